Context: an optimization exercise on an open-source flow, tuned for small area. The choices shown serve that exercise and are no tape-out recipe. At most, simulation tests tie the RTL to the original design; equivalence was not proved. The runs stand in the order in which they began. Some may have run side by side, so a run need not build on the results above it, and the first need not be the original design. The series may have gaps, and a smaller design here may also do less where the tests do not look. For run 2, only the layout was checked, not whether the RTL still works. In runs 5 to 9 the design's own scripts or RTL, not TritonCTS, make the clock network. The clock port is modelled as an ideal driver, which makes a skipped or thinned clock tree look cheaper than it is; a real chip needs a root buffer or a tree. Power and IR drop assume default switching activity.

--- flow/design.v ---
module apb_slave (
	input  wire        pclk      ,
	input  wire        preset_n  ,
	input  wire        psel      ,
	input  wire        pwrite    ,
	input  wire        penable   ,
	output wire        pready    ,
	output wire        wr_en     ,
	output wire        rd_en     
);
reg        pready_r   ;
assign wr_en = psel & pwrite & penable;
assign rd_en = psel & !pwrite & penable           ;
assign pready  = (!psel && !penable) ? 0 : pready_r;
always @(posedge pclk or negedge preset_n) begin
	if (!preset_n)
	begin
		pready_r   <= 0;
	end
	else begin
		if (psel && !penable && !pwrite) begin  
			pready_r <= 0;
		end
		else if (psel && penable && !pwrite) begin  
			pready_r <= 1;
		end
		else if (psel && !penable && pwrite) begin  
			pready_r <= 0;
		end
		else if (psel && penable && pwrite) begin  
			pready_r <= 1;
		end
		else
			pready_r <=  0;
	end
end
endmodule
module counter (
	input  wire        sys_clk   ,
	input  wire        sys_rst_n ,
	input  wire        cnt_en    ,
	input  wire [1:0]  wr_sel    ,
     input  wire [3:0]  pstrb     ,
	input  wire [31:0] wdt       ,
     input  wire        timer_en  ,
	output wire [63:0] cnt
);
parameter DEFAULT     = 32'h00;
parameter CNT_DEFAULT = 64'h00;
reg  [31:0] tdr0_r   ;
reg  [31:0] tdr1_r   ;
wire [31:0] tdr0_tmp ;
wire [31:0] tdr1_tmp ;
wire [63:0] cnt_tmp  ;
assign cnt      = {tdr1_r,tdr0_r};
assign cnt_tmp = cnt + 1'b1;
assign tdr0_tmp [7:0] = (wr_sel == 2'b01) & pstrb[0] ?  wdt[7:0]      : 
                        timer_en                     ?  8'h0          :
			         cnt_en                       ?  cnt_tmp [7:0] :
					     		               tdr0_r [7:0]  ;
assign tdr0_tmp [15:8] = (wr_sel == 2'b01) & pstrb[1] ?  wdt[15:8]     :      
                         timer_en                     ?  8'h0          :
                         cnt_en                       ?  cnt_tmp[15:8] :
                                                         tdr0_r [15:8] ;
assign tdr0_tmp [23:16] = (wr_sel == 2'b01) & pstrb[2] ?  wdt[23:16]     :      
                          timer_en                     ?  8'h0           :
                          cnt_en                       ?  cnt_tmp[23:16] :
                                                          tdr0_r [23:16] ;
assign tdr0_tmp [31:24] = (wr_sel == 2'b01) & pstrb[3] ?  wdt[31:24]      :      
                          timer_en                     ?  8'h0            :
                          cnt_en                       ?  cnt_tmp [31:24] :
                                                          tdr0_r [31:24]  ;
assign tdr1_tmp [7:0] = (wr_sel == 2'b10) & pstrb[0] ?  wdt[7:0]        :      
                        timer_en                     ?  8'h0            :
                        cnt_en                       ?  cnt_tmp [39:32] :
                                                        tdr1_r [7:0]    ;
assign tdr1_tmp [15:8] = (wr_sel == 2'b10) & pstrb[1] ?  wdt[15:8]     :  
                         timer_en                     ?  8'h0          :
                         cnt_en                       ?  cnt_tmp[47:40] :
                                                         tdr1_r [15:8] ;
assign tdr1_tmp [23:16] = (wr_sel == 2'b10) & pstrb[2] ?  wdt[23:16]     :
                          timer_en                     ?  8'h0           :
                          cnt_en                       ?  cnt_tmp[55:48] :
                                                          tdr1_r [23:16] ;
assign tdr1_tmp [31:24] = (wr_sel == 2'b10) & pstrb[3] ?  wdt[31:24]      :
                          timer_en                     ?  8'h0            :
                          cnt_en                       ?  cnt_tmp [63:56] :
                                                          tdr1_r [31:24]  ;
always @(posedge sys_clk or negedge sys_rst_n) begin
	if (!sys_rst_n) begin
		tdr0_r <= DEFAULT;
	end
	else begin
		tdr0_r <= tdr0_tmp;
	end
end		
always @(posedge sys_clk or negedge sys_rst_n) begin
     if (!sys_rst_n) begin
          tdr1_r <= DEFAULT;
     end 
     else begin
          tdr1_r <= tdr1_tmp;
     end 
end
endmodule
module counter_control (
	input  wire       sys_clk   ,
	input  wire       sys_rst_n ,
	input  wire       div_en    ,
	input  wire [3:0] div_val   ,
	input  wire       halt_req  ,
	input  wire       timer_en  ,
	output wire       cnt_en  
);
reg  [7:0]  div             ;
reg  [7:0]  cnt             ;
wire [7:0]  cnt_pre         ;
wire        cnt_rst         ;
wire        default_mode    ;
wire        cnt_ctrl_mode_0 ;
wire        cnt_ctrl_other  ;
assign cnt_rst = (cnt == div) | (!timer_en) | (!div_en);
assign cnt_pre = halt_req   ? cnt  :
                 cnt_rst    ? 8'h0 :
                 cnt + 1'b1 ;
always @(posedge sys_clk or negedge sys_rst_n) begin
     if (!sys_rst_n) begin
          cnt <= 8'h0;
     end else begin
          cnt <= cnt_pre;
     end
end
always @(*) begin
	case (div_val) 
		4'b0000: div = 8'd0   ;
		4'b0001: div = 8'd1   ;
		4'b0010: div = 8'd3   ;
		4'b0011: div = 8'd7   ;
		4'b0100: div = 8'd15  ;
		4'b0101: div = 8'd31  ;
		4'b0110: div = 8'd63  ;
		4'b0111: div = 8'd127 ;
		4'b1000: div = 8'd255 ;
		default: div = 8'd0      ;
	endcase
end
assign default_mode    = !div_en & timer_en ;
assign cnt_ctrl_mode_0 = div_en  & timer_en & (div_val == 0);
assign cnt_ctrl_other  = timer_en & div_en & (div_val != 0) & (cnt == div);
assign cnt_en          = (default_mode | cnt_ctrl_mode_0 | cnt_ctrl_other) & !halt_req ;
endmodule	
module register #(parameter N = 32)
(
	input  wire         sys_clk      ,
     input  wire         sys_rst_n    ,
	input  wire         wr_en        ,
	input  wire         rd_en        ,
	input  wire [11:0]  addr         ,
	input  wire [N-1:0] pwdata       ,
	input  wire [63:0]  cnt          ,
	input  wire         dbg_mode     ,
     input  wire [3:0]   pstrb        ,
	output wire [N-1:0] rdata        ,
	output wire         div_en       ,
	output wire [3:0]   div_val      ,
	output wire         halt_req     ,
	output wire         timer_en     ,
     output wire         timer_en_out ,
	output wire [1:0]   wr_sel       ,
	output wire         pslverr      ,
	output wire         tim_int      ,
	output wire [N-1:0] wdt       
);
parameter ADDR_TCR     = 12'h00;
parameter ADDR_TDR0    = 12'h04;
parameter ADDR_TDR1    = 12'h08;
parameter ADDR_TCMP0   = 12'h0C;
parameter ADDR_TCMP1   = 12'h10;
parameter ADDR_TIER    = 12'h14;
parameter ADDR_TISR    = 12'h18;
parameter ADDR_THCSR   = 12'h1C;
parameter TCR_DEFAULT   = 32'h100 ;
parameter TDR0_DEFAULT  = 32'h0   ;
parameter TDR1_DEFAULT  = 32'h0   ;
parameter TIER_DEFAULT  = 32'b0    ;
parameter TISR_DEFAULT  = 32'b0    ;
parameter THCSR_DEFAULT = 32'b0    ;
parameter TCMP0_DEFAULT = 32'hFFFF_FFFF ;
parameter TCMP1_DEFAULT = 32'hFFFF_FFFF ;
reg [7:0]    sel_reg      ;
reg [N-1:0]  tcr_r        ;
reg [N-1:0]  tcmp0_r      ;
reg [N-1:0]  tcmp1_r      ;
reg [N-1:0]  tisr_r       ;
reg [N-1:0]  tier_r       ;
reg [N-1:0]  thcsr_r      ;
reg [N-1:0]  rdata_r      ;
reg          timer_en_r   ;
wire [N-1:0] tcmp0_tmp    ;
wire [N-1:0] tcmp1_tmp    ;
wire         int_clr      ;
wire         int_set      ;
wire         int_st       ; 
wire         int_en       ;
wire         ctrl         ;
wire         halt_ack     ;
wire         halt_req_tmp ;
wire         err_div_en   ;
wire [N-1:0]   tcr_tmp      ;
wire         div_val_tmp  ;
wire         err_div_val_0  ;
wire         err_div_val_1  ;
always @(*) begin
	case (addr)
		ADDR_TCR   : sel_reg = 8'b0000_0001;
		ADDR_TDR0  : sel_reg = 8'b0000_0010;
		ADDR_TDR1  : sel_reg = 8'b0000_0100;
		ADDR_TCMP0 : sel_reg = 8'b0000_1000;
		ADDR_TCMP1 : sel_reg = 8'b0001_0000;
		ADDR_TIER  : sel_reg = 8'b0010_0000;
          ADDR_TISR  : sel_reg = 8'b0100_0000;
          ADDR_THCSR : sel_reg = 8'b1000_0000;
		default    : sel_reg = 8'b0000_0000;
	endcase
end
assign ctrl         = wr_en & sel_reg[0]     ;
assign timer_en_out = ~tcr_r[0] & timer_en_r ;
always @(posedge sys_clk or negedge sys_rst_n) begin
     if (!sys_rst_n) begin
          timer_en_r <= 1'b0;
     end else begin
          timer_en_r <= tcr_r[0];
     end
end
assign pslverr     = err_div_en | err_div_val_1 | err_div_val_0;
assign div_val_tmp = ctrl && pstrb[1] && (pwdata[11:8] <= 4'h8)            ;
assign div_val     = div_val_tmp & ~pslverr ? pwdata[11:8] : tcr_r[11:8] ;
assign div_en      = ctrl & pstrb[0] & ~pslverr ? pwdata [1] : tcr_r[1]  ;
assign timer_en    = ctrl & pstrb[0] & ~pslverr ? pwdata [0] : tcr_r[0]  ;
assign err_div_en = tcr_r[0] & ctrl & pstrb[0] & (pwdata[1] != tcr_r[1]);
assign err_div_val_1 = ctrl && pstrb[1] && (pwdata[11:8] > 8);
assign err_div_val_0 = tcr_r[0] && ctrl && pstrb[1] && (pwdata[11:8] != tcr_r[11:8]);
assign tcr_tmp = {20'h0, div_val, 6'h0, div_en, timer_en};
always @(posedge sys_clk or negedge sys_rst_n) begin
	if (!sys_rst_n) begin
		tcr_r <= TCR_DEFAULT; 
	end
	else begin
		tcr_r <= tcr_tmp;
	end
end
assign wr_sel    = wr_en & sel_reg[1] ? 2'b01   :
			    wr_en & sel_reg[2] ? 2'b10   :
								2'b00   ;
assign wdt     = (|wr_sel == 1) ? pwdata : 32'h0 ;
assign tcmp0_tmp[7:0]    = wr_en & sel_reg[3] & pstrb[0] ? pwdata[7:0]   : tcmp0_r[7:0]   ;
assign tcmp0_tmp[15:8]   = wr_en & sel_reg[3] & pstrb[1] ? pwdata[15:8]  : tcmp0_r[15:8]  ;
assign tcmp0_tmp[23:16]  = wr_en & sel_reg[3] & pstrb[2] ? pwdata[23:16] : tcmp0_r[23:16] ;
assign tcmp0_tmp[31:24]  = wr_en & sel_reg[3] & pstrb[3] ? pwdata[31:24] : tcmp0_r[31:24] ;
always @(posedge sys_clk or negedge sys_rst_n) begin
     if (!sys_rst_n) begin
          tcmp0_r <= TCMP0_DEFAULT;
     end
     else begin
          tcmp0_r <= tcmp0_tmp;
     end
end
assign tcmp1_tmp[7:0]    = wr_en & sel_reg[4] & pstrb[0] ? pwdata[7:0]   : tcmp1_r[7:0]   ;
assign tcmp1_tmp[15:8]   = wr_en & sel_reg[4] & pstrb[1] ? pwdata[15:8]  : tcmp1_r[15:8]  ;
assign tcmp1_tmp[23:16]  = wr_en & sel_reg[4] & pstrb[2] ? pwdata[23:16] : tcmp1_r[23:16] ;
assign tcmp1_tmp[31:24]  = wr_en & sel_reg[4] & pstrb[3] ? pwdata[31:24] : tcmp1_r[31:24] ;
always @(posedge sys_clk or negedge sys_rst_n) begin
     if (!sys_rst_n) begin
          tcmp1_r <= TCMP1_DEFAULT;
     end
     else begin
          tcmp1_r <= tcmp1_tmp;
     end
end
assign int_en = wr_en & sel_reg[5] & pstrb[0] ? pwdata[0] : tier_r[0];
always @(posedge sys_clk or negedge sys_rst_n) begin
     if (!sys_rst_n) begin
          tier_r <= TIER_DEFAULT;
     end
     else begin
          tier_r <= {31'h0, int_en};
     end
end
assign int_clr  = wr_en & sel_reg[6] & pstrb[0] & (pwdata[0] == 1'b1) & (tisr_r[0] == 1'b1) ;
assign int_set  = (cnt[63:0] == {tcmp1_r,tcmp0_r});
assign int_st   = int_clr ? 1'b0        :
			   int_set ? 1'b1        :
					   tisr_r[0]   ;
always @(posedge sys_clk or negedge sys_rst_n) begin
     if (!sys_rst_n) begin
          tisr_r <= TISR_DEFAULT;
     end
     else begin
          tisr_r <={31'h0, int_st};
     end
end
assign tim_int = int_en & int_st;
assign halt_req_tmp = (wr_en & sel_reg[7] & pstrb[0])? pwdata[0] : thcsr_r[0] ;
assign halt_ack     = dbg_mode & halt_req_tmp;
assign halt_req     = halt_ack       ;
always @(posedge sys_clk or negedge sys_rst_n) begin
     if (!sys_rst_n) begin
          thcsr_r <= THCSR_DEFAULT;
     end 
     else begin
          thcsr_r <= {30'h0, halt_ack, halt_req_tmp};
     end 
end
assign rdata       = rdata_r;
     always @(*) begin
         if (rd_en) begin
               case (addr)
                    ADDR_TCR   : rdata_r = tcr_r      ;
                    ADDR_TDR0  : rdata_r = cnt[31:0]  ; 
          		ADDR_TDR1  : rdata_r = cnt[63:32] ;
          		ADDR_TCMP0 : rdata_r = tcmp0_r    ;
          		ADDR_TCMP1 : rdata_r = tcmp1_r    ;
          		ADDR_TIER  : rdata_r = tier_r     ;
          		ADDR_TISR  : rdata_r = tisr_r     ;
          		ADDR_THCSR : rdata_r = thcsr_r    ;
                    default    : rdata_r = 32'h0      ;
               endcase
          end
          else begin
               rdata_r = 32'h0;
          end
     end
     endmodule
module timer_top (
	input  wire        sys_clk      ,
	input  wire        sys_rst_n    ,
	input  wire        tim_psel     ,
	input  wire        tim_pwrite   ,
	input  wire        tim_penable  ,
	input  wire [11:0] tim_paddr    ,
	input  wire [31:0] tim_pwdata   ,
	input  wire [3:0]  tim_pstrb    ,
	output wire        tim_pready   ,
	input  wire        dbg_mode     ,
	output wire [31:0] tim_prdata   ,
	output wire        tim_pslverr  ,
	output wire        tim_int      
);
wire [31:0] wdta            ;
wire        write_en        ;
wire        read_en         ;
wire [63:0] count           ;
wire        div_en          ;
wire [3:0]  div_val         ;
wire        halt_req        ;
wire        timer_en_out    ;
wire        timer_en_tmp    ;
wire [1:0]  wr_sel          ;
wire        count_en        ;
		apb_slave u_apb (
						.pclk     ( sys_clk     ),
						.preset_n ( sys_rst_n   ),
						.psel     ( tim_psel    ),
						.pwrite   ( tim_pwrite  ),
						.penable  ( tim_penable ),
						.pready   ( tim_pready  ),
						.wr_en    ( write_en    ),
						.rd_en    ( read_en     )
					);
		register u_reg (
						.sys_clk      ( sys_clk     ),
						.sys_rst_n    ( sys_rst_n   ),
						.wr_en        ( write_en    ),
						.rd_en        ( read_en     ),
						.addr         ( tim_paddr   ),
						.pwdata       ( tim_pwdata  ),
						.cnt          ( count       ),
						.dbg_mode     ( dbg_mode    ),
                              .pstrb        ( tim_pstrb   ),
						.rdata        ( tim_prdata  ),
						.div_en       ( div_en      ),					
						.div_val      ( div_val     ),
						.halt_req     ( halt_req	   ), 
  						.timer_en     ( timer_en_tmp),
                              .timer_en_out ( timer_en_out),
						.wr_sel       ( wr_sel      ),
						.pslverr      ( tim_pslverr ),
						.tim_int      ( tim_int     ),
						.wdt          ( wdta        )
					);
		counter_control u_cnt_ctrl (	
			                         .sys_clk   ( sys_clk      ),
     		                         .sys_rst_n ( sys_rst_n    ),
		                              .div_en    ( div_en       ),    
          		                    .div_val   ( div_val      ),
                    		          .halt_req  ( halt_req     ),
                             			.timer_en  ( timer_en_tmp ),
								.cnt_en    ( count_en     )
							);
		counter u_counter (
                                        .sys_clk   ( sys_clk      ),
                                        .sys_rst_n ( sys_rst_n    ),
                                        .cnt_en    ( count_en     ),
		                              .wr_sel    ( wr_sel       ),
                                        .pstrb     ( tim_pstrb    ),
		                              .wdt       ( wdta         ),
                                        .timer_en  ( timer_en_out ),
								.cnt       ( count        )
						);
endmodule
--- flow/run.sh ---
#!/bin/bash
# synth_recipe.tcl (not shown) runs the flow's synth.tcl, then flattens the netlist and writes it again
# the make line also repeats each setting of config.mk as NAME=value (left out here)
make -C /OpenROAD-flow-scripts/flow DESIGN_CONFIG=/design/flow/config.mk WORK_HOME=/design/flow/orfs CLKGATE_MAP_FILE= SYNTH_SCRIPT=/design/flow/synth_recipe.tcl finish
--- flow/config.mk ---
export PLATFORM = sky130hd
export DESIGN_NAME = timer_top
export DESIGN_NICKNAME = timer_top
export VERILOG_FILES = /design/flow/design.v
export SDC_FILE = /design/flow/constraint.sdc
export NUM_CORES = 4
export LEC_CHECK = 0
export CAP_MARGIN = 20
export CORE_MARGIN = 2
export CORE_UTILIZATION = 40
export SLEW_MARGIN = 20
--- flow/constraint.sdc ---
create_clock -name core_clock -period 6.0 [get_ports {sys_clk}]
set_input_delay 1.2000 -clock core_clock [delete_from_list [all_inputs] [get_ports {sys_clk}]]
set_output_delay 1.2000 -clock core_clock [all_outputs]
set_load 0.01 [all_outputs]
==> impl_metrics.env, run 1 <==
export IMPL_status="finished clean"
export IMPL_synth_distinct_cells=69
export IMPL_final_util_pct=48.6
export IMPL_grt_use_total_pct=26.9
export IMPL_htreeDepth=4
export IMPL_finalSetupTns_ns=0
export IMPL_num_nets_final=1128
export IMPL_clk_latency_ns=0.44
export IMPL_area_growth_pct=19.8
export IMPL_yosysTopAreaCell="dfrtp_1"
export IMPL_pin_count=89
export IMPL_leakage_nw=4.34
export IMPL_arrival_ns=4.20
export IMPL_cp_max_fo=6
export IMPL_coreArea_sq_um=23300
export IMPL_clk_pin_slew_ns=0.06
export IMPL_synth_edff_count=0
export IMPL_crit_start="tim_paddr[8]"
export IMPL_detail_route_antenna_nets=0
export IMPL_slew_viol_final=0
export IMPL_multi_input_area_sq_um=5350
export IMPL_min_path_type="flip-flop to flip-flop"
export IMPL_yosys_warnings=4
export IMPL_slew_headroom_pct=37.3
export IMPL_die_area_sq_um=24900
export IMPL_ys_ff_latch=148
export IMPL_finalSetupViolations=0
export IMPL_numCtsBuffers=17
export IMPL_cts_setup_buffers=0
export IMPL_seq_area_frac_synth_pct=40.0
export IMPL_portBuffers=88
export IMPL_antenna_found_initial=0
export IMPL_worst_pin_slew_ns=0.937
export IMPL_die_width_microns=158
export IMPL_synth_area_sq_um=9460
export IMPL_wire_per_inst_microns=23.3
export IMPL_setup_worst_path_start_class="input port"
export IMPL_vdd_ir_drop_max_v=0.000166
export IMPL_viasPerCell=6.29
export IMPL_diodes=0
export IMPL_grt_pass1_wl_microns=50600
export IMPL_hold_start="u_reg.tier_r[0]"
export IMPL_fin_crit_ns=5.40
export IMPL_timing_fmax_mhz=185
export IMPL_start_util_pct=40.5
export IMPL_cts_buffer_depth=2
export IMPL_min_period_over_period_pct=89.9
export IMPL_cts_sinks=148
export IMPL_grt_max_degree=95
export IMPL_cts_tree="done"
export IMPL_syn_nets=1054
export IMPL_gp_congestion=0.901
export IMPL_crit_required_ns=4.80
export IMPL_row_count=56
export IMPL_yosys_top_cells_area="dfrtp_1 22%, dfstp_2 18%, mux2_2 7.6%"
export IMPL_first_pass_iters=6
export IMPL_wl_microns=32700
export IMPL_register_area_sq_um=3780
export IMPL_r2r_start="u_reg.tcr_r[9]"
export IMPL_layout_drive_gt1_share_pct=18.6
export IMPL_synth_flop_cell="dfrtp_1"
export IMPL_finClkSkew_ns=0.0115
export IMPL_hpwlAfterDp_microns=23500
export IMPL_synth_cells=998
export IMPL_die_height_microns=158
export IMPL_end_kind="primary output"
export IMPL_synth_top_cell_area_share_pct=22.0
export IMPL_rsz0062_at_grt="no"
export IMPL_fill_cells=2218
export IMPL_critPathKind="input port to primary output"
export IMPL_overflow=0
export IMPL_drt_iter0_drc=947
export IMPL_avgSynthCellArea_sq_um=9.48
export IMPL_cts_resized=0
export IMPL_drc=0
export IMPL_hold_viol=0
export IMPL_cts_hold_fix_buffers=0
export IMPL_clockRootBuffer="clkbuf_16"
export IMPL_powerDensity_nw_per_um2=198
export IMPL_postSynth_asyncResetShare_pct=100
export IMPL_first_global_vias=8508
export IMPL_num_vias=8825
export IMPL_cap_viol_max_count=0
registers in the layout (all words and copies together), names as in the netlist:
name              cells
u_apb.pready_r        1
u_cnt_ctrl.cnt        8
u_counter.tdr0_r     32
u_counter.tdr1_r     32
u_reg.tcmp0_r        32
u_reg.tcmp1_r        32
u_reg.tcr_r           6
u_reg.thcsr_r         2
u_reg.tier_r          1
u_reg.timer_en_r      1
u_reg.tisr_r          1
synth_stat cells, types with 28 or more instances:
cell type and n:
nand4_1 44, xnor2_1 54, xor2_1 36, a22o_1 35, nand2_1 71, a22oi_1 74, clkbuf_1 44, mux2_2 64
nor2_1 45, a21oi_1 42, dfrtp_1 83, and3_1 34, o21ai_0 31, inv_1 28, nand3_1 53, dfstp_2 65
worst paths after layout:
check | end | slack (ns) | cells past startpoint
setup / recovery | tim_int | 0.60 | 9
hold / removal | u_reg.tier_r[0] | 0.53 | 1
setup reg to reg | u_counter.tdr0_r[21] | 1.80 | 12
hold reg to reg | u_reg.tier_r[0] | 0.53 | 1
max in group asynchronous | u_counter.tdr1_r[27] | 3.87 | 2
min in group asynchronous | u_counter.tdr1_r[22] | 0.86 | 1
placed cells by master (no fill, tap or decap), types with 36 or more instances in the layout:
cell and count:
nor2_1 42, clkdlybuf4s50_1 87, dfstp_2 65, xor2_1 36, dfrtp_1 83, nand3_1 53
xnor2_1 54, a21oi_1 42, a22oi_1 74, nand4_1 44, mux2_2 64, nand2_1 71
through the flow:
step	power, mW	hold slack (ns)	std cells	setup slack (ns)	instance area, sq um
after floorplan	1.04	0.352	998	1.49	9460
after global placement	1.12	0.508	1372	0.483	10700
after detailed placement	1.12	0.517	1372	0.459	10700
after CTS	2.25	0.531	1404	0.612	11300
after global routing	2.30	0.543	1404	0.419	11300
final	2.25	0.528	1404	0.603	11300
routing by layer:
metal  part of all wire, %  global-route usage (%)  up-vias
li1                      -                       -     3949
met1                    43                    37.8     4432
met2                    47                    42.9      389
met3                   7.4                    4.63       55
met4                   2.0                    6.75        0
met5                     0                       0        -
report_power, final:
part | total [mW] | internal [mW] | switching, mW
combinational | 0.0967 | 0.0396 | 0.0570
clock | 1.15 | 0.709 | 0.437
sequential | 1.00 | 1.00 | 0.00182
total | 2.25 | 1.75 | 0.496
cells by family (layout without fill, tap and decap cells):
family	count (synthesis)	in the layout	synth area share [%]
AOI/OAI and AO/OA	278	278	21.7
xor gates and xnor gates	90	90	8.33
adders and majority gates	2	2	0.265
buffers and inverters	87	174	3.57
DFF	148	148	40.0
muxes	67	67	7.94
and+or+nand+nor	326	326	18.2
layout make-up:
| type | instances | area share [%] |
|---|---|---|
| Clock buffer | 24 | 4.43 |
| Timing Repair Buffer | 113 | 9.44 |
| Sequential cell | 148 | 33.4 |
| Clock inverter | 8 | 1.08 |
| Tap cell | 319 | 3.52 |
| Inverter | 29 | 0.960 |
| Multi-Input combinational cell | 763 | 47.2 |
worst max-delay path, stage by stage:
cell and delay, ns:
clkdlybuf4s50_1 0.39, nor4_1 0.28, buf_4 0.19, nor4b_1 0.47, nand2_1 0.24, o31ai_1 0.47
o41ai_1 0.26, and2_1 0.22, clkdlybuf4s50_1 0.47
==> run 2, diff against run 1 <==
==> flow/design.v (replaced) <==
module timer_top (
	input  wire        sys_clk      ,
	input  wire        sys_rst_n    ,
	input  wire        tim_psel     ,
	input  wire        tim_pwrite   ,
	input  wire        tim_penable  ,
	input  wire [11:0] tim_paddr    ,
	input  wire [31:0] tim_pwdata   ,
	input  wire [3:0]  tim_pstrb    ,
	output wire        tim_pready   ,
	input  wire        dbg_mode     ,
	output wire [31:0] tim_prdata   ,
	output wire        tim_pslverr  ,
	output wire        tim_int
);
reg        pready_r;
reg [63:0] cnt;
reg [63:0] tcmp;
reg        ten, den;           
reg [3:0]  dval;               
reg        ten_d;              
reg        tier;
reg        tisr;
reg        hreq, hack;         
reg [7:0]  pc;                 
wire acc  = tim_psel & tim_penable;
wire wr   = acc & tim_pwrite;
wire rd   = acc & ~tim_pwrite;
wire abase = ~|tim_paddr[11:5] & ~|tim_paddr[1:0];
wire [7:0] sel;
assign sel[0] = abase & (tim_paddr[4:2] == 3'd0);
assign sel[1] = abase & (tim_paddr[4:2] == 3'd1);
assign sel[2] = abase & (tim_paddr[4:2] == 3'd2);
assign sel[3] = abase & (tim_paddr[4:2] == 3'd3);
assign sel[4] = abase & (tim_paddr[4:2] == 3'd4);
assign sel[5] = abase & (tim_paddr[4:2] == 3'd5);
assign sel[6] = abase & (tim_paddr[4:2] == 3'd6);
assign sel[7] = abase & (tim_paddr[4:2] == 3'd7);
assign tim_pready = (tim_psel | tim_penable) & pready_r;
wire ctrl  = wr & sel[0];
wire wb0   = ctrl & tim_pstrb[0];
wire wb1   = ctrl & tim_pstrb[1];
wire [3:0] wdv = tim_pwdata[11:8];
wire dv_big = wdv[3] & |wdv[2:0];
wire err   = (wb1 & dv_big)
           | (ten & wb1 & (wdv != dval))
           | (ten & wb0 & (tim_pwdata[1] != den));
assign tim_pslverr = err;
wire ten_c  = (wb0 & ~err) ? tim_pwdata[0] : ten;
wire den_c  = (wb0 & ~err) ? tim_pwdata[1] : den;
wire [3:0] dval_c = (wb1 & ~err) ? wdv : dval;
wire hreq_c = (wr & sel[7] & tim_pstrb[0]) ? tim_pwdata[0] : hreq;
wire halt   = dbg_mode & hreq_c;
wire [7:0] divm;
assign divm[0] = dval_c != 4'd0;
assign divm[1] = dval_c >  4'd1;
assign divm[2] = dval_c >  4'd2;
assign divm[3] = dval_c >  4'd3;
assign divm[4] = dval_c >  4'd4;
assign divm[5] = dval_c >  4'd5;
assign divm[6] = dval_c >  4'd6;
assign divm[7] = dval_c >  4'd7;
wire pc_hit = (pc == divm);
wire pc_rst = pc_hit | ~ten_c | ~den_c;
wire [7:0] pc_n = halt ? pc : pc_rst ? 8'h0 : pc + 8'd1;
wire cnt_en = ten_c & ~halt & (~den_c | ~divm[0] | pc_hit);
wire clr = ~ten & ten_d;
wire [63:0] inc = cnt + {63'd0, cnt_en};
wire [7:0] wcb;
assign wcb[3:0] = {4{wr & sel[1]}} & tim_pstrb;
assign wcb[7:4] = {4{wr & sel[2]}} & tim_pstrb;
wire [63:0] cnt_n;
genvar g;
generate for (g = 0; g < 8; g = g + 1) begin : gb
	assign cnt_n[g*8 +: 8] = wcb[g] ? tim_pwdata[(g%4)*8 +: 8] :
	                         clr    ? 8'h0 : inc[g*8 +: 8];
end endgenerate
wire [7:0] wtb;
assign wtb[3:0] = {4{wr & sel[3]}} & tim_pstrb;
assign wtb[7:4] = {4{wr & sel[4]}} & tim_pstrb;
wire [63:0] tcmp_n;
generate for (g = 0; g < 8; g = g + 1) begin : gt
	assign tcmp_n[g*8 +: 8] = wtb[g] ? tim_pwdata[(g%4)*8 +: 8] : tcmp[g*8 +: 8];
end endgenerate
wire tier_c = (wr & sel[5] & tim_pstrb[0]) ? tim_pwdata[0] : tier;
wire iclr   = wr & sel[6] & tim_pstrb[0] & tim_pwdata[0];
wire iset   = (cnt == tcmp);
wire ist    = tisr ? ~iclr : iset;
assign tim_int = tier_c & ist;
wire [7:0] rs = sel & {8{rd}};
assign tim_prdata =
	  ({32{rs[1]}} & cnt[31:0])
	| ({32{rs[2]}} & cnt[63:32])
	| ({32{rs[3]}} & tcmp[31:0])
	| ({32{rs[4]}} & tcmp[63:32])
	| {20'd0, {4{rs[0]}} & dval, 6'd0,
	   (rs[0] & den) | (rs[7] & hack),
	   (rs[0] & ten) | (rs[5] & tier) | (rs[6] & tisr) | (rs[7] & hreq)};
always @(posedge sys_clk or negedge sys_rst_n) begin
	if (!sys_rst_n) begin
		pready_r <= 1'b0;
		cnt      <= 64'd0;
		tcmp     <= {64{1'b1}};
		ten      <= 1'b0;
		den      <= 1'b0;
		dval     <= 4'd1;
		ten_d    <= 1'b0;
		tier     <= 1'b0;
		tisr     <= 1'b0;
		hreq     <= 1'b0;
		hack     <= 1'b0;
		pc       <= 8'd0;
	end else begin
		pready_r <= acc;
		cnt      <= cnt_n;
		tcmp     <= tcmp_n;
		ten      <= ten_c;
		den      <= den_c;
		dval     <= dval_c;
		ten_d    <= ten;
		tier     <= tier_c;
		tisr     <= ist;
		hreq     <= hreq_c;
		hack     <= halt;
		pc       <= pc_n;
	end
end
endmodule
==> flow/flow/run.sh (new file) <==
#!/bin/bash
# Standard ORFS layout, with small port buffers and a lighter clock tree.
set -euo pipefail
export BUFFER_PORTS_ARGS="-buffer_cell sky130_fd_sc_hd__buf_1"
export CTS_ARGS="-sink_clustering_enable -repair_clock_nets -buf_list {sky130_fd_sc_hd__clkbuf_4 sky130_fd_sc_hd__clkbuf_8} -dont_use_dummy_load"
bash standard.sh > standard.log 2>&1
==> flow/standard.sh (new file) <==
#!/bin/bash
# synth_recipe.tcl (not shown) runs the flow's synth.tcl, then flattens the netlist and writes it again
# the make line also repeats each setting of config.mk as NAME=value (left out here)
make -C /OpenROAD-flow-scripts/flow DESIGN_CONFIG=/design/flow/config.mk WORK_HOME=/design/flow/orfs CLKGATE_MAP_FILE= SYNTH_SCRIPT=/design/flow/synth_recipe.tcl "${@:-finish}"
--- a/flow/config.mk
+++ b/flow/config.mk
@@ -9,3 +9,3 @@
 export CORE_MARGIN = 2
-export CORE_UTILIZATION = 40
+export CORE_UTILIZATION = 60
 export SLEW_MARGIN = 20
removed: flow/run.sh
==> run 2 against run 1 <==
Net effect:
- still clean
- cell count is 15% lower
- global-route usage is 8.1 points higher
- worst setup slack worse by 0.25 ns
- highest routed layer unchanged
==> impl_metrics.env, run 2 <==
export IMPL_status="finished clean"
export IMPL_hold_start="tisr"
export IMPL_first_global_vias=7701
export IMPL_layout_drive_gt1_share_pct=20.6
export IMPL_finalNonFillerCells=1199
export IMPL_synth_distinct_cells=63
export IMPL_yosysMostFrequentCell="nand2_1"
export IMPL_die_height_microns=127
export IMPL_crit_path_max_incr_delay_ns=0.47
export IMPL_row_count=44
export IMPL_layout_commonest_cell="nand2_1"
export IMPL_fin_crit_ns=5.64
export IMPL_start_util_pct=61.6
export IMPL_crit_start="tim_pwdata[8]"
export IMPL_ys_ff_latch=148
export IMPL_antenna_found_initial=0
export IMPL_grt_pass1_wl_microns=43100
export IMPL_syn_nets=990
export IMPL_pin_count=89
export IMPL_critPathKind="input port to flip-flop"
export IMPL_final_util_pct=67.1
export IMPL_avgSynthCellArea_sq_um=9.68
export IMPL_timing_fmax_mhz=177
export IMPL_synth_cells=933
export IMPL_powerDensity_nw_per_um2=169
export IMPL_grt_max_degree=66
export IMPL_synth_top_cell_area_share_pct=23.0
export IMPL_arrival_ns=6.01
export IMPL_cts_tree="done"
export IMPL_hpwlAfterDp_microns=20000
export IMPL_yosys_warnings=1
export IMPL_overflow=0
export IMPL_area_growth_pct=8.91
export IMPL_synth_common_cells="135 x nand2_1, 87 x xnor2_1, 83 x dfrtp_1"
export IMPL_slew_viol_final=0
export IMPL_first_pass_iters=8
export IMPL_wl_microns=27000
export IMPL_finalSetupViolations=0
export IMPL_hold_viol=0
export IMPL_gp_congestion=0.921
export IMPL_die_area_sq_um=16000
export IMPL_postSynth_asyncResetShare_pct=100
export IMPL_finClkSkew_ns=0.0287
export IMPL_end_kind="flip-flop"
export IMPL_synth_flop_cell="dfrtp_1"
export IMPL_clockRootBuffer="clkbuf_8"
export IMPL_largestRegisters="cnt x64, tcmp x64, pc x8"
export IMPL_dp_cells=1182
export IMPL_seq_area_frac_synth_pct=41.9
export IMPL_final_cell_mix="135 x nand2_1, 87 x xnor2_1, 87 x buf_1"
export IMPL_power_total_mw=1.66
export IMPL_synth_edff_count=0
export IMPL_diodes=0
export IMPL_leakage_nw=3.88
export IMPL_grt_use_total_pct=34.9
export IMPL_r2r_start="dval[1]"
export IMPL_cp_cell_sequence="buf_1, xor2_2, o41ai_4, and4b_2, mux2i_1, xor2_1, a211o_1, or3_1, a311oi_1, ha_1, nand2_1, nor3_1, and3_1, nand2_1, nor3_1, buf_4, nand3_1, xor2_1, o21ai_0"
export IMPL_cts_buffer_depth=2
export IMPL_synth_area_sq_um=9030
export IMPL_htreeDepth=4
export IMPL_cap_viol_max_count=0
export IMPL_cp_max_fo=7
export IMPL_yosys_top_cells_area="dfrtp_1 23%, dfstp_2 19%, mux2_2 8.5%"
export IMPL_detail_route_antenna_nets=0
export IMPL_portBuffers=88
export IMPL_drt_iter0_drc=719
export IMPL_viasPerCell=6.53
export IMPL_cts_sinks=148
export IMPL_worst_slack_ns=0.356
export IMPL_cts_setup_buffers=0
export IMPL_drc=0
export IMPL_min_path_type="flip-flop to flip-flop"
export IMPL_crit_required_ns=6.36
export IMPL_rsz0062_at_grt="no"
export IMPL_clk_pin_slew_ns=0.07
export IMPL_post_place_ws_ns=-0.112
export IMPL_cts_hold_fix_buffers=0
export IMPL_wire_per_inst_microns=22.5
export IMPL_die_width_microns=127
export IMPL_finalSetupTns_ns=0
export IMPL_yosysTopAreaCell="dfrtp_1"
export IMPL_whs_ns=0.525
export IMPL_setup_worst_path_start_class="input port"
export IMPL_place_area_sq_um=9590
export IMPL_num_vias=7825
export IMPL_clk_latency_ns=0.45
export IMPL_coreArea_sq_um=14600
export IMPL_slew_headroom_pct=25.7
export IMPL_num_nets_final=1074
export IMPL_worst_pin_slew_ns=1.11
export IMPL_final_cell_area_sq_um=9830
export IMPL_vdd_ir_drop_max_v=0.000129
export IMPL_numCtsBuffers=17
export IMPL_min_period_over_period_pct=94.1
export IMPL_worst_path_max_delay_cell="o41ai_4"
[run 2: changes by cell type in the layout (fill, tap and decap cells not counted), sizes merged, moves of 19 or more]
cell	previous run	this run
a21oi	42	7
a22o	35	1
and3	34	15
buf	26	116
clkdlybuf4s50	87	0
inv	28	9
nand2	72	135
nand3	53	34
o21ai	32	56
xnor2	54	87
[run 2: timing repair]
item                                    CTS  global route
endpoints found under the setup margin    0             1
hold endpoints to repair                  0             0
resized for setup                         0             1
[run 2: worst max-delay path: cells and delay by family]
kind,cells,cell delay (ns)
simple gates,8,2.03
fa+ha+maj,1,0.26
buf+inv,2,0.51
mux,1,0.25
xor+xnor,3,0.44
compound gates,4,1.30
[run 2: kinds of logic after synthesis]
kind of cell,share of synthesized area [%]
compound gates,14.0
xor+xnor,13.6
fa+ha+maj,0.416
buf+inv,2.87
flops,41.9
mux,9.48
simple gates,17.8
[run 2: final cells by class]
class	instances	area [sq um]
Clock buffer	17	234
Fill cell	1211	4810
Inverter	9	33.8
Multi-Input combinational cell	724	5000
Sequential cell	148	3780
Tap cell	184	230
Timing Repair Buffer	117	552
[run 2: power by group]
part	internal [mW]	leakage, nW	switching [mW]
clock	0.250	0.122	0.331
sequential	1.00	1.82	0.00121
combinational	0.0202	1.93	0.0578
[run 2: final timing paths]
path	to	slack, ns	cells after the start
max	cnt[50]	0.36	19
min	tisr	0.52	1
max reg2reg	cnt[50]	0.82	18
min reg2reg	tisr	0.52	1
max in group asynchronous	cnt[8]	3.93	2
min in group asynchronous	cnt[29]	0.91	1
[run 2: per-layer routing]
| metal | part of all wire (%) | global-route usage, % | vias to the layer above |
|---|---|---|---|
| li1 | - | - | 3477 |
| met4 | 3.6 | 12.3 | 0 |
| met1 | 41 | 46.0 | 3923 |
| met3 | 7.7 | 8.81 | 72 |
| met2 | 48 | 56.5 | 353 |
| met5 | 0 | 0 | - |
==> run 3, diff against run 2 <==
--- a/flow/design.v
+++ b/flow/design.v
@@ -53,17 +53,35 @@
 wire halt   = dbg_mode & hreq_c;
-wire [7:0] divm;
-assign divm[0] = dval_c != 4'd0;
-assign divm[1] = dval_c >  4'd1;
-assign divm[2] = dval_c >  4'd2;
-assign divm[3] = dval_c >  4'd3;
-assign divm[4] = dval_c >  4'd4;
-assign divm[5] = dval_c >  4'd5;
-assign divm[6] = dval_c >  4'd6;
-assign divm[7] = dval_c >  4'd7;
-wire pc_hit = (pc == divm);
+function [7:0] divmask;
+	input [3:0] v;
+	integer i;
+	begin
+		for (i = 0; i < 8; i = i + 1) divmask[i] = (v > i);
+	end
+endfunction
+wire wdv_ok = wb1 & ~err;            
+wire hit_r  = (pc == divmask(dval));
+wire hit_w  = (pc == divmask(wdv));
+wire pc_hit = wdv_ok ? hit_w : hit_r;
+wire dz     = wdv_ok ? ~|wdv : ~|dval;
 wire pc_rst = pc_hit | ~ten_c | ~den_c;
 wire [7:0] pc_n = halt ? pc : pc_rst ? 8'h0 : pc + 8'd1;
-wire cnt_en = ten_c & ~halt & (~den_c | ~divm[0] | pc_hit);
+wire cnt_en = ten_c & ~halt & (~den_c | dz | pc_hit);
 wire clr = ~ten & ten_d;
-wire [63:0] inc = cnt + {63'd0, cnt_en};
+wire [15:0] nib;
+wire [16:0] blw;                     
+assign blw[0] = 1'b1;
+genvar g;
+generate for (g = 0; g < 16; g = g + 1) begin : gn
+	assign nib[g] = &cnt[g*4 +: 4];
+	assign blw[g+1] = blw[g] & nib[g];
+end endgenerate
+wire [63:0] cy;
+generate for (g = 0; g < 64; g = g + 1) begin : gc
+	if (g % 4 == 0) begin : h
+		assign cy[g] = cnt_en & blw[g/4];
+	end else begin : r
+		assign cy[g] = cy[g-1] & cnt[g-1];
+	end
+end endgenerate
+wire [63:0] inc = cnt ^ cy;
 wire [7:0] wcb;
@@ -72,3 +90,2 @@
 wire [63:0] cnt_n;
-genvar g;
 generate for (g = 0; g < 8; g = g + 1) begin : gb
==> flow/flow/run.sh (replaced) <==
#!/bin/bash
# The standard ORFS layout with three changes:
#  - synthesis is the standard flow's script, but ABC maps with flow/area.script (area oriented);
#  - every port still gets a buffer, but a buf_1 rather than the default choice;
#  - the clock tree uses smaller buffers and no dummy loads.
set -euo pipefail
W=$PWD
{ head -n 1 synth_recipe.tcl; cat flow/abc_override.tcl; tail -n +2 synth_recipe.tcl; } > flow_synth.tcl
sed "s#SYNTH_SCRIPT=[^ ]*#SYNTH_SCRIPT=$W/flow_synth.tcl#" standard.sh > flow_standard.sh
export MY_ABC_SCRIPT=$W/flow/area.script
export BUFFER_PORTS_ARGS="-buffer_cell sky130_fd_sc_hd__buf_1"
export CTS_ARGS="$(cat flow/cts_args)"
bash flow_standard.sh > standard.log 2>&1
==> flow/flow/abc_override.tcl (new file) <==
# Map with an area-oriented ABC script instead of the speed one (registers are untouched).
proc abc {args} {
  set i [lsearch -exact $args -script]
  if { $i >= 0 && [info exists ::env(MY_ABC_SCRIPT)] } {
    set args [lreplace $args [expr {$i + 1}] [expr {$i + 1}] $::env(MY_ABC_SCRIPT)]
  }
  yosys abc {*}$args
}
==> flow/flow/area.script (new file) <==
strash
&get -n
&st
&syn2
&dch
&nf -a
&put
strash
dch
amap
topo
stime -c
==> flow/flow/cts_args (new file) <==
-sink_clustering_enable -repair_clock_nets -buf_list {sky130_fd_sc_hd__clkbuf_8} -dont_use_dummy_load -sink_clustering_size 25 -sink_clustering_max_diameter 60
==> run 3 against run 2 <==
Net effect:
- routed wire length up 3.7%
- cell area down 3.8%
- via count up 6.5%
- sequential power about the same
- flip-flop and latch count unchanged
- cell count up 3.8%
- synthesized cell count unchanged
- critical path depth up 5
- critical path type unchanged
- critical endpoint is now cnt[51]
- largest cell class unchanged
- largest power group unchanged
- highest routed layer unchanged
==> impl_metrics.env, run 3 <==
export IMPL_min_period_over_period_pct=93.1
export IMPL_synth_flop_cell="dfrtp_1"
export IMPL_status="finished clean"
export IMPL_whs_ns=0.502
export IMPL_cts_setup_buffers=0
export IMPL_portBuffers=88
export IMPL_powerDensity_nw_per_um2=175
export IMPL_setup_worst_path_start_class="input port"
export IMPL_layout_drive_gt1_share_pct=11.0
export IMPL_syn_nets=1036
export IMPL_hpwlAfterDp_microns=20500
export IMPL_synth_edff_count=0
export IMPL_min_path_type="flip-flop to flip-flop"
export IMPL_clockRootBuffer="clkbuf_8"
export IMPL_synth_cells=933
export IMPL_coreArea_sq_um=13800
export IMPL_pin_count=89
export IMPL_postSynth_asyncResetShare_pct=100
export IMPL_post_place_ws_ns=-0.00690
export IMPL_cp_max_fo=8
export IMPL_vdd_ir_drop_max_v=0.000155
export IMPL_power_total_mw=1.66
export IMPL_start_util_pct=61.0
export IMPL_slew_headroom_pct=48.2
export IMPL_antenna_found_initial=0
export IMPL_final_cell_mix="214 x clkinv_1, 116 x o22ai_1, 87 x buf_1"
export IMPL_critPathKind="input port to flip-flop"
export IMPL_leakage_nw=3.62
export IMPL_grt_max_degree=65
export IMPL_htreeDepth=4
export IMPL_grt_use_total_pct=38.5
export IMPL_cts_buffer_depth=2
export IMPL_worst_pin_slew_ns=0.777
export IMPL_yosys_top_cells_area="dfrtp_1 25%, dfstp_2 20%, clkinv_1 9.5%"
export IMPL_end_kind="flip-flop"
export IMPL_finalSetupViolations=0
export IMPL_ys_ff_latch=148
export IMPL_wire_per_inst_microns=22.5
export IMPL_die_area_sq_um=15000
export IMPL_cts_sinks=148
export IMPL_seq_area_frac_synth_pct=44.9
export IMPL_yosysMostFrequentCell="clkinv_1"
export IMPL_finalNonFillerCells=1245
export IMPL_synth_common_cells="214 x clkinv_1, 116 x o22ai_1, 83 x dfrtp_1"
export IMPL_die_height_microns=123
export IMPL_row_count=43
export IMPL_cap_viol_max_count=0
export IMPL_hold_viol=0
export IMPL_layout_commonest_cell="clkinv_1"
export IMPL_grt_pass1_wl_microns=43600
export IMPL_avgSynthCellArea_sq_um=9.04
export IMPL_cts_hold_fix_buffers=0
export IMPL_area_growth_pct=12.2
export IMPL_drt_iter0_drc=1069
export IMPL_dp_cells=1228
export IMPL_largestRegisters="cnt x64, tcmp x64, pc x8"
export IMPL_arrival_ns=5.94
export IMPL_synth_area_sq_um=8430
export IMPL_fin_crit_ns=5.58
export IMPL_num_nets_final=1170
export IMPL_gp_congestion=1.04
export IMPL_numCtsBuffers=17
export IMPL_worst_slack_ns=0.416
export IMPL_detail_route_antenna_nets=0
export IMPL_num_vias=8335
export IMPL_finClkSkew_ns=0.0272
export IMPL_first_pass_iters=6
export IMPL_synth_distinct_cells=39
export IMPL_slew_viol_final=0
export IMPL_final_util_pct=68.4
export IMPL_crit_required_ns=6.35
export IMPL_drc=0
export IMPL_die_width_microns=123
export IMPL_first_global_vias=7967
export IMPL_diodes=0
export IMPL_viasPerCell=6.69
export IMPL_wl_microns=28000
export IMPL_cts_tree="done"
export IMPL_yosysTopAreaCell="dfrtp_1"
export IMPL_overflow=0
export IMPL_yosys_warnings=1
export IMPL_timing_fmax_mhz=179
export IMPL_clk_latency_ns=0.46
export IMPL_synth_top_cell_area_share_pct=24.6
export IMPL_clk_pin_slew_ns=0.07
==> run 3: cell types whose count changed after synthesis, moves of 43 or more <==
cell and delta:
xor2_1 -49, o22ai_1 +115, clkinv_1 +214, nand2_1 -88, mux2_2 -68, clkbuf_1 -43, ha_1 +46, xnor2_1 -87
o32ai_1 +48
==> run 3: path summary, 6_finish.rpt <==
kind | endpoint | slack, ns | cells past startpoint | startpoint
min reg2reg | tcmp[63] | 0.50 | 2 | tcmp[63]
max in group asynchronous | cnt[35] | 4.06 | 2 | sys_rst_n
max reg2reg | cnt[51] | 0.67 | 23 | dval[0]
min | tcmp[63] | 0.50 | 2 | tcmp[63]
max | cnt[51] | 0.42 | 24 | tim_pwdata[8]
min in group asynchronous | cnt[29] | 0.79 | 1 | sys_rst_n
==> run 3: cell families (layout without fill, tap and decap cells) <==
family	after synthesis	after routing	share of synthesized area, %
flip-flops	148	148	44.9
AND/OR/NAND/NOR	194	194	10.5
buffers and inverters	214	346	9.53
adder cells (fa/ha/maj)	49	49	7.27
AO/OA/AOI/OAI	328	328	27.8
==> run 3: report_power, final <==
part	switching, mW	leakage, nW	internal (mW)
clock network	0.329	0.122	0.250
logic	0.0560	1.67	0.0208
registers	0.00135	1.82	1.00
==> run 3: repair_timing <==
item / CTS / global route
hold endpoints to repair: 0 / 0
setup endpoints to repair: 0 / 9
resized for setup: 0 / 5
==> run 3: layout make-up <==
cell class / count / area, sq um
sequential: 148 / 3780
inverter: 214 / 803
timing repair buffer: 115 / 537
multi-input combinational: 571 / 3880
fill: 1186 / 4370
tap: 180 / 225
clock buffer: 17 / 234
==> run 3: metal layers <==
layer | vias up | part of all wire [%] | track usage (%)
met5 | - | 0 | 0
met4 | 0 | 4.5 | 18.7
met3 | 98 | 10 | 9.94
met2 | 505 | 45 | 58.9
met1 | 3976 | 41 | 51.1
li1 | 3756 | - | -
==> run 3: through the flow <==
stage                     TNS [ns]  cell area, sq um
after floorplan                  0              8430
after global placement           0              9210
after detailed placement  -0.00690              9210
after CTS                        0              9440
after global routing       -0.0443              9460
final                            0              9460
==> run 3: critical path: stages <==
cell	delay [ns]
buf_1	0.14
clkinv_1	0.10
o22ai_1	0.16
o221ai_1	0.12
a221oi_1	0.22
o221ai_1	0.16
a21oi_1	0.29
nand3_2	0.19
buf_4	0.22
o22ai_1	0.19
a21oi_1	0.11
a2111oi_1	0.35
o2111ai_1	0.16
o31ai_1	0.29
o211ai_1	0.32
nor2_1	0.24
clkinv_1	0.17
nor3_1	0.29
ha_1	0.22
ha_1	0.15
ha_1	0.16
nor2_1	0.04
a211o_1	0.25
o22ai_1	0.16
==> run 4, diff against run 3 <==
==> flow/flow/cts_args (replaced) <==
-sink_clustering_enable -repair_clock_nets -buf_list {sky130_fd_sc_hd__clkbuf_4 sky130_fd_sc_hd__clkbuf_8} -dont_use_dummy_load -sink_clustering_size 20 -sink_clustering_max_diameter 50
--- a/flow/config.mk
+++ b/flow/config.mk
@@ -7,5 +7,5 @@
 export LEC_CHECK = 0
-export CAP_MARGIN = 20
+export CAP_MARGIN = 5
 export CORE_MARGIN = 2
-export CORE_UTILIZATION = 60
-export SLEW_MARGIN = 20
+export CORE_UTILIZATION = 70
+export SLEW_MARGIN = 5
==> run 4 against run 3 <==
Net effect:
- largest power group unchanged
- clock power barely moved
- worst setup slack got worse by 0.073 ns
- clock skew fell by 0.012 ns
- flip-flop and latch count did not move
- still clean
- sequential share of layout area rose by 0.21 points
- core utilization rose by 11 points
==> impl_metrics.env, run 4 <==
export IMPL_slew_viol_final=0
export IMPL_cp_common_cell="nor2_1"
export IMPL_cp_max_fo=5
export IMPL_end_kind="flip-flop"
export IMPL_numCtsBuffers=17
export IMPL_overflow=0
export IMPL_cts_buffer_depth=2
export IMPL_switching_share_pct=23.4
export IMPL_cts_sinks=148
export IMPL_r2r_slack_ns=0.60
export IMPL_hold_start="tcmp[63]"
export IMPL_area_growth_pct=11.6
export IMPL_first_pass_iters=8
export IMPL_first_global_vias=8050
export IMPL_p_comb_share_pct=4.5
export IMPL_final_util_pct=79.3
export IMPL_hpwlAfterDp_microns=19600
export IMPL_rsz0062_at_grt="no"
export IMPL_cap_viol_max_count=0
export IMPL_powerDensity_nw_per_um2=176
export IMPL_path_depth=26
export IMPL_synth_top_cell_area_share_pct=24.6
export IMPL_clockRootBuffer="clkbuf_8"
export IMPL_critPathKind="input port to flip-flop"
export IMPL_final_cell_mix="214 x clkinv_1, 116 x o22ai_1, 87 x buf_1"
export IMPL_worst_path_max_delay_cell="a2111oi_0"
export IMPL_yosys_top_cells_area="dfrtp_1 25%, dfstp_2 20%, clkinv_1 9.5%"
export IMPL_setup_worst_path_start_class="input port"
export IMPL_diodes=0
export IMPL_largestRegisters="cnt x64, tcmp x64, pc x8"
export IMPL_clk_latency_ns=0.47
export IMPL_synth_distinct_cells=39
export IMPL_cts_tree="done"
export IMPL_layout_drive_gt1_share_pct=10.9
export IMPL_dp_cells=1193
export IMPL_grt_pass1_wl_microns=42600
export IMPL_vdd_ir_drop_max_v=0.000157
export IMPL_p_int_mw=1.27
export IMPL_reg2reg_to="cnt[23]"
export IMPL_syn_nets=1036
export IMPL_arrival_ns=6.03
export IMPL_htreeDepth=4
export IMPL_viasPerCell=6.99
export IMPL_finalSetupViolations=0
export IMPL_pin_count=89
export IMPL_start_util_pct=71.1
export IMPL_hold_viol=0
export IMPL_seq_area_frac_synth_pct=44.9
export IMPL_status="finished clean"
export IMPL_crit_path_max_incr_delay_ns=0.40
export IMPL_wire_per_inst_microns=22.3
export IMPL_synth_common_cells="214 x clkinv_1, 116 x o22ai_1, 83 x dfrtp_1"
export IMPL_seq_power_share_pct=60.5
export IMPL_grt_use_total_pct=43.3
export IMPL_antenna_found_initial=0
export IMPL_crit_path_end="cnt[23]"
export IMPL_drc=0
export IMPL_synth_area_sq_um=8430
export IMPL_leakage_nw=3.61
export IMPL_fill_cells=866
export IMPL_num_vias=8459
export IMPL_layout_commonest_cell="clkinv_1"
export IMPL_die_width_microns=114
export IMPL_die_area_sq_um=12900
export IMPL_slew_headroom_pct=48.9
export IMPL_grt_max_degree=65
export IMPL_wl_microns=27000
export IMPL_min_period_over_period_pct=94.3
export IMPL_avgSynthCellArea_sq_um=9.04
export IMPL_synth_cells=933
export IMPL_drt_iter0_drc=1297
export IMPL_row_count=40
export IMPL_worst_pin_slew_ns=0.763
export IMPL_finalNonFillerCells=1211
export IMPL_detail_route_antenna_nets=0
export IMPL_gp_congestion=1.01
export IMPL_die_height_microns=114
export IMPL_yosys_warnings=1
export IMPL_portBuffers=88
export IMPL_synth_flop_cell="dfrtp_1"
export IMPL_timing_fmax_mhz=177
export IMPL_ys_ff_latch=148
export IMPL_p_switching_uw=388
export IMPL_synth_edff_count=0
export IMPL_crit_start="tim_pwdata[8]"
export IMPL_rr_worst_depth=25
export IMPL_clk_pin_slew_ns=0.07
export IMPL_crit_required_ns=6.37
export IMPL_finClkSkew_ns=0.0151
export IMPL_coreArea_sq_um=11900
export IMPL_min_path_type="flip-flop to flip-flop"
export IMPL_yosysTopAreaCell="dfrtp_1"
export IMPL_cp_top_family="compound AO/OA/AOI/OAI gates"
export IMPL_cts_hold_fix_buffers=0
export IMPL_num_nets_final=1169
export IMPL_fin_crit_ns=5.66
export IMPL_crit_buf_inv=5
export IMPL_yosysMostFrequentCell="clkinv_1"
export IMPL_r2r_start="dval[0]"
export IMPL_clockPowerShare_pct=35.0
export IMPL_postSynth_asyncResetShare_pct=100
[run 4: cell counts after synthesis]
Identical to the previous run, type by type.
[run 4: worst min path at each step]
stage / cells past startpoint / end / slack [ns]
after CTS: 2 / tcmp[54] / 0.50
after floorplan: 0 / ten_d / 0.43
after global routing: 2 / tcmp[51] / 0.53
final: 2 / tcmp[63] / 0.51
after detailed placement: 2 / tcmp[54] / 0.49
after global placement: 2 / tcmp[42] / 0.49
[run 4: metrics by stage]
stage	power [mW]	cell area [sq um]	hold slack, ns	setup TNS [ns]	worst slack, ns
CTS	1.65	9380	0.503	0	0.360
global route	1.71	9410	0.528	0	0.00549
global placement	1.09	9150	0.486	0	0.148
detailed placement	1.09	9150	0.494	-0.0322	-0.0322
floorplan	1.05	8430	0.433	0	0.441
finish	1.66	9410	0.508	0	0.343
[run 4: layer usage]
layer | track usage [%] | wire length (microns) | up-vias
met2 | 66.2 | 12100 | 604
met5 | 0 | 0 | -
met1 | 57.8 | 10200 | 3969
li1 | - | - | 3760
met3 | 11.3 | 3200 | 126
met4 | 21.1 | 1470 | 0
[run 4: cell type report]
| type | count | area, sq um | area share [%] |
|---|---|---|---|
| flip-flops and latches | 148 | 3780 | 40.2 |
| clock buffers | 17 | 234 | 2.49 |
| repair buffers | 114 | 529 | 5.62 |
| multi-input cells | 571 | 3870 | 41.2 |
| well taps | 147 | 184 | 1.95 |
| inverters | 214 | 803 | 8.54 |
[run 4: cell families after synthesis]
family / after synthesis / synth area share (%)
AOI/OAI and AO/OA: 328 / 27.8
adders and majority gates: 49 / 7.27
buffers and inverters: 214 / 9.53
DFF: 148 / 44.9
and+or+nand+nor: 194 / 10.5
[run 4: tightest hold or removal path: cells and delay by family, from the launching register on]
family	cells	cell delay, ns
buffers and inverters	1	0.05
flip-flops	1	0.38
AO/OA/AOI/OAI	1	0.07
[run 4: power by group through the flow]
stage / registers, mW / logic (mW) / clock network (mW)
finish: 1.00 / 0.0754 / 0.581
detailed placement: 1.02 / 0.0745 / 0
floorplan: 1.02 / 0.0253 / 0
CTS: 1.00 / 0.0748 / 0.575
global route: 1.00 / 0.0839 / 0.623
global placement: 1.02 / 0.0735 / 0
[run 4: repair_timing]
item                       4_1_cts  5_1_grt
setup buffers                    0        1
gates resized for setup          0        4
hold endpoints to repair         0        0
setup endpoints to repair        0       10
==> run 5, diff against run 4 <==
--- a/flow/design.v
+++ b/flow/design.v
@@ -17,3 +17,4 @@
 reg [63:0] cnt;
-reg [63:0] tcmp;
+reg [63:0] tcmpi;                 
+wire [63:0] tcmp = ~tcmpi;
 reg        ten, den;           
@@ -61,6 +62,4 @@
 wire wdv_ok = wb1 & ~err;            
-wire hit_r  = (pc == divmask(dval));
-wire hit_w  = (pc == divmask(wdv));
-wire pc_hit = wdv_ok ? hit_w : hit_r;
-wire dz     = wdv_ok ? ~|wdv : ~|dval;
+wire pc_hit = (pc == divmask(dval_c));
+wire dz     = ~|dval_c;
 wire pc_rst = pc_hit | ~ten_c | ~den_c;
@@ -97,5 +96,5 @@
 assign wtb[7:4] = {4{wr & sel[4]}} & tim_pstrb;
-wire [63:0] tcmp_n;
+wire [63:0] tcmpi_n;
 generate for (g = 0; g < 8; g = g + 1) begin : gt
-	assign tcmp_n[g*8 +: 8] = wtb[g] ? tim_pwdata[(g%4)*8 +: 8] : tcmp[g*8 +: 8];
+	assign tcmpi_n[g*8 +: 8] = wtb[g] ? ~tim_pwdata[(g%4)*8 +: 8] : tcmpi[g*8 +: 8];
 end endgenerate
@@ -119,3 +118,3 @@
 		cnt      <= 64'd0;
-		tcmp     <= {64{1'b1}};
+		tcmpi    <= 64'd0;
 		ten      <= 1'b0;
@@ -132,3 +131,3 @@
 		cnt      <= cnt_n;
-		tcmp     <= tcmp_n;
+		tcmpi    <= tcmpi_n;
 		ten      <= ten_c;
--- a/flow/flow/run.sh
+++ b/flow/flow/run.sh
@@ -1,6 +1,8 @@
 #!/bin/bash
-# The standard ORFS layout with three changes:
+# The standard ORFS layout with four changes:
 #  - synthesis is the standard flow's script, but ABC maps with flow/area.script (area oriented);
 #  - every port still gets a buffer, but a buf_1 rather than the default choice;
-#  - the clock tree uses smaller buffers and no dummy loads.
+#  - the clock tree is built by flow/manual_cts.tcl (a root buffer and a grid of
+#    leaf buffers, one per region of flip-flops) in place of TritonCTS;
+#  - the rest (repair, routing, finishing) is ORFS's as usual.
 set -euo pipefail
@@ -11,3 +13,4 @@
 export BUFFER_PORTS_ARGS="-buffer_cell sky130_fd_sc_hd__buf_1"
-export CTS_ARGS="$(cat flow/cts_args)"
+export PRE_CTS_TCL=$W/flow/manual_cts.tcl
+export MCTS_NET=sys_clk MCTS_NBUF=16 MCTS_NCOL=4 MCTS_BUF=sky130_fd_sc_hd__clkbuf_4 MCTS_ROOT=sky130_fd_sc_hd__clkbuf_8
 bash flow_standard.sh > standard.log 2>&1
==> flow/flow/area.script (replaced) <==
strash
&get -n
&st
&syn2
&dch -f
&nf -a -p -F 8 -A 8 -R 100
&put
topo
stime -c
==> flow/flow/manual_cts.tcl (new file) <==
# Clock tree by hand: the clock port drives NBUF clock buffers, each driving
# the flip-flops of one region of the placement. Replaces TritonCTS, whose
# H-tree builds 17 buffers for 148 flip-flops.
proc clock_tree_synthesis { args } {
  set nbuf $::env(MCTS_NBUF)
  set bufm $::env(MCTS_BUF)
  set block [ord::get_db_block]
  set db [ord::get_db]
  set master [$db findMaster $bufm]
  set clk [$block findNet $::env(MCTS_NET)]
  set sinks {}
  foreach it [$clk getITerms] {
    set inst [$it getInst]
    set bb [$inst getBBox]
    lappend sinks [list $it [expr {([$bb xMin] + [$bb xMax]) / 2}] [expr {([$bb yMin] + [$bb yMax]) / 2}]]
  }
  # split into nbuf groups: sort by x into columns, then each column by y
  set ncol $::env(MCTS_NCOL)
  set nrow [expr {$nbuf / $ncol}]
  set sinks [lsort -integer -index 1 $sinks]
  set n [llength $sinks]
  set groups {}
  for {set c 0} {$c < $ncol} {incr c} {
    set col [lrange $sinks [expr {$c * $n / $ncol}] [expr {($c + 1) * $n / $ncol - 1}]]
    set col [lsort -integer -index 2 $col]
    set m [llength $col]
    for {set r 0} {$r < $nrow} {incr r} {
      lappend groups [lrange $col [expr {$r * $m / $nrow}] [expr {($r + 1) * $m / $nrow - 1}]]
    }
  }
  # optional root buffer between the clock port and the leaf buffers
  set src $clk
  if {[info exists ::env(MCTS_ROOT)] && $::env(MCTS_ROOT) ne ""} {
    set rinst [odb::dbInst_create $block [$db findMaster $::env(MCTS_ROOT)] "clkbuf_m_root"]
    set src [odb::dbNet_create $block "clknet_m_root"]
    $src setSigType CLOCK
    [$rinst findITerm A] connect $clk
    [$rinst findITerm X] connect $src
    set rx 0; set ry 0
    foreach s $sinks { incr rx [lindex $s 1]; incr ry [lindex $s 2] }
    $rinst setLocation [expr {$rx / $n}] [expr {$ry / $n}]
    $rinst setPlacementStatus PLACED
  }
  set k 0
  foreach g $groups {
    set inst [odb::dbInst_create $block $master "clkbuf_m_$k"]
    set net [odb::dbNet_create $block "clknet_m_$k"]
    $net setSigType CLOCK
    set sx 0; set sy 0
    foreach s $g {
      set it [lindex $s 0]
      $it disconnect
      $it connect $net
      incr sx [lindex $s 1]; incr sy [lindex $s 2]
    }
    [$inst findITerm A] connect $src
    [$inst findITerm X] connect $net
    $inst setLocation [expr {$sx / [llength $g]}] [expr {$sy / [llength $g]}]
    $inst setPlacementStatus PLACED
    incr k
  }
  puts "manual clock tree: $k x $bufm"
  set_propagated_clock [all_clocks]
}
removed: flow/flow/cts_args
==> run 5 against run 4 <==
Net effect:
- worst hold slack improved by 0.015 ns
- core utilization is 0.89 points lower
- power fell by 8.9%
- routed wire length down 15%
- highest routed layer unchanged
- still clean
==> impl_metrics.env, run 5 <==
export IMPL_clk_pin_slew_ns=0.11
export IMPL_timing_fmax_mhz=182
export IMPL_arrival_ns=5.82
export IMPL_grt_max_degree=77
export IMPL_clk_latency_ns=0.46
export IMPL_synth_top_cell_area_share_pct=45.1
export IMPL_synth_area_sq_um=8160
export IMPL_critPathKind="input port to flip-flop"
export IMPL_worst_path_max_delay_cell="or4_1"
export IMPL_r2r_start="dval[0]"
export IMPL_antenna_found_initial=0
export IMPL_slew_viol_final=0
export IMPL_largestRegisters="cnt x64, tcmpi x64, pc x8"
export IMPL_yosysTopAreaCell="dfrtp_1"
export IMPL_area_growth_pct=9.36
export IMPL_hold_start="tier"
export IMPL_yosys_top_cells_area="dfrtp_1 45%, nand2_1 7.9%, a21oi_1 7.5%"
export IMPL_diodes=0
export IMPL_status="finished clean"
export IMPL_crit_required_ns=6.34
export IMPL_final_util_pct=78.4
export IMPL_post_place_ws_ns=0.0163
export IMPL_dp_cells=1170
export IMPL_vdd_ir_drop_max_v=0.000184
export IMPL_first_global_vias=7184
export IMPL_synth_flop_cell="dfrtp_1"
export IMPL_globalRouteMet1Util_pct=54.6
export IMPL_crit_path_max_incr_delay_ns=0.61
export IMPL_layout_commonest_cell="nand2_1"
export IMPL_synth_distinct_cells=39
export IMPL_die_width_microns=112
export IMPL_portBuffers=88
export IMPL_synthMuxAreaShare_pct=3.50
export IMPL_hpwlAfterDp_microns=16500
export IMPL_cts_hold_fix_buffers=0
export IMPL_drt_iter0_drc=750
export IMPL_worst_pin_slew_ns=1.25
export IMPL_finalNonFillerCells=1187
export IMPL_synth_edff_count=0
export IMPL_row_count=39
export IMPL_hold_path_depth=1
export IMPL_synth_compound_area_share_pct=18.8
export IMPL_synth_xor_area_share_pct=4.30
export IMPL_wire_per_inst_microns=19.5
export IMPL_met2_usage_pct=58.4
export IMPL_first_pass_iters=5
export IMPL_ys_ff_latch=148
export IMPL_finalSetupTns_ns=0
export IMPL_whs_ns=0.523
export IMPL_slew_headroom_pct=16.9
export IMPL_syn_nets=1032
export IMPL_cp_max_fo=13
export IMPL_detail_route_antenna_nets=0
export IMPL_grt_use_total_pct=37.2
export IMPL_use_met3_pct=5.61
export IMPL_viasPerCell=6.41
export IMPL_powerDensity_nw_per_um2=170
export IMPL_drc=0
export IMPL_start_util_pct=71.7
export IMPL_fill_cells=860
export IMPL_min_to="tier"
export IMPL_synth_cells=929
export IMPL_num_vias=7610
export IMPL_die_height_microns=112
export IMPL_wl_microns=23100
export IMPL_r2r_slack_ns=1.16
export IMPL_leakage_nw=4.09
export IMPL_finClkSkew_ns=0.0178
export IMPL_synthAdderAreaFrac_pct=7.52
export IMPL_reg2reg_to="cnt[23]"
export IMPL_seq_area_frac_synth_pct=45.4
export IMPL_yosys_area_share_simple_pct=20.0
export IMPL_layout_drive_gt1_share_pct=3.16
export IMPL_cp_cell_sequence="buf_1, nor4_2, nand4b_1, or4_1, nand2_1, nor2_1, mux2i_1, clkinv_1, nor2_1, nand2_1, nor2_1, o21ai_0, a21oi_1, nand4_1, o21ai_0, o211ai_1, buf_12, nor4_1, nor2b_1, ha_1, ha_1, ha_1, a21oi_1, mux2_1"
export IMPL_yosys_warnings=1
export IMPL_gp_congestion=0.948
export IMPL_rsz0062_at_grt="no"
export IMPL_finalSetupViolations=0
export IMPL_setup_worst_path_start_class="input port"
export IMPL_place_area_sq_um=8780
export IMPL_power_total_mw=1.51
export IMPL_num_nets_final=1149
export IMPL_worst_slack_ns=0.520
export IMPL_fin_crit_ns=5.48
export IMPL_final_cell_mix="172 x nand2_1, 147 x dfrtp_1, 134 x nor2_1"
export IMPL_die_area_sq_um=12500
export IMPL_grt_pass1_wl_microns=37500
export IMPL_end_kind="flip-flop"
export IMPL_min_path_type="flip-flop to flip-flop"
export IMPL_final_cell_area_sq_um=8920
export IMPL_hold_viol=0
export IMPL_synth_top_family_by_area="simple AND/OR/NAND/NOR gates"
export IMPL_pin_count=89
export IMPL_min_period_over_period_pct=91.3
export IMPL_postSynth_asyncResetShare_pct=100
export IMPL_synth_common_cells="172 x nand2_1, 147 x dfrtp_1, 135 x nor2_1"
export IMPL_busiest_layer="met2"
export IMPL_avgSynthCellArea_sq_um=8.78
export IMPL_coreArea_sq_um=11400
export IMPL_cap_viol_max_count=0
export IMPL_yosysMostFrequentCell="nand2_1"
export IMPL_cts_resized=0
export IMPL_cts_setup_buffers=0
export IMPL_rr_worst_depth=23
export IMPL_overflow=0
-- run 5: critical path, delay by kind of cell --
family	cells	cell delay, ns
compound gates	5	0.66
fa+ha+maj	3	0.45
buf+inv	3	0.47
mux	2	0.57
simple gates	11	2.50
-- run 5: kinds of logic (layout without fill, tap and decap cells) --
logic type	after synthesis	count (layout)
fa+ha+maj	49	49
compound gates	270	270
buf+inv	10	125
simple gates	386	386
xor+xnor	40	40
flops	148	148
mux	26	26
-- run 5: area by class of cell --
class | instances | area (sq um) | share of cell area (%)
inverter | 10 | 37.5 | 0.421
sequential | 148 | 3700 | 41.5
buffer | 17 | 134 | 1.50
timing repair buffer | 98 | 434 | 4.87
multi-input combinational | 771 | 4430 | 49.7
tap | 143 | 179 | 2.01
-- run 5: worst max-delay path by stage --
stage | cells past startpoint | endpoint | start | slack (ns)
2_1_floorplan | 22 | cnt[23] | tim_paddr[6] | 0.42
6_report | 24 | cnt[23] | tim_paddr[6] | 0.52
5_1_grt | 24 | cnt[23] | tim_paddr[6] | 0.06
3_3_place_gp | 24 | cnt[35] | tim_paddr[6] | 0.27
3_5_place_dp | 24 | cnt[23] | tim_paddr[6] | 0.02
4_1_cts | 24 | cnt[23] | tim_paddr[6] | 0.49
-- run 5: routing by layer --
metal | wire length [microns] | up-vias | part of all wire (%)
li1 | - | 3578 | -
met1 | 9570 | 3571 | 41
met2 | 10600 | 403 | 46
met3 | 2330 | 58 | 10
met4 | 585 | 0 | 2.5
met5 | 0 | - | 0
-- run 5: where the power goes --
part	total, mW	switching, mW	leakage [nW]	internal [mW]
logic	0.0617	0.0468	1.96	0.0150
registers	1.00	0.00150	2.05	0.998
clock network	0.450	0.312	0.0808	0.139
total	1.51	0.360	4.09	1.15
==> run 6, diff against run 5 <==
==> flow/flow/area.script (replaced) <==
&get -n
&st
&deepsyn -J 100
&put
strash
&get -n
&st
&dch -f
&nf -p -F 8 -A 8 -R 30
&put
topo
==> run 6 against run 5 <==
Net effect:
- critical path depth is 3 higher
- worst hold slack better by 0.034 ns
- maximum frequency is 15% lower
- critical path type unchanged
- the layout now fails its checks (setup timing)
==> impl_metrics.env, run 6 <==
export IMPL_rsz0062_at_grt="yes"
export IMPL_start_util_pct=72.2
export IMPL_synth_top_cell_area_share_pct=46.6
export IMPL_timing_fmax_mhz=155
export IMPL_yosysMostFrequentCell="dfrtp_1"
export IMPL_num_nets_final=1069
export IMPL_first_pass_iters=6
export IMPL_clk_pin_slew_ns=0.10
export IMPL_critPathKind="input port to flip-flop"
export IMPL_synth_common_cells="147 x dfrtp_1, 127 x nor2_1, 99 x a21oi_1"
export IMPL_yosysTopAreaCell="dfrtp_1"
export IMPL_leakage_nw=4.44
export IMPL_largestRegisters="cnt x64, tcmpi x64, pc x8"
export IMPL_wire_per_inst_microns=26.2
export IMPL_hold_path_depth=2
export IMPL_dp_cells=1074
export IMPL_worst_pin_slew_ns=1.21
export IMPL_area_growth_pct=19.2
export IMPL_finClkSkew_ns=0.0230
export IMPL_layout_commonest_cell="dfrtp_1"
export IMPL_yosys_top_cells_area="dfrtp_1 47%, ha_1 7.8%, a22o_1 7.1%"
export IMPL_seq_area_frac_synth_pct=47.0
export IMPL_finalNonFillerCells=1104
export IMPL_post_place_ws_ns=-0.877
export IMPL_overflow=0
export IMPL_powerDensity_nw_per_um2=164
export IMPL_finalSetupViolations=19
export IMPL_setup_worst_path_start_class="input port"
export IMPL_crit_required_ns=6.37
export IMPL_hpwlAfterDp_microns=18800
export IMPL_grt_use_total_pct=47.0
export IMPL_final_cell_area_sq_um=9410
export IMPL_viasPerCell=7.51
export IMPL_die_width_microns=110
export IMPL_r2r_start="dval[0]"
export IMPL_drc=0
export IMPL_min_path_type="flip-flop to flip-flop"
export IMPL_num_vias=8292
export IMPL_first_global_vias=8163
export IMPL_yosys_warnings=1
export IMPL_cts_hold_fix_buffers=0
export IMPL_worst_slack_ns=-0.456
export IMPL_row_count=38
export IMPL_slew_viol_final=0
export IMPL_cp_max_fo=4
export IMPL_synth_area_sq_um=7890
export IMPL_coreArea_sq_um=10900
export IMPL_avgSynthCellArea_sq_um=9.85
export IMPL_status="complete, but fails checks"
export IMPL_diodes=0
export IMPL_met2_usage_pct=74.4
export IMPL_arrival_ns=6.82
export IMPL_so_faults="setup timing"
export IMPL_die_area_sq_um=12100
export IMPL_final_cell_mix="147 x dfrtp_1, 125 x nor2_1, 98 x a21oi_1"
export IMPL_gp_congestion=1.01
export IMPL_end_kind="flip-flop"
export IMPL_reg2reg_to="cnt[63]"
export IMPL_min_period_over_period_pct=108
export IMPL_wl_microns=28900
export IMPL_grt_pass1_wl_microns=43200
export IMPL_r2r_slack_ns=-0.08
export IMPL_die_height_microns=110
export IMPL_fin_crit_ns=6.46
export IMPL_slew_headroom_pct=18.7
export IMPL_place_area_sq_um=8850
export IMPL_grt_max_degree=54
export IMPL_pin_count=89
export IMPL_min_to="tcmpi[46]"
export IMPL_synth_flop_cell="dfrtp_1"
export IMPL_synth_edff_count=0
export IMPL_syn_nets=904
export IMPL_fill_cells=559
export IMPL_hold_start="tcmpi[46]"
export IMPL_hold_viol=0
export IMPL_synth_distinct_cells=45
export IMPL_busiest_layer="met2"
export IMPL_detail_route_antenna_nets=0
export IMPL_drt_iter0_drc=1512
export IMPL_cap_viol_max_count=0
export IMPL_vdd_ir_drop_max_v=0.000166
export IMPL_use_met3_pct=11.5
export IMPL_synth_cells=801
export IMPL_rr_worst_depth=25
export IMPL_portBuffers=88
export IMPL_ys_ff_latch=148
export IMPL_clk_latency_ns=0.48
export IMPL_antenna_found_initial=0
export IMPL_layout_drive_gt1_share_pct=12.7
export IMPL_whs_ns=0.557
export IMPL_postSynth_asyncResetShare_pct=100
export IMPL_globalRouteMet1Util_pct=58.7
run 6: cell count changes in the layout (fill, tap and decap cells not counted), moves of 7 or more:
cell     delta
nand2_1   -112
o21ai_0    -63
a22o_1     +62
buf_4      +45
a21oi_1    -25
mux2_1     -18
xor2_1     +14
ha_1       -10
nor2_1      -9
o22ai_1     +9
ha_4        +8
xnor2_1     -8
buf_6       +7
nor3_1      -7
run 6: worst max-delay path by stage:
| stage | cells past startpoint | start | endpoint |
|---|---|---|---|
| finish | 27 | tim_paddr[7] | cnt[63] |
| global route | 27 | tim_paddr[7] | cnt[63] |
| CTS | 26 | tim_pwdata[8] | cnt[63] |
| detailed placement | 25 | tim_paddr[8] | cnt[62] |
| global placement | 25 | tim_paddr[8] | cnt[62] |
| floorplan | 23 | tim_paddr[8] | cnt[62] |
run 6: final cells by class:
class | count | area, sq um | area share [%]
Inverter | 8 | 37.5 | 0.399
Buffer | 17 | 134 | 1.42
Tap cell | 140 | 175 | 1.86
Timing Repair Buffer | 146 | 803 | 8.54
Sequential cell | 148 | 3700 | 39.4
Multi-Input combinational cell | 645 | 4550 | 48.4
run 6: logic make-up (layout without fill, tap and decap cells):
group,after synthesis,count (layout),synth area share (%)
muxes,6,6,0.793
adders and majority gates,49,49,7.77
and+or+nand+nor,273,273,15.8
xor gates and xnor gates,47,47,5.22
AOI/OAI and AO/OA,270,270,23.0
DFF,148,148,47.0
buffers and inverters,8,171,0.381
run 6: power by group:
| part | leakage (nW) | internal [mW] | total [mW] | switching (mW) |
|---|---|---|---|---|
| logic | 2.31 | 0.0217 | 0.0771 | 0.0554 |
| clock network | 0.0808 | 0.138 | 0.461 | 0.323 |
| registers | 2.06 | 0.998 | 1.00 | 0.00170 |
run 6: metrics by stage:
stage / setup TNS (ns) / util [%] / power, mW
global placement: -5.39 / 80.9 / 1.09
global route: -6.42 / 86.0 / 1.58
finish: -4.34 / 86.0 / 1.54
floorplan: -4.50 / - / 1.03
CTS: 0 / 84.3 / 1.53
detailed placement: -13.55 / 80.9 / 1.09
run 6: routing by layer:
metal | part of all wire (%) | up-vias
met4 | 8.5 | 0
met1 | 34 | 3922
met3 | 13 | 226
met2 | 45 | 775
li1 | - | 3369
met5 | 0 | -
run 6: critical path, cell delays in order:
cell       delay (ns)
buf_1            0.10
nor4_4           0.31
nand4b_1         0.27
buf_6            0.22
a2111oi_4        0.47
nor4_4           0.07
buf_4            0.18
mux2i_4          0.24
nand3_2          0.10
xnor2_1          0.19
a2111oi_4        0.34
nand4_1          0.13
o21a_1           0.25
a2111oi_4        0.39
nor4b_4          0.29
nor4b_4          0.27
nor2b_4          0.20
nor2b_4          0.17
nor2b_4          0.16
nor2b_4          0.15
nor3b_4          0.24
nor2b_4          0.22
ha_4             0.15
ha_4             0.13
ha_4             0.12
xor2_1           0.05
a22o_1           0.20
run 6: repair_timing:
action / CTS / global route
gates cloned: 0 / 0
resized for setup: 32 / 31
buffers inserted: 11 / 3
endpoints found under the setup margin: 17 / 27
pin swaps: 11 / 12
==> run 7, diff against run 6 <==
==> flow/flow/area.script (replaced) <==
strash
&get -n
&st
&syn2
&dch
&nf -a -p
&put
topo
stime -c
==> run 7 against run 6 <==
Net effect:
- the run now finishes clean
- worst setup slack better by 0.89 ns
- worst hold slack worse by 0.019 ns
- global-route usage is 6.4 points lower
- first-iteration DRC count is 25% lower
- critical endpoint is now cnt[23]
- largest cell class unchanged
- largest power group unchanged
==> impl_metrics.env, run 7 <==
export IMPL_yosysMostFrequentCell="nand2_1"
export IMPL_rr_worst_depth=19
export IMPL_synth_common_cells="205 x nand2_1, 147 x dfrtp_1, 125 x o21ai_0"
export IMPL_cts_resized=0
export IMPL_die_height_microns=112
export IMPL_cts_setup_buffers=0
export IMPL_die_area_sq_um=12500
export IMPL_avgSynthCellArea_sq_um=9.10
export IMPL_leakage_nw=4.24
export IMPL_reg2reg_to="cnt[23]"
export IMPL_crit_path_end="cnt[23]"
export IMPL_vdd_ir_drop_max_v=0.000154
export IMPL_grt_use_total_pct=40.7
export IMPL_worst_path_max_delay_cell="or4b_1"
export IMPL_drc=0
export IMPL_detail_route_antenna_nets=0
export IMPL_synth_edff_count=0
export IMPL_switching_share_pct=24.4
export IMPL_first_pass_iters=5
export IMPL_synth_cells=892
export IMPL_finalSetupTns_ns=0
export IMPL_area_growth_pct=9.45
export IMPL_synth_distinct_cells=42
export IMPL_setup_worst_path_start_class="input port"
export IMPL_p_switching_uw=371
export IMPL_clockPowerShare_pct=30.2
export IMPL_slew_headroom_pct=25.4
export IMPL_crit_required_ns=6.41
export IMPL_fin_crit_ns=5.56
export IMPL_wl_met3_microns=2740
export IMPL_synth_top_cell_area_share_pct=45.3
export IMPL_m1WireLength_microns=9750
export IMPL_overflow=0
export IMPL_finClkSkew_ns=0.0155
export IMPL_postSynth_asyncResetShare_pct=100
export IMPL_powerDensity_nw_per_um2=171
export IMPL_final_cell_mix="205 x nand2_1, 147 x dfrtp_1, 125 x o21ai_0"
export IMPL_slew_viol_final=0
export IMPL_synth_area_sq_um=8120
export IMPL_worst_pin_slew_ns=1.11
export IMPL_p_comb_share_pct=4.2
export IMPL_crit_start="tim_pwdata[10]"
export IMPL_layout_drive_gt1_share_pct=3.66
export IMPL_first_global_vias=7661
export IMPL_antenna_found_initial=0
export IMPL_wl_microns=25600
export IMPL_rsz0062_at_grt="no"
export IMPL_portBuffers=88
export IMPL_cap_viol_max_count=0
export IMPL_crit_path_max_incr_delay_ns=0.66
export IMPL_top_layer_used="met4"
export IMPL_r2r_start="dval[0]"
export IMPL_row_count=39
export IMPL_layout_commonest_cell="nand2_1"
export IMPL_grt_max_degree=63
export IMPL_cts_hold_fix_buffers=0
export IMPL_diodes=0
export IMPL_coreArea_sq_um=11400
export IMPL_min_path_type="flip-flop to flip-flop"
export IMPL_cp_cell_sequence="buf_1, xor2_1, o41ai_1, nand2_1, or4b_1, mux2i_1, clkinv_1, nor2_1, a31oi_1, xor2_1, o31ai_1, o211ai_1, buf_4, nor4_1, ha_1, ha_1, ha_1, o21ai_0, a211oi_1, a21o_1"
export IMPL_p_int_mw=1.15
export IMPL_synth_flop_cell="dfrtp_1"
export IMPL_gp_congestion=0.986
export IMPL_start_util_pct=71.4
export IMPL_wire_per_inst_microns=22.2
export IMPL_drt_iter0_drc=1139
export IMPL_die_width_microns=112
export IMPL_yosys_top_cells_area="dfrtp_1 45%, nand2_1 9.5%, o21ai_0 7.7%"
export IMPL_cp_common_cell="ha_1"
export IMPL_seq_area_frac_synth_pct=45.6
export IMPL_finalSetupViolations=0
export IMPL_largestRegisters="cnt x64, tcmpi x64, pc x8"
export IMPL_yosys_warnings=1
export IMPL_viasPerCell=6.96
export IMPL_met2_length_microns=11800
export IMPL_min_period_over_period_pct=92.7
export IMPL_hold_viol=0
export IMPL_power_total_mw=1.52
export IMPL_num_nets_final=1117
export IMPL_clk_latency_ns=0.47
export IMPL_num_vias=8040
export IMPL_ys_ff_latch=148
export IMPL_arrival_ns=5.97
export IMPL_whs_ns=0.538
export IMPL_grt_pass1_wl_microns=40900
export IMPL_status="finished clean"
export IMPL_hpwlAfterDp_microns=18500
export IMPL_end_kind="flip-flop"
export IMPL_pin_count=89
export IMPL_syn_nets=995
export IMPL_critPathKind="input port to flip-flop"
export IMPL_cp_max_fo=16
export IMPL_r2r_slack_ns=0.78
export IMPL_clk_pin_slew_ns=0.10
export IMPL_seq_power_share_pct=65.6
export IMPL_timing_fmax_mhz=180
export IMPL_yosysTopAreaCell="dfrtp_1"
## run 7: routing by layer
layer  track usage (%)  vias to the layer above
li1                  -                     3543
met1              56.4                     3795
met2              64.7                      591
met3              5.99                      111
met4              17.2                        0
met5                 0                        -
## run 7: worst min path at each step
stage,startpoint,end,slack (ns),cells past startpoint
after floorplan,ten,ten_d,0.44,0
after global placement,tier,tier,0.49,1
after detailed placement,tier,tier,0.51,1
after CTS,tier,tier,0.53,1
after global routing,tier,tier,0.56,1
final,tcmpi[10],tcmpi[10],0.54,2
## run 7: area by class of cell
| type | instances | area (sq um) |
|---|---|---|
| Sequential cell | 148 | 3700 |
| Fill cell | 827 | 2490 |
| Buffer | 17 | 134 |
| Inverter | 10 | 37.5 |
| Timing Repair Buffer | 103 | 447 |
| Multi-Input combinational cell | 734 | 4380 |
| Tap cell | 143 | 179 |
## run 7: stage by stage
stage                     area [sq um]  setup slack, ns  util, %  instances
after floorplan                   8120            0.570        -        892
after global placement            8750            0.406     77.0       1138
after detailed placement          8750           0.0879     77.0       1138
after CTS                         8880            0.557     78.1       1155
after global routing              8880           0.0633     78.1       1155
final                             8880            0.436     78.1       1155
## run 7: logic make-up (layout without fill, tap and decap cells)
| family | count (synthesis) | after routing | synth area share (%) |
|---|---|---|---|
| AND/OR/NAND/NOR | 365 | 365 | 19.9 |
| AO/OA/AOI/OAI | 266 | 266 | 20.5 |
| flip-flops | 148 | 148 | 45.6 |
| adder cells (fa/ha/maj) | 49 | 49 | 7.55 |
| XOR/XNOR | 45 | 45 | 4.86 |
| buffers and inverters | 10 | 130 | 0.463 |
| multiplexers | 9 | 9 | 1.16 |
## run 7: power by group through the flow
stage	Clock [mW]	Combinational, mW	Sequential, mW
CTS	0.454	0.0637	0.999
global placement	0	0.0614	1.02
floorplan	0	0.00843	1.02
finish	0.459	0.0642	0.999
detailed placement	0	0.0633	1.02
global route	0.487	0.0717	0.999
## run 7: critical path, delay by kind of cell
family | cells | cell delay [ns]
AO/OA/AOI/OAI | 7 | 1.34
adder cells (fa/ha/maj) | 3 | 0.52
buffers and inverters | 3 | 0.74
multiplexers | 1 | 0.51
AND/OR/NAND/NOR | 4 | 1.36
XOR/XNOR | 2 | 0.30
==> run 8, diff against run 7 <==
--- a/flow/config.mk
+++ b/flow/config.mk
@@ -9,3 +9,3 @@
 export CORE_MARGIN = 2
-export CORE_UTILIZATION = 70
+export CORE_UTILIZATION = 55
 export SLEW_MARGIN = 5
==> run 8 against run 7 <==
Net effect:
- highest routed layer unchanged
- register-to-register slack gained 0.16 ns
- critical path depth is the same
- clock skew grew 0.0041 ns
- synthesized cell count is the same
- clock power grew 2%
- combinational power grew 0.6%
- first-iteration DRC count shrank 44%
- still clean
- largest power group unchanged
- cell area grew 1.0%
- power grew 0.53%
- maximum frequency grew 2.6%
- synthesized area is the same
- die area grew 26%
==> impl_metrics.env, run 8 <==
export IMPL_grt_max_degree=64
export IMPL_wire_per_inst_microns=21.9
export IMPL_wl_microns=26200
export IMPL_seq_area_frac_synth_pct=45.6
export IMPL_vdd_ir_drop_max_v=0.000146
export IMPL_clockPowerShare_pct=30.5
export IMPL_synth_flop_cell="dfrtp_1"
export IMPL_start_util_pct=56.1
export IMPL_seq_power_share_pct=65.3
export IMPL_yosys_top_cells_area="dfrtp_1 45%, nand2_1 9.5%, o21ai_0 7.7%"
export IMPL_hold_viol=0
export IMPL_num_nets_final=1121
export IMPL_powerDensity_nw_per_um2=171
export IMPL_num_vias=7707
export IMPL_synth_cells=892
export IMPL_finClkSkew_ns=0.0195
export IMPL_slew_headroom_pct=33.1
export IMPL_layout_drive_gt1_share_pct=3.94
export IMPL_post_place_ws_ns=0.115
export IMPL_arrival_ns=5.85
export IMPL_synth_top_cell_area_share_pct=45.3
export IMPL_avgSynthCellArea_sq_um=9.10
export IMPL_hpwlAfterDp_microns=19200
export IMPL_area_growth_pct=10.6
export IMPL_cts_hold_fix_buffers=0
export IMPL_largestRegisters="cnt x64, tcmpi x64, pc x8"
export IMPL_diodes=0
export IMPL_end_kind="flip-flop"
export IMPL_switching_share_pct=24.8
export IMPL_yosysMostFrequentCell="nand2_1"
export IMPL_syn_nets=995
export IMPL_first_pass_iters=5
export IMPL_fin_crit_ns=5.42
export IMPL_cp_max_fo=7
export IMPL_p_comb_share_pct=4.2
export IMPL_cts_resized=0
export IMPL_die_height_microns=125
export IMPL_antenna_found_initial=0
export IMPL_synth_common_cells="205 x nand2_1, 147 x dfrtp_1, 125 x o21ai_0"
export IMPL_min_path_type="flip-flop to flip-flop"
export IMPL_ys_ff_latch=148
export IMPL_yosysTopAreaCell="dfrtp_1"
export IMPL_die_area_sq_um=15700
export IMPL_p_switching_uw=379
export IMPL_status="finished clean"
export IMPL_timing_fmax_mhz=184
export IMPL_rsz0062_at_grt="no"
export IMPL_postSynth_asyncResetShare_pct=100
export IMPL_cap_viol_max_count=0
export IMPL_row_count=44
export IMPL_first_global_vias=7602
export IMPL_gp_congestion=0.942
export IMPL_synth_distinct_cells=42
export IMPL_crit_required_ns=6.43
export IMPL_setup_worst_path_start_class="input port"
export IMPL_viasPerCell=6.42
export IMPL_drc=0
export IMPL_grt_pass1_wl_microns=41500
export IMPL_overflow=0
export IMPL_p_int_mw=1.15
export IMPL_drt_iter0_drc=641
export IMPL_grt_use_total_pct=32.9
export IMPL_coreArea_sq_um=14500
export IMPL_slew_viol_final=0
export IMPL_final_cell_mix="205 x nand2_1, 147 x dfrtp_1, 125 x o21ai_0"
export IMPL_yosys_warnings=1
export IMPL_whs_ns=0.545
export IMPL_finalSetupViolations=0
export IMPL_min_period_over_period_pct=90.4
export IMPL_synth_area_sq_um=8120
export IMPL_finalSetupTns_ns=0
export IMPL_worst_slack_ns=0.578
export IMPL_portBuffers=88
export IMPL_pin_count=89
export IMPL_die_width_microns=125
export IMPL_layout_commonest_cell="nand2_1"
export IMPL_worst_pin_slew_ns=0.996
export IMPL_cts_setup_buffers=0
export IMPL_detail_route_antenna_nets=0
export IMPL_synth_edff_count=0
export IMPL_clk_pin_slew_ns=0.10
export IMPL_critPathKind="input port to flip-flop"
export IMPL_leakage_nw=4.26
export IMPL_clk_latency_ns=0.50
[run 8: cell count changes in the layout (fill, tap and decap cells not counted), sizes merged]
cell | before | now
buf | 102 | 106
[run 8: power by group through the flow]
stage / Sequential (mW) / Combinational [mW] / Clock (mW)
after floorplan: 1.02 / 0.00843 / 0
after global placement: 1.02 / 0.0638 / 0
after detailed placement: 1.02 / 0.0653 / 0
after CTS: 0.999 / 0.0656 / 0.474
after global routing: 0.999 / 0.0723 / 0.506
final: 0.999 / 0.0646 / 0.467
[run 8: area by class of cell]
type	instances	area, sq um
Fill cell	1340	5500
Multi-Input combinational cell	734	4380
Sequential cell	148	3700
Timing Repair Buffer	107	489
Tap cell	184	230
Buffer	17	134
Inverter	10	37.5
[run 8: per-stage QoR]
stage / util [%] / total power [mW] / cell area [sq um] / instances
final: 62.0 / 1.53 / 8970 / 1200
after global routing: 62.0 / 1.58 / 8970 / 1200
after CTS: 62.0 / 1.54 / 8970 / 1200
after detailed placement: 61.1 / 1.08 / 8840 / 1183
after global placement: 61.1 / 1.08 / 8840 / 1183
after floorplan: - / 1.03 / 8120 / 892
[run 8: cell families after synthesis]
group           count (synthesis)  share of synthesized area, %
compound gates                266                          20.5
mux                             9                          1.16
fa+ha+maj                      49                          7.55
flops                         148                          45.6
simple gates                  365                          19.9
buf+inv                        10                         0.463
xor+xnor                       45                          4.86
[run 8: worst paths after layout]
path | cells after the start | slack, ns | to | from
max in group asynchronous | 2 | 4.00 | pready_r | sys_rst_n
hold reg to reg | 2 | 0.55 | tcmpi[52] | tcmpi[52]
setup / recovery | 20 | 0.58 | cnt[35] | tim_pwdata[9]
hold / removal | 2 | 0.55 | tcmpi[52] | tcmpi[52]
setup reg to reg | 19 | 0.94 | cnt[35] | dval[0]
min in group asynchronous | 1 | 0.75 | cnt[24] | sys_rst_n
[run 8: worst max-delay path: stages]
cell and delay (ns):
buf_1 0.26, xor2_1 0.11, o41ai_1 0.34, nand2_1 0.12, or4b_1 0.65, mux2i_1 0.47
clkinv_1 0.21, nor2_1 0.17, a31oi_1 0.08, xor2_1 0.18, o31ai_1 0.30, o211ai_1 0.19
buf_4 0.20, nor4_1 0.37, ha_1 0.22, ha_1 0.15, ha_1 0.16, o21ai_0 0.08
a211oi_1 0.28, a21o_1 0.12
[run 8: layer usage]
layer	vias to the layer above	global-route usage (%)	wire, microns
met3	84	5.35	2360
met5	-	0	0
met4	0	13.7	1170
met1	3667	45.2	10800
met2	397	52.3	11900
li1	3559	-	-
==> run 9, diff against run 8 <==
--- a/flow/config.mk
+++ b/flow/config.mk
@@ -9,3 +9,4 @@
 export CORE_MARGIN = 2
-export CORE_UTILIZATION = 55
+export CORE_UTILIZATION = 70
+export GPL_TIMING_DRIVEN = 0
 export SLEW_MARGIN = 5
==> run 9 against run 8 <==
Net effect:
- still clean
- clock skew shrank 0.0051 ns
- cell count shrank 4.3%
- flip-flop and latch count stayed put
- first-iteration DRC count increased by 57%
- core utilization is 17 points higher
- via count grew 4.2%
- critical path type unchanged
- largest cell class unchanged
- highest routed layer unchanged
==> impl_metrics.env, run 9 <==
export IMPL_avgSynthCellArea_sq_um=9.10
export IMPL_end_kind="flip-flop"
export IMPL_synth_common_cells="205 x nand2_1, 147 x dfrtp_1, 125 x o21ai_0"
export IMPL_pin_count=89
export IMPL_first_global_vias=7871
export IMPL_critPathKind="input port to flip-flop"
export IMPL_cap_viol_max_count=0
export IMPL_num_nets_final=1110
export IMPL_seq_area_frac_synth_pct=45.6
export IMPL_final_cell_mix="205 x nand2_1, 147 x dfrtp_1, 125 x o21ai_0"
export IMPL_drc=0
export IMPL_slew_headroom_pct=30.3
export IMPL_hold_start="hreq"
export IMPL_diodes=0
export IMPL_worst_pin_slew_ns=1.04
export IMPL_area_growth_pct=10.7
export IMPL_finalSetupTns_ns=0
export IMPL_syn_nets=995
export IMPL_p_comb_share_pct=4.4
export IMPL_wire_per_inst_microns=21.9
export IMPL_hold_viol=0
export IMPL_die_height_microns=112
export IMPL_setup_worst_path_start_class="input port"
export IMPL_die_area_sq_um=12500
export IMPL_leakage_nw=4.22
export IMPL_synth_edff_count=0
export IMPL_synth_top_cell_area_share_pct=45.3
export IMPL_synth_distinct_cells=42
export IMPL_yosysTopAreaCell="dfrtp_1"
export IMPL_yosys_warnings=1
export IMPL_status="finished clean"
export IMPL_die_width_microns=112
export IMPL_num_vias=8032
export IMPL_antenna_found_initial=0
export IMPL_synth_cells=892
export IMPL_p_int_mw=1.15
export IMPL_min_path_type="flip-flop to flip-flop"
export IMPL_yosys_top_cells_area="dfrtp_1 45%, nand2_1 9.5%, o21ai_0 7.7%"
export IMPL_cts_setup_buffers=0
export IMPL_whs_ns=0.525
export IMPL_hpwlAfterDp_microns=18000
export IMPL_layout_drive_gt1_share_pct=3.98
export IMPL_portBuffers=88
export IMPL_min_period_over_period_pct=96.8
export IMPL_clockPowerShare_pct=30.2
export IMPL_row_count=39
export IMPL_grt_use_total_pct=39.7
export IMPL_seq_power_share_pct=65.4
export IMPL_grt_pass1_wl_microns=40100
export IMPL_r2r_start="dval[0]"
export IMPL_fin_crit_ns=5.81
export IMPL_ys_ff_latch=148
export IMPL_viasPerCell=7.00
export IMPL_finalSetupViolations=0
export IMPL_finClkSkew_ns=0.0144
export IMPL_p_switching_uw=373
export IMPL_arrival_ns=6.23
export IMPL_yosysMostFrequentCell="nand2_1"
export IMPL_first_pass_iters=8
export IMPL_timing_fmax_mhz=172
export IMPL_synth_area_sq_um=8120
export IMPL_largestRegisters="cnt x64, tcmpi x64, pc x8"
export IMPL_clk_pin_slew_ns=0.10
export IMPL_cp_max_fo=9
export IMPL_slew_viol_final=0
export IMPL_start_util_pct=71.4
export IMPL_wl_microns=25100
export IMPL_switching_share_pct=24.4
export IMPL_coreArea_sq_um=11400
export IMPL_powerDensity_nw_per_um2=170
export IMPL_detail_route_antenna_nets=0
export IMPL_crit_start="tim_pwdata[8]"
export IMPL_synth_flop_cell="dfrtp_1"
export IMPL_grt_max_degree=41
export IMPL_rsz0062_at_grt="no"
export IMPL_drt_iter0_drc=1004
export IMPL_clk_latency_ns=0.48
export IMPL_vdd_ir_drop_max_v=0.000136
export IMPL_crit_required_ns=6.42
export IMPL_overflow=0
export IMPL_gp_congestion=0.982
export IMPL_postSynth_asyncResetShare_pct=100
export IMPL_layout_commonest_cell="nand2_1"
run 9: cell counts after synthesis:
No cell type changed its count.
run 9: power groups by stage:
stage / Sequential, mW / Combinational [mW] / Clock, mW
finish: 0.999 / 0.0672 / 0.461
floorplan: 1.02 / 0.00843 / 0
detailed placement: 1.02 / 0.0653 / 0
global placement: 1.02 / 0.0561 / 0
CTS: 0.999 / 0.0654 / 0.457
global route: 0.999 / 0.0748 / 0.489
run 9: final timing paths:
check | to | slack, ns | depth (start not counted)
min in group asynchronous | tcmpi[20] | 0.66 | 1
worst min-delay path | hreq | 0.53 | 2
worst max-delay path | cnt[23] | 0.19 | 20
max in group asynchronous | tcmpi[28] | 4.60 | 3
worst max register to register | cnt[23] | 0.72 | 19
worst min register to register | hreq | 0.53 | 2
run 9: metal layers:
layer	global-route usage, %	up-vias	wire [microns]
met5	0	-	0
met1	52.4	3790	9400
met2	65.5	564	11700
met4	16.5	0	1280
met3	6.91	130	2750
li1	-	3548	-
run 9: timing repair:
item / CTS / global route
endpoints found under the setup margin: 0 / 18
hold buffers: 0 / 0
gates resized for setup: 0 / 12
run 9: layout make-up:
class / count / area [sq um]
flip-flops and latches: 148 / 3700
plain buffers: 17 / 134
fillers: 822 / 2390
multi-input cells: 734 / 4450
repair buffers: 96 / 475
inverters: 10 / 37.5
well taps: 143 / 179
run 9: through the flow:
stage	cells	area (sq um)	setup slack, ns	power [mW]	util, %
finish	1148	8980	0.192	1.53	79.0
global route	1148	8980	0.00174	1.56	79.0
CTS	1148	8920	0.0201	1.52	78.5
detailed placement	1131	8790	-0.415	1.08	77.3
global placement	1123	8630	-2.77	1.07	75.9
floorplan	892	8120	0.570	1.03	-
run 9: cells by family (layout without fill, tap and decap cells):
family,Yosys count,in the layout,share of synthesized area (%)
flip-flops,148,148,45.6
adder cells (fa/ha/maj),49,49,7.55
AO/OA/AOI/OAI,266,266,20.5
multiplexers,9,9,1.16
buffers and inverters,10,123,0.463
AND/OR/NAND/NOR,365,365,19.9
XOR/XNOR,45,45,4.86
run 9: worst max-delay path, cell delays in order:
cell and delay, ns:
buf_1 0.35, xor2_1 0.15, o41ai_1 0.37, nand2_1 0.14, or4b_4 0.64, mux2i_4 0.33, and4_1 0.31, xor2_1 0.22
nand4_1 0.13, o31ai_1 0.37, o211ai_1 0.24, buf_4 0.25, buf_4 0.18, nor4_1 0.41, ha_1 0.24, ha_1 0.15
ha_1 0.16, o21ai_0 0.08, a211oi_1 0.19, a21o_1 0.11

==> re-timing with driven ports <==
The flow's constraints put no driver on any port. The routed layouts listed below were extracted and timed again, unchanged, in two steps. Step 1: set_driving_cell puts a clkbuf_16 on sys_clk and a buf_2 on each other input, an assumption about the parent block. Step 2 moves the port delays by t, midway between the first and last clock arrival at a register: inputs arrive t later, outputs are due t later. That takes back most of the time a late clock gives input paths. Slacks: no drivers / after step 1 / after step 2; pairs: no drivers / after step 1.
run | t (ns) | slack for setup (ns) | worst register clock-pin slew, ns
run 1 | 0.478 | 0.603 / 0.579 / 0.349 | 0.07 / 0.07
run 2 | 0.480 | 0.356 / 0.376 / -0.104 | 0.08 / 0.08
run 3 | 0.484 | 0.416 / 0.433 / -0.051 | 0.09 / 0.09
run 4 | 0.496 | 0.343 / 0.360 / -0.137 | 0.08 / 0.08
run 5 | 0.488 | 0.520 / 0.536 / 0.047 | 0.11 / 0.11
run 6 | 0.514 | -0.456 / -0.455 / -0.968 | 0.12 / 0.12
run 7 | 0.502 | 0.436 / 0.452 / -0.050 | 0.11 / 0.11
run 8 | 0.529 | 0.578 / 0.595 / 0.066 | 0.12 / 0.12
run 9 | 0.512 | 0.192 / 0.207 / -0.305 | 0.11 / 0.11
With both steps, setup timing fails in 5 of these runs, where it was met with ideal ports.
